Context: an optimization exercise on an open-source flow, tuned for small area, a short achievable clock period and few clock cycles per item. The choices shown serve that exercise and are no tape-out recipe. RTL that was checked went through simulation tests only; none was proved equivalent to the original. The runs stand in the order in which they began. Some may have run side by side, so a run need not build on the results above it, and the first need not be the original design. Some runs may be left out. An edit can pass the tests and still lose a function that they never use. No functional check of the RTL was part of runs 2 to 5. Power is estimated from default activity; no workload was simulated.

`design.v`:
```
module Multiplicacion_Matricial_Hipercubica (
	input			RST,		 
	input			CLK,		 
	input			STM,		 
	input[3:0]		A00,A01,	 
	input[3:0]		A10,A11,
	input[3:0]		B00,B01,	 
	input[3:0]		B10,B11,
	output reg[7:0]	C00,C01,	 
	output reg[7:0]	C10,C11,
	output			EOM			 
	);
	assign EOM = 1'b1;
	always @ (posedge CLK)
	begin
		if (STM) begin
			C00 <= A00*B00 + A01*B10;
			C01 <= A00*B01 + A01*B11;
			C10 <= A10*B00 + A11*B10;
			C11 <= A10*B01 + A11*B11;
		end
	end
endmodule
```
`run.sh`:
```
#!/bin/bash
# synth_recipe.tcl (not shown) runs the flow's synth.tcl, then flattens the netlist and writes it again
# the make line also repeats each setting of config.mk as NAME=value (left out here)
make -C /OpenROAD-flow-scripts/flow DESIGN_CONFIG=/design/flow/config.mk WORK_HOME=/design/flow/orfs CLKGATE_MAP_FILE= SYNTH_SCRIPT=/design/flow/synth_recipe.tcl finish
```
`config.mk`:
```
export PLATFORM = sky130hd
export DESIGN_NAME = Multiplicacion_Matricial_Hipercubica
export DESIGN_NICKNAME = Multiplicacion_Matricial_Hipercubica
export VERILOG_FILES = /design/flow/design.v
export SDC_FILE = /design/flow/constraint.sdc
export NUM_CORES = 4
export LEC_CHECK = 0
export CAP_MARGIN = 20
export CORE_MARGIN = 2
export CORE_UTILIZATION = 40
export SLEW_MARGIN = 20
```
`constraint.sdc`:
```
create_clock -name core_clock -period 5.0 [get_ports {CLK}]
set_input_delay 1.0000 -clock core_clock [delete_from_list [all_inputs] [get_ports {CLK}]]
set_output_delay 1.0000 -clock core_clock [all_outputs]
set_load 0.01 [all_outputs]
```
==> out/qor.txt, run 1 <==
Outcome: complete, no violations
First-pass GRT wire length: 19.1 mm
Number of I/O port buffers: 65
Antenna fix cells: 0
Max-cap violations: 0
CTS max path bufs: 2
Fin Hold WS: 1.34 ns
WS Path Type: in -> reg
PwrDens: 329 nW/µm²
P_int: 1.31 mW
Cell variety after synth: 17
Ys Warns: 1
Via count: 3552
# H-tree levels: 2
Pre-CTS WS: -0.296 ns
Sequential fraction of design power: 0.232
Core Util, Final: 0.524
CTS root buffer: clkbuf_16
CP Launch Type: input port
CP required: 5.04 ns
Row cnt: 40
Setup Buffers After CTS: 0
CTS tree: done
Clk pwr share: 0.148
Net Switching: 0.777 mW
Residual DRC: 0
Post-synthesis sequential area ratio: 0.192
Core ar.: 12100 µm²
Fmax: 0.206 GHz
DRT antenna net count: 0
Layout cells sized above 1: 0.0998
Syn Std Cell Area: 4990 µm²
All-Layer GR Usage: 0.185
CTS clk-pin slew, worst paths: 0.06 ns
Unrepaired setup endpoints after global routing: no
Most numerous cell on the critical path: fa_1
Area delta synth->final: 27.0%
Synthesized instance count: 494
Ports: 68
Drt total wl: 11.1 mm
Vias per inst: 4.56
CTS Sinks: 32
Worst path arrival time: 4.89 ns
Initial Utilization: 0.412
Die area: 13400 µm²
Max-slew violation count: 0
TritonRoute pass-1 iters: 4
Logic pwr share: 0.621
Tcrit/Tclk final: 0.969
Crit. End Element: flip-flop
VDD IR max: 0.000195 V
Largest net degree at the start of global routing: 33
Hold Crit Class: in -> reg
Nets: 793
RePlAce Congestion: 0.855
GRT overflow: 0
Number of global-route vias before repair: 4001
Initial DRC count: 98
HPWL after DPL: 9.22 mm
Post-Syn Nets: 677
Syn_area_per_cell: 10.1 µm²
Crit path max-delay cell type: clkdlybuf4s50_1
Crit-path max cell delay: 0.61 ns
Hold Vio Cnt, Final: 0
Max FO, Critical Path: 4
Chip Height: 116 µm
Minimum clock period: 4.85 ns
Sw Ratio: 0.372
Initial antenna violation count: 0
Pleak: 3.18 nW
Register bit count reported by yosys: 32
CTS Buf Count: 5
Critical path, cell by cell: clkdlybuf4s50_1 -> nand2_1 -> fa_1 -> fa_1 -> inv_1 -> fa_1 -> inv_1 -> fa_1 -> inv_1 -> ha_1 -> a211oi_2 -> o21bai_1 -> a21oi_2 -> xnor2_1
Die width: 116 µm
Final WS setup: 0.153 ns
Endpoints failing setup: 0
Wire per inst: 14.2 µm
-- worst max-delay path, delay by kind of cell --
family                   cells  cell delay [ns]
adder cells (fa/ha/maj)      5             2.36
AND/OR/NAND/NOR              1             0.12
buffers and inverters        4             0.80
XOR/XNOR                     1             0.09
AO/OA/AOI/OAI                3             0.52
-- cell type report --
type | count | area (µm²)
Sequential cell | 32 | 961
Tap cell | 168 | 210
Fill cell | 1170 | 5770
Inverter | 128 | 480
Clock buffer | 5 | 125
Multi-Input combinational cell | 333 | 3540
Timing Repair Buffer | 110 | 1010
Clock inverter | 3 | 13.8
-- cells in the final DEF (no fill, tap or decap), drive strengths merged --
cell type,synthesis,layout
a211oi,4,4
a21o,8,8
a21oi,12,12
and2,88,88
buf,1,45
clkbuf,0,5
clkdlybuf4s50,0,57
clkinv,0,3
conb,1,1
dlymetal6s2s,0,8
edfxtp,32,32
fa,72,72
ha,76,76
inv,128,128
nand2,40,40
o21ai,4,4
o21bai,4,4
xnor2,21,21
xor2,3,3
-- per-stage QoR --
stage          cell area (µm²)  setup TNS (ns)  std cells  total power [mW]
2_1_floorplan             4990               0        494              1.29
3_3_place_gp              6180           -1.12        771              1.76
3_5_place_dp              6180           -1.78        771              1.80
4_1_cts                   6320               0        779              2.12
5_1_grt                   6340               0        779              2.30
6_report                  6340               0        779              2.09
-- Yosys cell counts --
library cell	count	area [µm²]
inv_1	128	480
and2_1	88	551
ha_1	76	951
fa_1	72	1440
nand2_1	40	150
edfxtp_1	32	961
xnor2_1	21	184
a21oi_1	8	40.0
a21o_1	7	52.6
a211oi_2	4	50.1
a21oi_2	4	35.0
o21ai_0	4	20.0
o21bai_1	4	30.0
xor2_1	3	26.3
a21o_2	1	8.76
buf_4	1	7.51
conb_1	1	3.75
-- kinds of logic (layout without fill, tap and decap cells) --
logic type                 after synthesis  count (layout)  share of synthesized area
buffers and inverters                  129             246                     0.0977
and+or+nand+nor                        128             128                      0.140
adders and majority gates              148             148                      0.479
xor gates and xnor gates                24              24                     0.0421
DFF                                     32              32                      0.192
AOI/OAI and AO/OA                       32              32                     0.0474
other                                    1               1                   0.000751
-- flip-flops by register name, indices dropped and copies added (netlist names) --
register	flops
C11	8
C00	8
C10	8
C01	8
-- power groups by stage --
stage | clock network (mW) | registers, mW | logic, mW
finish | 0.308 | 0.484 | 1.30
global route | 0.326 | 0.494 | 1.48
CTS | 0.316 | 0.486 | 1.32
detailed placement | 0 | 0.490 | 1.31
global placement | 0 | 0.486 | 1.27
floorplan | 0 | 0.546 | 0.746
-- routing by layer --
metal / up-vias / track usage / wire length, µm
met4: 0 / 0.0556 / 163
met3: 10 / 0.0220 / 283
met1: 1758 / 0.239 / 4950
met5: - / 0 / 0
li1: 1730 / - / -
met2: 54 / 0.327 / 5680
-- path summary, 6_finish.rpt --
check | startpoint | endpoint | slack [ns] | depth (start not counted)
max | A10[0] | C11[7] | 0.15 | 14
min | A11[0] | C10[0] | 1.34 | 3
-- timing repair --
action / 4_1_cts / 5_1_grt
resized for setup: 0 / 8
hold buffers: 0 / 0
setup endpoints to repair: 0 / 4
Testbench counts, summed over its fixed seeds: cycles 1,600, items 1,600.
==> run 2, diff against run 1 <==
==> design.v (replaced) <==
module Multiplicacion_Matricial_Hipercubica (
	input			RST,		 
	input			CLK,		 
	input			STM,		 
	input[3:0]		A00,A01,	 
	input[3:0]		A10,A11,
	input[3:0]		B00,B01,	 
	input[3:0]		B10,B11,
	output[7:0]		C00,C01,	 
	output[7:0]		C10,C11,
	output			EOM			 
	);
	assign EOM = 1'b1;
	wire s1 = (A00[0] & B00[1]) ^ (A00[1] & B00[0]) ^ (A01[0] & B10[1]);
	wire c2 = ((A00[0] & B00[1]) & (A00[1] & B00[0])) | ((A00[0] & B00[1]) & (A01[0] & B10[1])) | ((A00[1] & B00[0]) & (A01[0] & B10[1]));
	wire s3 = (A00[0] & B00[2]) ^ (A00[1] & B00[1]) ^ (A00[2] & B00[0]);
	wire c4 = ((A00[0] & B00[2]) & (A00[1] & B00[1])) | ((A00[0] & B00[2]) & (A00[2] & B00[0])) | ((A00[1] & B00[1]) & (A00[2] & B00[0]));
	wire s5 = (A01[0] & B10[2]) ^ (A01[1] & B10[1]) ^ (A01[2] & B10[0]);
	wire c6 = ((A01[0] & B10[2]) & (A01[1] & B10[1])) | ((A01[0] & B10[2]) & (A01[2] & B10[0])) | ((A01[1] & B10[1]) & (A01[2] & B10[0]));
	wire s7 = c2 ^ s3;
	wire c8 = c2 & s3;
	wire s9 = (A00[0] & B00[3]) ^ (A00[1] & B00[2]) ^ (A00[2] & B00[1]);
	wire c10 = ((A00[0] & B00[3]) & (A00[1] & B00[2])) | ((A00[0] & B00[3]) & (A00[2] & B00[1])) | ((A00[1] & B00[2]) & (A00[2] & B00[1]));
	wire s11 = (A00[3] & B00[0]) ^ (A01[0] & B10[3]) ^ (A01[1] & B10[2]);
	wire c12 = ((A00[3] & B00[0]) & (A01[0] & B10[3])) | ((A00[3] & B00[0]) & (A01[1] & B10[2])) | ((A01[0] & B10[3]) & (A01[1] & B10[2]));
	wire s13 = (A01[2] & B10[1]) ^ (A01[3] & B10[0]) ^ c4;
	wire c14 = ((A01[2] & B10[1]) & (A01[3] & B10[0])) | ((A01[2] & B10[1]) & c4) | ((A01[3] & B10[0]) & c4);
	wire s15 = c6 ^ s9 ^ s11;
	wire c16 = (c6 & s9) | (c6 & s11) | (s9 & s11);
	wire s17 = c8 ^ s13;
	wire c18 = c8 & s13;
	wire s19 = (A00[1] & B00[3]) ^ (A00[2] & B00[2]) ^ (A00[3] & B00[1]);
	wire c20 = ((A00[1] & B00[3]) & (A00[2] & B00[2])) | ((A00[1] & B00[3]) & (A00[3] & B00[1])) | ((A00[2] & B00[2]) & (A00[3] & B00[1]));
	wire s21 = (A01[1] & B10[3]) ^ (A01[2] & B10[2]) ^ (A01[3] & B10[1]);
	wire c22 = ((A01[1] & B10[3]) & (A01[2] & B10[2])) | ((A01[1] & B10[3]) & (A01[3] & B10[1])) | ((A01[2] & B10[2]) & (A01[3] & B10[1]));
	wire s23 = c10 ^ c12 ^ s19;
	wire c24 = (c10 & c12) | (c10 & s19) | (c12 & s19);
	wire s25 = s21 ^ c14 ^ c16;
	wire c26 = (s21 & c14) | (s21 & c16) | (c14 & c16);
	wire s27 = s23 ^ c18;
	wire c28 = s23 & c18;
	wire s29 = (A00[2] & B00[3]) ^ (A00[3] & B00[2]) ^ (A01[2] & B10[3]);
	wire c30 = ((A00[2] & B00[3]) & (A00[3] & B00[2])) | ((A00[2] & B00[3]) & (A01[2] & B10[3])) | ((A00[3] & B00[2]) & (A01[2] & B10[3]));
	wire s31 = (A01[3] & B10[2]) ^ c20 ^ c22;
	wire c32 = ((A01[3] & B10[2]) & c20) | ((A01[3] & B10[2]) & c22) | (c20 & c22);
	wire s33 = s29 ^ c24 ^ s31;
	wire c34 = (s29 & c24) | (s29 & s31) | (c24 & s31);
	wire s35 = c26 ^ s33;
	wire c36 = c26 & s33;
	wire s37 = (A00[3] & B00[3]) ^ (A01[3] & B10[3]) ^ c30;
	wire c38 = ((A00[3] & B00[3]) & (A01[3] & B10[3])) | ((A00[3] & B00[3]) & c30) | ((A01[3] & B10[3]) & c30);
	wire s39 = c32 ^ s37 ^ c34;
	wire c40 = (c32 & s37) | (c32 & c34) | (s37 & c34);
	wire s41 = c38 ^ c40;
	wire s43 = (A00[0] & B01[1]) ^ (A00[1] & B01[0]) ^ (A01[0] & B11[1]);
	wire c44 = ((A00[0] & B01[1]) & (A00[1] & B01[0])) | ((A00[0] & B01[1]) & (A01[0] & B11[1])) | ((A00[1] & B01[0]) & (A01[0] & B11[1]));
	wire s45 = (A00[0] & B01[2]) ^ (A00[1] & B01[1]) ^ (A00[2] & B01[0]);
	wire c46 = ((A00[0] & B01[2]) & (A00[1] & B01[1])) | ((A00[0] & B01[2]) & (A00[2] & B01[0])) | ((A00[1] & B01[1]) & (A00[2] & B01[0]));
	wire s47 = (A01[0] & B11[2]) ^ (A01[1] & B11[1]) ^ (A01[2] & B11[0]);
	wire c48 = ((A01[0] & B11[2]) & (A01[1] & B11[1])) | ((A01[0] & B11[2]) & (A01[2] & B11[0])) | ((A01[1] & B11[1]) & (A01[2] & B11[0]));
	wire s49 = c44 ^ s45;
	wire c50 = c44 & s45;
	wire s51 = (A00[0] & B01[3]) ^ (A00[1] & B01[2]) ^ (A00[2] & B01[1]);
	wire c52 = ((A00[0] & B01[3]) & (A00[1] & B01[2])) | ((A00[0] & B01[3]) & (A00[2] & B01[1])) | ((A00[1] & B01[2]) & (A00[2] & B01[1]));
	wire s53 = (A00[3] & B01[0]) ^ (A01[0] & B11[3]) ^ (A01[1] & B11[2]);
	wire c54 = ((A00[3] & B01[0]) & (A01[0] & B11[3])) | ((A00[3] & B01[0]) & (A01[1] & B11[2])) | ((A01[0] & B11[3]) & (A01[1] & B11[2]));
	wire s55 = (A01[2] & B11[1]) ^ (A01[3] & B11[0]) ^ c46;
	wire c56 = ((A01[2] & B11[1]) & (A01[3] & B11[0])) | ((A01[2] & B11[1]) & c46) | ((A01[3] & B11[0]) & c46);
	wire s57 = c48 ^ s51 ^ s53;
	wire c58 = (c48 & s51) | (c48 & s53) | (s51 & s53);
	wire s59 = c50 ^ s55;
	wire c60 = c50 & s55;
	wire s61 = (A00[1] & B01[3]) ^ (A00[2] & B01[2]) ^ (A00[3] & B01[1]);
	wire c62 = ((A00[1] & B01[3]) & (A00[2] & B01[2])) | ((A00[1] & B01[3]) & (A00[3] & B01[1])) | ((A00[2] & B01[2]) & (A00[3] & B01[1]));
	wire s63 = (A01[1] & B11[3]) ^ (A01[2] & B11[2]) ^ (A01[3] & B11[1]);
	wire c64 = ((A01[1] & B11[3]) & (A01[2] & B11[2])) | ((A01[1] & B11[3]) & (A01[3] & B11[1])) | ((A01[2] & B11[2]) & (A01[3] & B11[1]));
	wire s65 = c52 ^ c54 ^ s61;
	wire c66 = (c52 & c54) | (c52 & s61) | (c54 & s61);
	wire s67 = s63 ^ c56 ^ c58;
	wire c68 = (s63 & c56) | (s63 & c58) | (c56 & c58);
	wire s69 = s65 ^ c60;
	wire c70 = s65 & c60;
	wire s71 = (A00[2] & B01[3]) ^ (A00[3] & B01[2]) ^ (A01[2] & B11[3]);
	wire c72 = ((A00[2] & B01[3]) & (A00[3] & B01[2])) | ((A00[2] & B01[3]) & (A01[2] & B11[3])) | ((A00[3] & B01[2]) & (A01[2] & B11[3]));
	wire s73 = (A01[3] & B11[2]) ^ c62 ^ c64;
	wire c74 = ((A01[3] & B11[2]) & c62) | ((A01[3] & B11[2]) & c64) | (c62 & c64);
	wire s75 = s71 ^ c66 ^ s73;
	wire c76 = (s71 & c66) | (s71 & s73) | (c66 & s73);
	wire s77 = c68 ^ s75;
	wire c78 = c68 & s75;
	wire s79 = (A00[3] & B01[3]) ^ (A01[3] & B11[3]) ^ c72;
	wire c80 = ((A00[3] & B01[3]) & (A01[3] & B11[3])) | ((A00[3] & B01[3]) & c72) | ((A01[3] & B11[3]) & c72);
	wire s81 = c74 ^ s79 ^ c76;
	wire c82 = (c74 & s79) | (c74 & c76) | (s79 & c76);
	wire s83 = c80 ^ c82;
	wire s85 = (A10[0] & B00[1]) ^ (A10[1] & B00[0]) ^ (A11[0] & B10[1]);
	wire c86 = ((A10[0] & B00[1]) & (A10[1] & B00[0])) | ((A10[0] & B00[1]) & (A11[0] & B10[1])) | ((A10[1] & B00[0]) & (A11[0] & B10[1]));
	wire s87 = (A10[0] & B00[2]) ^ (A10[1] & B00[1]) ^ (A10[2] & B00[0]);
	wire c88 = ((A10[0] & B00[2]) & (A10[1] & B00[1])) | ((A10[0] & B00[2]) & (A10[2] & B00[0])) | ((A10[1] & B00[1]) & (A10[2] & B00[0]));
	wire s89 = (A11[0] & B10[2]) ^ (A11[1] & B10[1]) ^ (A11[2] & B10[0]);
	wire c90 = ((A11[0] & B10[2]) & (A11[1] & B10[1])) | ((A11[0] & B10[2]) & (A11[2] & B10[0])) | ((A11[1] & B10[1]) & (A11[2] & B10[0]));
	wire s91 = c86 ^ s87;
	wire c92 = c86 & s87;
	wire s93 = (A10[0] & B00[3]) ^ (A10[1] & B00[2]) ^ (A10[2] & B00[1]);
	wire c94 = ((A10[0] & B00[3]) & (A10[1] & B00[2])) | ((A10[0] & B00[3]) & (A10[2] & B00[1])) | ((A10[1] & B00[2]) & (A10[2] & B00[1]));
	wire s95 = (A10[3] & B00[0]) ^ (A11[0] & B10[3]) ^ (A11[1] & B10[2]);
	wire c96 = ((A10[3] & B00[0]) & (A11[0] & B10[3])) | ((A10[3] & B00[0]) & (A11[1] & B10[2])) | ((A11[0] & B10[3]) & (A11[1] & B10[2]));
	wire s97 = (A11[2] & B10[1]) ^ (A11[3] & B10[0]) ^ c88;
	wire c98 = ((A11[2] & B10[1]) & (A11[3] & B10[0])) | ((A11[2] & B10[1]) & c88) | ((A11[3] & B10[0]) & c88);
	wire s99 = c90 ^ s93 ^ s95;
	wire c100 = (c90 & s93) | (c90 & s95) | (s93 & s95);
	wire s101 = c92 ^ s97;
	wire c102 = c92 & s97;
	wire s103 = (A10[1] & B00[3]) ^ (A10[2] & B00[2]) ^ (A10[3] & B00[1]);
	wire c104 = ((A10[1] & B00[3]) & (A10[2] & B00[2])) | ((A10[1] & B00[3]) & (A10[3] & B00[1])) | ((A10[2] & B00[2]) & (A10[3] & B00[1]));
	wire s105 = (A11[1] & B10[3]) ^ (A11[2] & B10[2]) ^ (A11[3] & B10[1]);
	wire c106 = ((A11[1] & B10[3]) & (A11[2] & B10[2])) | ((A11[1] & B10[3]) & (A11[3] & B10[1])) | ((A11[2] & B10[2]) & (A11[3] & B10[1]));
	wire s107 = c94 ^ c96 ^ s103;
	wire c108 = (c94 & c96) | (c94 & s103) | (c96 & s103);
	wire s109 = s105 ^ c98 ^ c100;
	wire c110 = (s105 & c98) | (s105 & c100) | (c98 & c100);
	wire s111 = s107 ^ c102;
	wire c112 = s107 & c102;
	wire s113 = (A10[2] & B00[3]) ^ (A10[3] & B00[2]) ^ (A11[2] & B10[3]);
	wire c114 = ((A10[2] & B00[3]) & (A10[3] & B00[2])) | ((A10[2] & B00[3]) & (A11[2] & B10[3])) | ((A10[3] & B00[2]) & (A11[2] & B10[3]));
	wire s115 = (A11[3] & B10[2]) ^ c104 ^ c106;
	wire c116 = ((A11[3] & B10[2]) & c104) | ((A11[3] & B10[2]) & c106) | (c104 & c106);
	wire s117 = s113 ^ c108 ^ s115;
	wire c118 = (s113 & c108) | (s113 & s115) | (c108 & s115);
	wire s119 = c110 ^ s117;
	wire c120 = c110 & s117;
	wire s121 = (A10[3] & B00[3]) ^ (A11[3] & B10[3]) ^ c114;
	wire c122 = ((A10[3] & B00[3]) & (A11[3] & B10[3])) | ((A10[3] & B00[3]) & c114) | ((A11[3] & B10[3]) & c114);
	wire s123 = c116 ^ s121 ^ c118;
	wire c124 = (c116 & s121) | (c116 & c118) | (s121 & c118);
	wire s125 = c122 ^ c124;
	wire s127 = (A10[0] & B01[1]) ^ (A10[1] & B01[0]) ^ (A11[0] & B11[1]);
	wire c128 = ((A10[0] & B01[1]) & (A10[1] & B01[0])) | ((A10[0] & B01[1]) & (A11[0] & B11[1])) | ((A10[1] & B01[0]) & (A11[0] & B11[1]));
	wire s129 = (A10[0] & B01[2]) ^ (A10[1] & B01[1]) ^ (A10[2] & B01[0]);
	wire c130 = ((A10[0] & B01[2]) & (A10[1] & B01[1])) | ((A10[0] & B01[2]) & (A10[2] & B01[0])) | ((A10[1] & B01[1]) & (A10[2] & B01[0]));
	wire s131 = (A11[0] & B11[2]) ^ (A11[1] & B11[1]) ^ (A11[2] & B11[0]);
	wire c132 = ((A11[0] & B11[2]) & (A11[1] & B11[1])) | ((A11[0] & B11[2]) & (A11[2] & B11[0])) | ((A11[1] & B11[1]) & (A11[2] & B11[0]));
	wire s133 = c128 ^ s129;
	wire c134 = c128 & s129;
	wire s135 = (A10[0] & B01[3]) ^ (A10[1] & B01[2]) ^ (A10[2] & B01[1]);
	wire c136 = ((A10[0] & B01[3]) & (A10[1] & B01[2])) | ((A10[0] & B01[3]) & (A10[2] & B01[1])) | ((A10[1] & B01[2]) & (A10[2] & B01[1]));
	wire s137 = (A10[3] & B01[0]) ^ (A11[0] & B11[3]) ^ (A11[1] & B11[2]);
	wire c138 = ((A10[3] & B01[0]) & (A11[0] & B11[3])) | ((A10[3] & B01[0]) & (A11[1] & B11[2])) | ((A11[0] & B11[3]) & (A11[1] & B11[2]));
	wire s139 = (A11[2] & B11[1]) ^ (A11[3] & B11[0]) ^ c130;
	wire c140 = ((A11[2] & B11[1]) & (A11[3] & B11[0])) | ((A11[2] & B11[1]) & c130) | ((A11[3] & B11[0]) & c130);
	wire s141 = c132 ^ s135 ^ s137;
	wire c142 = (c132 & s135) | (c132 & s137) | (s135 & s137);
	wire s143 = c134 ^ s139;
	wire c144 = c134 & s139;
	wire s145 = (A10[1] & B01[3]) ^ (A10[2] & B01[2]) ^ (A10[3] & B01[1]);
	wire c146 = ((A10[1] & B01[3]) & (A10[2] & B01[2])) | ((A10[1] & B01[3]) & (A10[3] & B01[1])) | ((A10[2] & B01[2]) & (A10[3] & B01[1]));
	wire s147 = (A11[1] & B11[3]) ^ (A11[2] & B11[2]) ^ (A11[3] & B11[1]);
	wire c148 = ((A11[1] & B11[3]) & (A11[2] & B11[2])) | ((A11[1] & B11[3]) & (A11[3] & B11[1])) | ((A11[2] & B11[2]) & (A11[3] & B11[1]));
	wire s149 = c136 ^ c138 ^ s145;
	wire c150 = (c136 & c138) | (c136 & s145) | (c138 & s145);
	wire s151 = s147 ^ c140 ^ c142;
	wire c152 = (s147 & c140) | (s147 & c142) | (c140 & c142);
	wire s153 = s149 ^ c144;
	wire c154 = s149 & c144;
	wire s155 = (A10[2] & B01[3]) ^ (A10[3] & B01[2]) ^ (A11[2] & B11[3]);
	wire c156 = ((A10[2] & B01[3]) & (A10[3] & B01[2])) | ((A10[2] & B01[3]) & (A11[2] & B11[3])) | ((A10[3] & B01[2]) & (A11[2] & B11[3]));
	wire s157 = (A11[3] & B11[2]) ^ c146 ^ c148;
	wire c158 = ((A11[3] & B11[2]) & c146) | ((A11[3] & B11[2]) & c148) | (c146 & c148);
	wire s159 = s155 ^ c150 ^ s157;
	wire c160 = (s155 & c150) | (s155 & s157) | (c150 & s157);
	wire s161 = c152 ^ s159;
	wire c162 = c152 & s159;
	wire s163 = (A10[3] & B01[3]) ^ (A11[3] & B11[3]) ^ c156;
	wire c164 = ((A10[3] & B01[3]) & (A11[3] & B11[3])) | ((A10[3] & B01[3]) & c156) | ((A11[3] & B11[3]) & c156);
	wire s165 = c158 ^ s163 ^ c160;
	wire c166 = (c158 & s163) | (c158 & c160) | (s163 & c160);
	wire s167 = c164 ^ c166;
	reg[7:0]	S00;
	reg[6:0]	T00;
	reg[7:0]	S01;
	reg[6:0]	T01;
	reg[7:0]	S10;
	reg[6:0]	T10;
	reg[7:0]	S11;
	reg[6:0]	T11;
	always @ (posedge CLK)
	begin
		if (STM) begin
			S00[0] <= (A00[0] & B00[0]);
			S00[1] <= (A01[1] & B10[0]);
			S00[2] <= s5;
			S00[3] <= s15;
			S00[4] <= s25;
			S00[5] <= c28;
			S00[6] <= c36;
			S00[7] <= s41;
			T00[0] <= (A01[0] & B10[0]);
			T00[1] <= s1;
			T00[2] <= s7;
			T00[3] <= s17;
			T00[4] <= s27;
			T00[5] <= s35;
			T00[6] <= s39;
			S01[0] <= (A00[0] & B01[0]);
			S01[1] <= (A01[1] & B11[0]);
			S01[2] <= s47;
			S01[3] <= s57;
			S01[4] <= s67;
			S01[5] <= c70;
			S01[6] <= c78;
			S01[7] <= s83;
			T01[0] <= (A01[0] & B11[0]);
			T01[1] <= s43;
			T01[2] <= s49;
			T01[3] <= s59;
			T01[4] <= s69;
			T01[5] <= s77;
			T01[6] <= s81;
			S10[0] <= (A10[0] & B00[0]);
			S10[1] <= (A11[1] & B10[0]);
			S10[2] <= s89;
			S10[3] <= s99;
			S10[4] <= s109;
			S10[5] <= c112;
			S10[6] <= c120;
			S10[7] <= s125;
			T10[0] <= (A11[0] & B10[0]);
			T10[1] <= s85;
			T10[2] <= s91;
			T10[3] <= s101;
			T10[4] <= s111;
			T10[5] <= s119;
			T10[6] <= s123;
			S11[0] <= (A10[0] & B01[0]);
			S11[1] <= (A11[1] & B11[0]);
			S11[2] <= s131;
			S11[3] <= s141;
			S11[4] <= s151;
			S11[5] <= c154;
			S11[6] <= c162;
			S11[7] <= s167;
			T11[0] <= (A11[0] & B11[0]);
			T11[1] <= s127;
			T11[2] <= s133;
			T11[3] <= s143;
			T11[4] <= s153;
			T11[5] <= s161;
			T11[6] <= s165;
		end
	end
	assign C00 = {S00} + {1'b0, T00};
	assign C01 = {S01} + {1'b0, T01};
	assign C10 = {S10} + {1'b0, T10};
	assign C11 = {S11} + {1'b0, T11};
endmodule
==> out/qor.txt, run 2 <==
Outcome: complete, no violations
Max-cap violations: 0 (unchanged)
CTS Sinks: 60 (+88%)
DRT antenna net count: 0 (unchanged)
CP Depth: 7 (-7)
Buffers plus inverters on the worst setup path: 1 (-3)
Tcrit/Tclk final: 0.740 (-0.229)
Sw Ratio: 0.320 (-0.0518)
Wire per inst: 13.8 µm (-2.8%)
Post-synthesis async set-or-reset flop share: 0 (unchanged)
Fin Hold WS: 1.35 ns (+0.00831 ns)
Setup_tns: 0 ns (unchanged)
CP Launch Type: input port
Sequential fraction of design power: 0.288 (+0.056)
CTS root buffer: clkbuf_16
HPWL after DPL: 8.54 mm (-7.4%)
Post-CTS sizing: 0 (unchanged)
Most frequent cells after synthesis: 94 x nand2_1, 83 x inv_1, 68 x fa_1
Number of flops mapped to enable cells by yosys: 60 (+88%)
Antenna fix cells: 0 (unchanged)
Critical path, cell by cell: clkdlybuf4s50_1 -> nand2_1 -> fa_1 -> fa_1 -> fa_1 -> fa_1 -> xor2_1
Post-synth top area cell: edfxtp_1
Ys flop type: edfxtp_1
Row cnt: 42 (+5.0%)
Syn Std Cell Area: 5390 µm² (+8.0%)
Area delta synth->final: 20.8%
Pleak: 2.75 nW (-14%)
Crit-path max cell delay: 0.66 ns (+0.05 ns)
Layout cells sized above 1: 0.0505 (-0.0493)
Vias per inst: 4.77 (+4.5%)
Nets: 716 (-9.7%)
# H-tree levels: 3 (+1)
Net Switching: 0.773 mW (-0.47%)
Drt total wl: 10.4 mm (-6.4%)
Worst relative slew slack: 0.510
VDD IR max: 0.000164 V (-16%)
Most numerous cell on the critical path: fa_1
CTS max path bufs: 2 (unchanged)
Worst slew pin tran: 0.736 ns
First-pass GRT wire length: 18.7 mm (-1.8%)
Fmax: 0.270 GHz (+31%)
Share of the synthesized area in the top cell type: 0.334 (+0.0455)
Number of global-route vias before repair: 3959 (-1.0%)
Crit. End Element: flip-flop
Number of I/O port buffers: 65 (unchanged)
GRT overflow: 0 (unchanged)
Die width: 120 µm (+3.8%)
All-Layer GR Usage: 0.165 (-0.0198)
Logic pwr share: 0.468 (-0.153)
Minimum clock period: 3.70 ns (-1.15 ns)
RePlAce Congestion: 0.832 (-2.7%)
Simple-gate share of the synthesized area: 0.164 (+0.0235)
Most numerous cell in the Yosys netlist: nand2_1
PwrDens: 371 nW/µm² (+13%)
Largest net degree at the start of global routing: 61 (+85%)
Synthesized instance count: 501 (+1.4%)
Combinational family with the most area after synthesis: adder cells
CTS clk-pin slew, worst paths: 0.05 ns (about the same)
FILL cells: 1220 (+4.3%)
Initial DRC count: 205 (+110%)
Post-Syn Nets: 648 (-4.3%)
CP required: 5.07 ns (+0.03 ns)
Post-synthesis xor/xnor area fraction: 0.0357 (-0.00637)
Residual DRC: 0 (unchanged)
Die area: 14400 µm² (+7.7%)
Register bit count reported by yosys: 60 (+88%)
Chip Height: 120 µm (+3.8%)
Setup Buffers After CTS: 0 (unchanged)
Ports: 68 (unchanged)
Worst path arrival time: 3.77 ns (-1.12 ns)
Initial Utilization: 0.409 (-0.00344)
Mux cell area share after synthesis: 0.00371 (+0.00371)
CTS Buf Count: 9 (+4)
P_int: 1.64 mW (+25%)
Hold path cells: 2 (-1)
Post-synthesis compound-gate area fraction: 0.0425 (-0.00490)
CTS tree: done
CTS Hold Buffers Added: 0 (unchanged)
Most frequent cells in the layout: 94 x nand2_1, 83 x inv_1, 68 x fa_1
Initial antenna violation count: 0 (unchanged)
Most common cell after layout, fill and taps aside: nand2_1
Ys Warns: 1 (unchanged)
Core ar.: 13200 µm² (+8.9%)
Syn_area_per_cell: 10.8 µm² (+6.5%)
Hold Vio Cnt, Final: 0 (unchanged)
Crit path capture: S10[7]
Unrepaired setup endpoints after global routing: no
Via count: 3575 (+0.65%)
Synth Area in Adders: 0.355 (-0.125)
Crit path max-delay cell type: clkdlybuf4s50_1
Clk pwr share: 0.243 (+0.095)
Hold Crit Class: in -> reg
Synth area leaders: edfxtp_1 33%, fa_1 25%, ha_1 10%
Delay-heaviest family, CP: adder cells
Endpoints failing setup: 0 (unchanged)
Max FO, Critical Path: 8 (+4)
Worst Setup SP: B00[1]
TritonRoute pass-1 iters: 4 (unchanged)
WS Path Type: in -> reg
Post-synthesis sequential area ratio: 0.334 (+0.142)
Max-slew violation count: 0 (unchanged)
Cell variety after synth: 32 (+15)
==> run 2: power by group through the flow <==
stage	clock [mW]	combinational (mW)	sequential, mW
global placement	0	1.12	0.706
global route	0.628	1.28	0.706
detailed placement	0	1.15	0.708
finish	0.588	1.13	0.697
CTS	0.602	1.15	0.698
floorplan	0	0.686	0.697
==> run 2: final cells by class <==
type	count	area (µm²)	share of cell area
clock buffers	11	233	0.0357
repair buffers	66	653	0.100
multi-input cells	349	3240	0.498
inverters	83	312	0.0478
flip-flops and latches	60	1800	0.277
clock inverters	5	52.6	0.00807
well taps	176	220	0.0338
==> run 2: logic make-up after synthesis <==
| family | Yosys count |
|---|---|
| and+or+nand+nor | 183 |
| adders and majority gates | 112 |
| buffers and inverters | 92 |
| DFF | 60 |
| AOI/OAI and AO/OA | 29 |
| xor gates and xnor gates | 22 |
| muxes | 2 |
| other | 1 |
==> run 2: worst min-delay path by stage <==
stage | to | startpoint | slack, ns
6_report | T00[6] | STM | 1.35
5_1_grt | T00[6] | STM | 1.42
4_1_cts | T00[6] | STM | 1.39
3_5_place_dp | T00[6] | STM | 1.73
3_3_place_gp | T00[6] | STM | 1.71
2_1_floorplan | S00[0] | STM | 1.11
==> run 2: per-stage QoR <==
stage                     worst slack [ns]  area [µm²]  utilization  instances  power (mW)
after CTS                             1.30        6510        0.494        750        2.45
after global routing                  1.21        6510        0.494        750        2.61
after global placement               0.990        6230        0.472        734        1.83
after floorplan                       1.56        5390            -        501        1.38
final                                 1.30        6510        0.494        750        2.41
after detailed placement             0.959        6230        0.472        734        1.85
==> run 2: per-layer routing <==
metal	vias up	wire length, µm	GRT usage
li1	1720	-	-
met5	-	0	0
met4	0	158	0.0522
met3	13	675	0.0304
met1	1730	4540	0.218
met2	112	5000	0.276
==> run 3, diff against run 2 <==
==> design.v (replaced) <==
module Multiplicacion_Matricial_Hipercubica (
	input			RST,		 
	input			CLK,		 
	input			STM,		 
	input[3:0]		A00,A01,	 
	input[3:0]		A10,A11,
	input[3:0]		B00,B01,	 
	input[3:0]		B10,B11,
	output[7:0]		C00,C01,	 
	output[7:0]		C10,C11,
	output			EOM			 
	);
	assign EOM = 1'b1;
	wire s1 = (A00[0] & B00[0]) ^ (A01[0] & B10[0]);
	wire c2 = (A00[0] & B00[0]) & (A01[0] & B10[0]);
	wire s3 = (A00[0] & B00[1]) ^ (A00[1] & B00[0]) ^ (A01[0] & B10[1]);
	wire c4 = ((A00[0] & B00[1]) & (A00[1] & B00[0])) | ((A00[0] & B00[1]) & (A01[0] & B10[1])) | ((A00[1] & B00[0]) & (A01[0] & B10[1]));
	wire s5 = (A01[1] & B10[0]) ^ c2 ^ s3;
	wire c6 = ((A01[1] & B10[0]) & c2) | ((A01[1] & B10[0]) & s3) | (c2 & s3);
	wire s7 = (A00[0] & B00[2]) ^ (A00[1] & B00[1]) ^ (A00[2] & B00[0]);
	wire c8 = ((A00[0] & B00[2]) & (A00[1] & B00[1])) | ((A00[0] & B00[2]) & (A00[2] & B00[0])) | ((A00[1] & B00[1]) & (A00[2] & B00[0]));
	wire s9 = (A01[0] & B10[2]) ^ (A01[1] & B10[1]) ^ (A01[2] & B10[0]);
	wire c10 = ((A01[0] & B10[2]) & (A01[1] & B10[1])) | ((A01[0] & B10[2]) & (A01[2] & B10[0])) | ((A01[1] & B10[1]) & (A01[2] & B10[0]));
	wire s11 = c4 ^ s7 ^ s9;
	wire c12 = (c4 & s7) | (c4 & s9) | (s7 & s9);
	wire s13 = c6 ^ s11;
	wire c14 = c6 & s11;
	wire s15 = (A00[0] & B00[3]) ^ (A00[1] & B00[2]) ^ (A00[2] & B00[1]);
	wire c16 = ((A00[0] & B00[3]) & (A00[1] & B00[2])) | ((A00[0] & B00[3]) & (A00[2] & B00[1])) | ((A00[1] & B00[2]) & (A00[2] & B00[1]));
	wire s17 = (A00[3] & B00[0]) ^ (A01[0] & B10[3]) ^ (A01[1] & B10[2]);
	wire c18 = ((A00[3] & B00[0]) & (A01[0] & B10[3])) | ((A00[3] & B00[0]) & (A01[1] & B10[2])) | ((A01[0] & B10[3]) & (A01[1] & B10[2]));
	wire s19 = (A01[2] & B10[1]) ^ (A01[3] & B10[0]) ^ c8;
	wire c20 = ((A01[2] & B10[1]) & (A01[3] & B10[0])) | ((A01[2] & B10[1]) & c8) | ((A01[3] & B10[0]) & c8);
	wire s21 = c10 ^ s15 ^ s17;
	wire c22 = (c10 & s15) | (c10 & s17) | (s15 & s17);
	wire s23 = c12 ^ s19 ^ s21;
	wire c24 = (c12 & s19) | (c12 & s21) | (s19 & s21);
	wire s25 = (A00[1] & B00[3]) ^ (A00[2] & B00[2]) ^ (A00[3] & B00[1]);
	wire c26 = ((A00[1] & B00[3]) & (A00[2] & B00[2])) | ((A00[1] & B00[3]) & (A00[3] & B00[1])) | ((A00[2] & B00[2]) & (A00[3] & B00[1]));
	wire s27 = (A01[1] & B10[3]) ^ (A01[2] & B10[2]) ^ (A01[3] & B10[1]);
	wire c28 = ((A01[1] & B10[3]) & (A01[2] & B10[2])) | ((A01[1] & B10[3]) & (A01[3] & B10[1])) | ((A01[2] & B10[2]) & (A01[3] & B10[1]));
	wire s29 = c16 ^ c18 ^ s25;
	wire c30 = (c16 & c18) | (c16 & s25) | (c18 & s25);
	wire s31 = s27 ^ c20 ^ c22;
	wire c32 = (s27 & c20) | (s27 & c22) | (c20 & c22);
	wire s33 = s29 ^ c24;
	wire c34 = s29 & c24;
	wire s35 = (A00[2] & B00[3]) ^ (A00[3] & B00[2]) ^ (A01[2] & B10[3]);
	wire c36 = ((A00[2] & B00[3]) & (A00[3] & B00[2])) | ((A00[2] & B00[3]) & (A01[2] & B10[3])) | ((A00[3] & B00[2]) & (A01[2] & B10[3]));
	wire s37 = (A01[3] & B10[2]) ^ c26 ^ c28;
	wire c38 = ((A01[3] & B10[2]) & c26) | ((A01[3] & B10[2]) & c28) | (c26 & c28);
	wire s39 = s35 ^ c30 ^ s37;
	wire c40 = (s35 & c30) | (s35 & s37) | (c30 & s37);
	wire s41 = c32 ^ s39;
	wire c42 = c32 & s39;
	wire s43 = (A00[3] & B00[3]) ^ (A01[3] & B10[3]) ^ c36;
	wire c44 = ((A00[3] & B00[3]) & (A01[3] & B10[3])) | ((A00[3] & B00[3]) & c36) | ((A01[3] & B10[3]) & c36);
	wire s45 = c38 ^ s43 ^ c40;
	wire c46 = (c38 & s43) | (c38 & c40) | (s43 & c40);
	wire s47 = c44 ^ c46;
	wire s49 = (A00[0] & B01[0]) ^ (A01[0] & B11[0]);
	wire c50 = (A00[0] & B01[0]) & (A01[0] & B11[0]);
	wire s51 = (A00[0] & B01[1]) ^ (A00[1] & B01[0]) ^ (A01[0] & B11[1]);
	wire c52 = ((A00[0] & B01[1]) & (A00[1] & B01[0])) | ((A00[0] & B01[1]) & (A01[0] & B11[1])) | ((A00[1] & B01[0]) & (A01[0] & B11[1]));
	wire s53 = (A01[1] & B11[0]) ^ c50 ^ s51;
	wire c54 = ((A01[1] & B11[0]) & c50) | ((A01[1] & B11[0]) & s51) | (c50 & s51);
	wire s55 = (A00[0] & B01[2]) ^ (A00[1] & B01[1]) ^ (A00[2] & B01[0]);
	wire c56 = ((A00[0] & B01[2]) & (A00[1] & B01[1])) | ((A00[0] & B01[2]) & (A00[2] & B01[0])) | ((A00[1] & B01[1]) & (A00[2] & B01[0]));
	wire s57 = (A01[0] & B11[2]) ^ (A01[1] & B11[1]) ^ (A01[2] & B11[0]);
	wire c58 = ((A01[0] & B11[2]) & (A01[1] & B11[1])) | ((A01[0] & B11[2]) & (A01[2] & B11[0])) | ((A01[1] & B11[1]) & (A01[2] & B11[0]));
	wire s59 = c52 ^ s55 ^ s57;
	wire c60 = (c52 & s55) | (c52 & s57) | (s55 & s57);
	wire s61 = c54 ^ s59;
	wire c62 = c54 & s59;
	wire s63 = (A00[0] & B01[3]) ^ (A00[1] & B01[2]) ^ (A00[2] & B01[1]);
	wire c64 = ((A00[0] & B01[3]) & (A00[1] & B01[2])) | ((A00[0] & B01[3]) & (A00[2] & B01[1])) | ((A00[1] & B01[2]) & (A00[2] & B01[1]));
	wire s65 = (A00[3] & B01[0]) ^ (A01[0] & B11[3]) ^ (A01[1] & B11[2]);
	wire c66 = ((A00[3] & B01[0]) & (A01[0] & B11[3])) | ((A00[3] & B01[0]) & (A01[1] & B11[2])) | ((A01[0] & B11[3]) & (A01[1] & B11[2]));
	wire s67 = (A01[2] & B11[1]) ^ (A01[3] & B11[0]) ^ c56;
	wire c68 = ((A01[2] & B11[1]) & (A01[3] & B11[0])) | ((A01[2] & B11[1]) & c56) | ((A01[3] & B11[0]) & c56);
	wire s69 = c58 ^ s63 ^ s65;
	wire c70 = (c58 & s63) | (c58 & s65) | (s63 & s65);
	wire s71 = c60 ^ s67 ^ s69;
	wire c72 = (c60 & s67) | (c60 & s69) | (s67 & s69);
	wire s73 = (A00[1] & B01[3]) ^ (A00[2] & B01[2]) ^ (A00[3] & B01[1]);
	wire c74 = ((A00[1] & B01[3]) & (A00[2] & B01[2])) | ((A00[1] & B01[3]) & (A00[3] & B01[1])) | ((A00[2] & B01[2]) & (A00[3] & B01[1]));
	wire s75 = (A01[1] & B11[3]) ^ (A01[2] & B11[2]) ^ (A01[3] & B11[1]);
	wire c76 = ((A01[1] & B11[3]) & (A01[2] & B11[2])) | ((A01[1] & B11[3]) & (A01[3] & B11[1])) | ((A01[2] & B11[2]) & (A01[3] & B11[1]));
	wire s77 = c64 ^ c66 ^ s73;
	wire c78 = (c64 & c66) | (c64 & s73) | (c66 & s73);
	wire s79 = s75 ^ c68 ^ c70;
	wire c80 = (s75 & c68) | (s75 & c70) | (c68 & c70);
	wire s81 = s77 ^ c72;
	wire c82 = s77 & c72;
	wire s83 = (A00[2] & B01[3]) ^ (A00[3] & B01[2]) ^ (A01[2] & B11[3]);
	wire c84 = ((A00[2] & B01[3]) & (A00[3] & B01[2])) | ((A00[2] & B01[3]) & (A01[2] & B11[3])) | ((A00[3] & B01[2]) & (A01[2] & B11[3]));
	wire s85 = (A01[3] & B11[2]) ^ c74 ^ c76;
	wire c86 = ((A01[3] & B11[2]) & c74) | ((A01[3] & B11[2]) & c76) | (c74 & c76);
	wire s87 = s83 ^ c78 ^ s85;
	wire c88 = (s83 & c78) | (s83 & s85) | (c78 & s85);
	wire s89 = c80 ^ s87;
	wire c90 = c80 & s87;
	wire s91 = (A00[3] & B01[3]) ^ (A01[3] & B11[3]) ^ c84;
	wire c92 = ((A00[3] & B01[3]) & (A01[3] & B11[3])) | ((A00[3] & B01[3]) & c84) | ((A01[3] & B11[3]) & c84);
	wire s93 = c86 ^ s91 ^ c88;
	wire c94 = (c86 & s91) | (c86 & c88) | (s91 & c88);
	wire s95 = c92 ^ c94;
	wire s97 = (A10[0] & B00[0]) ^ (A11[0] & B10[0]);
	wire c98 = (A10[0] & B00[0]) & (A11[0] & B10[0]);
	wire s99 = (A10[0] & B00[1]) ^ (A10[1] & B00[0]) ^ (A11[0] & B10[1]);
	wire c100 = ((A10[0] & B00[1]) & (A10[1] & B00[0])) | ((A10[0] & B00[1]) & (A11[0] & B10[1])) | ((A10[1] & B00[0]) & (A11[0] & B10[1]));
	wire s101 = (A11[1] & B10[0]) ^ c98 ^ s99;
	wire c102 = ((A11[1] & B10[0]) & c98) | ((A11[1] & B10[0]) & s99) | (c98 & s99);
	wire s103 = (A10[0] & B00[2]) ^ (A10[1] & B00[1]) ^ (A10[2] & B00[0]);
	wire c104 = ((A10[0] & B00[2]) & (A10[1] & B00[1])) | ((A10[0] & B00[2]) & (A10[2] & B00[0])) | ((A10[1] & B00[1]) & (A10[2] & B00[0]));
	wire s105 = (A11[0] & B10[2]) ^ (A11[1] & B10[1]) ^ (A11[2] & B10[0]);
	wire c106 = ((A11[0] & B10[2]) & (A11[1] & B10[1])) | ((A11[0] & B10[2]) & (A11[2] & B10[0])) | ((A11[1] & B10[1]) & (A11[2] & B10[0]));
	wire s107 = c100 ^ s103 ^ s105;
	wire c108 = (c100 & s103) | (c100 & s105) | (s103 & s105);
	wire s109 = c102 ^ s107;
	wire c110 = c102 & s107;
	wire s111 = (A10[0] & B00[3]) ^ (A10[1] & B00[2]) ^ (A10[2] & B00[1]);
	wire c112 = ((A10[0] & B00[3]) & (A10[1] & B00[2])) | ((A10[0] & B00[3]) & (A10[2] & B00[1])) | ((A10[1] & B00[2]) & (A10[2] & B00[1]));
	wire s113 = (A10[3] & B00[0]) ^ (A11[0] & B10[3]) ^ (A11[1] & B10[2]);
	wire c114 = ((A10[3] & B00[0]) & (A11[0] & B10[3])) | ((A10[3] & B00[0]) & (A11[1] & B10[2])) | ((A11[0] & B10[3]) & (A11[1] & B10[2]));
	wire s115 = (A11[2] & B10[1]) ^ (A11[3] & B10[0]) ^ c104;
	wire c116 = ((A11[2] & B10[1]) & (A11[3] & B10[0])) | ((A11[2] & B10[1]) & c104) | ((A11[3] & B10[0]) & c104);
	wire s117 = c106 ^ s111 ^ s113;
	wire c118 = (c106 & s111) | (c106 & s113) | (s111 & s113);
	wire s119 = c108 ^ s115 ^ s117;
	wire c120 = (c108 & s115) | (c108 & s117) | (s115 & s117);
	wire s121 = (A10[1] & B00[3]) ^ (A10[2] & B00[2]) ^ (A10[3] & B00[1]);
	wire c122 = ((A10[1] & B00[3]) & (A10[2] & B00[2])) | ((A10[1] & B00[3]) & (A10[3] & B00[1])) | ((A10[2] & B00[2]) & (A10[3] & B00[1]));
	wire s123 = (A11[1] & B10[3]) ^ (A11[2] & B10[2]) ^ (A11[3] & B10[1]);
	wire c124 = ((A11[1] & B10[3]) & (A11[2] & B10[2])) | ((A11[1] & B10[3]) & (A11[3] & B10[1])) | ((A11[2] & B10[2]) & (A11[3] & B10[1]));
	wire s125 = c112 ^ c114 ^ s121;
	wire c126 = (c112 & c114) | (c112 & s121) | (c114 & s121);
	wire s127 = s123 ^ c116 ^ c118;
	wire c128 = (s123 & c116) | (s123 & c118) | (c116 & c118);
	wire s129 = s125 ^ c120;
	wire c130 = s125 & c120;
	wire s131 = (A10[2] & B00[3]) ^ (A10[3] & B00[2]) ^ (A11[2] & B10[3]);
	wire c132 = ((A10[2] & B00[3]) & (A10[3] & B00[2])) | ((A10[2] & B00[3]) & (A11[2] & B10[3])) | ((A10[3] & B00[2]) & (A11[2] & B10[3]));
	wire s133 = (A11[3] & B10[2]) ^ c122 ^ c124;
	wire c134 = ((A11[3] & B10[2]) & c122) | ((A11[3] & B10[2]) & c124) | (c122 & c124);
	wire s135 = s131 ^ c126 ^ s133;
	wire c136 = (s131 & c126) | (s131 & s133) | (c126 & s133);
	wire s137 = c128 ^ s135;
	wire c138 = c128 & s135;
	wire s139 = (A10[3] & B00[3]) ^ (A11[3] & B10[3]) ^ c132;
	wire c140 = ((A10[3] & B00[3]) & (A11[3] & B10[3])) | ((A10[3] & B00[3]) & c132) | ((A11[3] & B10[3]) & c132);
	wire s141 = c134 ^ s139 ^ c136;
	wire c142 = (c134 & s139) | (c134 & c136) | (s139 & c136);
	wire s143 = c140 ^ c142;
	wire s145 = (A10[0] & B01[0]) ^ (A11[0] & B11[0]);
	wire c146 = (A10[0] & B01[0]) & (A11[0] & B11[0]);
	wire s147 = (A10[0] & B01[1]) ^ (A10[1] & B01[0]) ^ (A11[0] & B11[1]);
	wire c148 = ((A10[0] & B01[1]) & (A10[1] & B01[0])) | ((A10[0] & B01[1]) & (A11[0] & B11[1])) | ((A10[1] & B01[0]) & (A11[0] & B11[1]));
	wire s149 = (A11[1] & B11[0]) ^ c146 ^ s147;
	wire c150 = ((A11[1] & B11[0]) & c146) | ((A11[1] & B11[0]) & s147) | (c146 & s147);
	wire s151 = (A10[0] & B01[2]) ^ (A10[1] & B01[1]) ^ (A10[2] & B01[0]);
	wire c152 = ((A10[0] & B01[2]) & (A10[1] & B01[1])) | ((A10[0] & B01[2]) & (A10[2] & B01[0])) | ((A10[1] & B01[1]) & (A10[2] & B01[0]));
	wire s153 = (A11[0] & B11[2]) ^ (A11[1] & B11[1]) ^ (A11[2] & B11[0]);
	wire c154 = ((A11[0] & B11[2]) & (A11[1] & B11[1])) | ((A11[0] & B11[2]) & (A11[2] & B11[0])) | ((A11[1] & B11[1]) & (A11[2] & B11[0]));
	wire s155 = c148 ^ s151 ^ s153;
	wire c156 = (c148 & s151) | (c148 & s153) | (s151 & s153);
	wire s157 = c150 ^ s155;
	wire c158 = c150 & s155;
	wire s159 = (A10[0] & B01[3]) ^ (A10[1] & B01[2]) ^ (A10[2] & B01[1]);
	wire c160 = ((A10[0] & B01[3]) & (A10[1] & B01[2])) | ((A10[0] & B01[3]) & (A10[2] & B01[1])) | ((A10[1] & B01[2]) & (A10[2] & B01[1]));
	wire s161 = (A10[3] & B01[0]) ^ (A11[0] & B11[3]) ^ (A11[1] & B11[2]);
	wire c162 = ((A10[3] & B01[0]) & (A11[0] & B11[3])) | ((A10[3] & B01[0]) & (A11[1] & B11[2])) | ((A11[0] & B11[3]) & (A11[1] & B11[2]));
	wire s163 = (A11[2] & B11[1]) ^ (A11[3] & B11[0]) ^ c152;
	wire c164 = ((A11[2] & B11[1]) & (A11[3] & B11[0])) | ((A11[2] & B11[1]) & c152) | ((A11[3] & B11[0]) & c152);
	wire s165 = c154 ^ s159 ^ s161;
	wire c166 = (c154 & s159) | (c154 & s161) | (s159 & s161);
	wire s167 = c156 ^ s163 ^ s165;
	wire c168 = (c156 & s163) | (c156 & s165) | (s163 & s165);
	wire s169 = (A10[1] & B01[3]) ^ (A10[2] & B01[2]) ^ (A10[3] & B01[1]);
	wire c170 = ((A10[1] & B01[3]) & (A10[2] & B01[2])) | ((A10[1] & B01[3]) & (A10[3] & B01[1])) | ((A10[2] & B01[2]) & (A10[3] & B01[1]));
	wire s171 = (A11[1] & B11[3]) ^ (A11[2] & B11[2]) ^ (A11[3] & B11[1]);
	wire c172 = ((A11[1] & B11[3]) & (A11[2] & B11[2])) | ((A11[1] & B11[3]) & (A11[3] & B11[1])) | ((A11[2] & B11[2]) & (A11[3] & B11[1]));
	wire s173 = c160 ^ c162 ^ s169;
	wire c174 = (c160 & c162) | (c160 & s169) | (c162 & s169);
	wire s175 = s171 ^ c164 ^ c166;
	wire c176 = (s171 & c164) | (s171 & c166) | (c164 & c166);
	wire s177 = s173 ^ c168;
	wire c178 = s173 & c168;
	wire s179 = (A10[2] & B01[3]) ^ (A10[3] & B01[2]) ^ (A11[2] & B11[3]);
	wire c180 = ((A10[2] & B01[3]) & (A10[3] & B01[2])) | ((A10[2] & B01[3]) & (A11[2] & B11[3])) | ((A10[3] & B01[2]) & (A11[2] & B11[3]));
	wire s181 = (A11[3] & B11[2]) ^ c170 ^ c172;
	wire c182 = ((A11[3] & B11[2]) & c170) | ((A11[3] & B11[2]) & c172) | (c170 & c172);
	wire s183 = s179 ^ c174 ^ s181;
	wire c184 = (s179 & c174) | (s179 & s181) | (c174 & s181);
	wire s185 = c176 ^ s183;
	wire c186 = c176 & s183;
	wire s187 = (A10[3] & B01[3]) ^ (A11[3] & B11[3]) ^ c180;
	wire c188 = ((A10[3] & B01[3]) & (A11[3] & B11[3])) | ((A10[3] & B01[3]) & c180) | ((A11[3] & B11[3]) & c180);
	wire s189 = c182 ^ s187 ^ c184;
	wire c190 = (c182 & s187) | (c182 & c184) | (s187 & c184);
	wire s191 = c188 ^ c190;
	reg[7:0]	S00;
	reg[6:3]	T00;
	reg[7:0]	S01;
	reg[6:3]	T01;
	reg[7:0]	S10;
	reg[6:3]	T10;
	reg[7:0]	S11;
	reg[6:3]	T11;
	always @ (posedge CLK)
	begin
		if (STM) begin
			S00[0] <= s1;
			S00[1] <= s5;
			S00[2] <= s13;
			S00[3] <= c14;
			S00[4] <= s31;
			S00[5] <= c34;
			S00[6] <= c42;
			S00[7] <= s47;
			T00[3] <= s23;
			T00[4] <= s33;
			T00[5] <= s41;
			T00[6] <= s45;
			S01[0] <= s49;
			S01[1] <= s53;
			S01[2] <= s61;
			S01[3] <= c62;
			S01[4] <= s79;
			S01[5] <= c82;
			S01[6] <= c90;
			S01[7] <= s95;
			T01[3] <= s71;
			T01[4] <= s81;
			T01[5] <= s89;
			T01[6] <= s93;
			S10[0] <= s97;
			S10[1] <= s101;
			S10[2] <= s109;
			S10[3] <= c110;
			S10[4] <= s127;
			S10[5] <= c130;
			S10[6] <= c138;
			S10[7] <= s143;
			T10[3] <= s119;
			T10[4] <= s129;
			T10[5] <= s137;
			T10[6] <= s141;
			S11[0] <= s145;
			S11[1] <= s149;
			S11[2] <= s157;
			S11[3] <= c158;
			S11[4] <= s175;
			S11[5] <= c178;
			S11[6] <= c186;
			S11[7] <= s191;
			T11[3] <= s167;
			T11[4] <= s177;
			T11[5] <= s185;
			T11[6] <= s189;
		end
	end
	assign C00 = {S00} + {1'b0, T00, 3'b0};
	assign C01 = {S01} + {1'b0, T01, 3'b0};
	assign C10 = {S10} + {1'b0, T10, 3'b0};
	assign C11 = {S11} + {1'b0, T11, 3'b0};
endmodule
==> out/qor.txt, run 3 <==
Outcome: complete, no violations
Register bit count reported by yosys: 48 (-20%)
FILL cells: 1077 (-12%)
Crit path max-delay cell type: clkdlybuf4s50_1
Minimum clock period: 3.58 ns (-0.124 ns)
Sequential fraction of design power: 0.313 (+0.025)
Number of I/O port buffers: 65 (unchanged)
Initial Utilization: 0.415 (+0.00605)
Ports: 68 (unchanged)
CP Launch Type: input port
Most frequent cells in the layout: 93 x inv_1, 85 x nand2_1, 80 x fa_1
Setup Buffers After CTS: 0 (unchanged)
Residual DRC: 0 (unchanged)
Crit. End Element: flip-flop
CTS Sinks: 48 (-20%)
Post-synthesis sequential area ratio: 0.300 (-0.0337)
Tcrit/Tclk final: 0.715 (-0.0247)
Nets: 641 (-10%)
CTS clk-pin slew, worst paths: 0.06 ns (about the same)
Cell variety after synth: 16 (-50%)
Area delta synth->final: 17.7%
Syn_area_per_cell: 10.9 µm² (+1.3%)
CTS Hold Buffers Added: 0 (unchanged)
Net Switching: 0.644 mW (-17%)
Most numerous cell in the Yosys netlist: inv_1
Wire per inst: 13.9 µm (+0.41%)
Logic pwr share: 0.523 (+0.055)
Post-synthesis async set-or-reset flop share: 0 (unchanged)
Hold Vio Cnt, Final: 0 (unchanged)
Synthesized instance count: 440 (-12%)
Most frequent cells after synthesis: 93 x inv_1, 85 x nand2_1, 80 x fa_1
Critical path, cell by cell: clkdlybuf4s50_1 -> and2_1 -> fa_1 -> fa_1 -> inv_1 -> fa_1 -> inv_1 -> ha_1
CP required: 5.03 ns (-0.04 ns)
DRT antenna net count: 0 (unchanged)
Ys Warns: 1 (unchanged)
Setup_tns: 0 ns (unchanged)
RePlAce Congestion: 0.818 (-1.6%)
Sw Ratio: 0.332 (+0.0120)
GRT overflow: 0 (unchanged)
First-pass GRT wire length: 15.6 mm (-17%)
Worst path arrival time: 3.61 ns (-0.16 ns)
Share of the synthesized area in the top cell type: 0.334 (about the same)
Die area: 12900 µm² (-11%)
Vias per inst: 4.73 (-0.79%)
Most common cell after layout, fill and taps aside: inv_1
PwrDens: 343 nW/µm² (-7.5%)
Hold_sp: STM
# H-tree levels: 2 (-1)
CTS max path bufs: 2 (unchanged)
Number of global-route vias before repair: 3293 (-17%)
TritonRoute pass-1 iters: 4 (unchanged)
Placed Cells incl. Taps: 630 (-14%)
Clk pwr share: 0.164 (-0.079)
Die width: 114 µm (-5.5%)
Number of flops mapped to enable cells by yosys: 48 (-20%)
Initial antenna violation count: 0 (unchanged)
Chip Height: 114 µm (-5.5%)
CTS root buffer: clkbuf_16
Pleak: 2.51 nW (-8.7%)
Crit-path max cell delay: 0.64 ns (-0.02 ns)
Post-CTS sizing: 0 (unchanged)
Core Util, Final: 0.488 (-0.00559)
Initial DRC count: 97 (-53%)
Worst relative slew slack: 0.594 (+0.0844)
Row cnt: 39 (-7.1%)
Max-cap violations: 0 (unchanged)
P_int: 1.29 mW (-21%)
HPWL after DPL: 7.45 mm (-13%)
Post-Syn Nets: 587 (-9.4%)
VDD IR max: 0.000177 V (+7.5%)
Hold Crit Class: in -> reg
Unrepaired setup endpoints after global routing: no
All-Layer GR Usage: 0.154 (-0.0111)
Final Non-Filler Cells: 638 (-15%)
Antenna fix cells: 0 (unchanged)
Synth area leaders: fa_1 33%, edfxtp_1 30%, ha_1 8.3%
Post-synth top area cell: fa_1
Largest net degree at the start of global routing: 49 (-20%)
Drt total wl: 8.86 mm (-15%)
Core ar.: 11600 µm² (-12%)
Fmax: 0.280 GHz (+3.5%)
Most numerous cell on the critical path: fa_1
Max-slew violation count: 0 (unchanged)
Worst slew pin tran: 0.609 ns (-0.127 ns)
Syn Std Cell Area: 4800 µm² (-11%)
Layout cells sized above 1: 0.0323 (-0.0182)
Endpoints failing setup: 0 (unchanged)
Worst Setup SP: A01[2]
CTS tree: done
Via count: 3017 (-16%)
WS Path Type: in -> reg
Max FO, Critical Path: 8 (unchanged)
Ys flop type: edfxtp_1
CTS Buf Count: 5 (-4)
Design Power: 1.94 mW (-20%)
run 3: cell types whose count changed in the layout (fill, tap and decap cells not counted), sizes merged, moves of 6 or more:
cell,change
clkbuf,-6
edfxtp,-12
fa,+12
ha,-12
inv,+10
nand2,-9
nor2,-11
nor2b,-13
nor3,-7
o21ai,-6
run 3: power by group through the flow:
stage / logic, mW / registers [mW] / clock network [mW]
after floorplan: 0.612 / 0.606 / 0
after CTS: 1.04 / 0.609 / 0.327
after global routing: 1.15 / 0.618 / 0.342
after detailed placement: 1.03 / 0.618 / 0
after global placement: 1.01 / 0.615 / 0
final: 1.01 / 0.607 / 0.318
run 3: metrics by stage:
step / hold slack (ns) / instance area [µm²] / setup slack, ns
2_1_floorplan: 1.11 / 4800 / 1.71
4_1_cts: 1.50 / 5640 / 1.43
6_report: 1.23 / 5650 / 1.42
3_3_place_gp: 1.79 / 5500 / 1.15
3_5_place_dp: 1.81 / 5500 / 1.13
5_1_grt: 1.26 / 5650 / 1.31
run 3: layer usage:
metal	vias to the layer above	routed length [µm]	part of all wire	GRT usage
li1	1409	-	-	-
met1	1533	4000	0.45	0.214
met2	69	4280	0.48	0.255
met3	6	468	0.053	0.0228
met4	0	109	0.012	0.0415
met5	-	0	0	0
run 3: worst paths after layout:
path,endpoint,cells after the start,slack [ns]
min,T00[5],1,1.23
max,T01[4],8,1.42
run 3: worst max-delay path: cells and delay by family:
family / cells / cell delay, ns
adders and majority gates: 4 / 1.56
buffers and inverters: 3 / 0.75
and+or+nand+nor: 1 / 0.30
run 3: cell families after synthesis:
family,count (synthesis),synth area share
AOI/OAI and AO/OA,12,0.0209
xor gates and xnor gates,16,0.0292
adders and majority gates,112,0.417
buffers and inverters,111,0.0973
DFF,48,0.300
other,1,0.000782
and+or+nand+nor,140,0.134
run 3: final cells by class:
class	count	area [µm²]	share of cell area
clock inverters	3	13.8	0.00244
clock buffers	5	125	0.0222
repair buffers	65	648	0.115
multi-input cells	281	2890	0.512
well taps	143	179	0.0317
flip-flops and latches	48	1440	0.255
inverters	93	349	0.0618
==> run 4, diff against run 3 <==
--- a/config.mk
+++ b/config.mk
@@ -9,3 +9,4 @@
 export CORE_MARGIN = 2
 export CORE_UTILIZATION = 40
+export SETUP_SLACK_MARGIN = 1.5
 export SLEW_MARGIN = 20
==> out/qor.txt, run 4 <==
Outcome: complete, no violations
Number of I/O port buffers: 65 (unchanged)
Syn Std Cell Area: 4800 µm² (unchanged)
GR Util met1: 0.214 (unchanged)
Core Util, Final: 0.493 (+0.00498)
Pleak: 2.75 nW (+9.4%)
CTS Buf Count: 5 (unchanged)
Worst path arrival time: 2.32 ns (-1.29 ns)
CTS Hold Buffers Added: 0 (unchanged)
Most common cell after layout, fill and taps aside: inv_1
Core ar.: 11600 µm² (unchanged)
Worst relative slew slack: 0.590 (-0.00357)
TritonRoute pass-1 iters: 4 (unchanged)
Unrepaired setup endpoints after global routing: no
Area delta synth->final: 18.9%
First-pass GRT wire length: 15.6 mm (unchanged)
Met2 usage: 0.255 (unchanged)
Net Switching: 0.643 mW (about the same)
Post-synthesis sequential area ratio: 0.300 (unchanged)
Chip Height: 114 µm (unchanged)
VDD IR max: 0.000177 V (about the same)
CTS root buffer: clkbuf_16
Die area: 12900 µm² (unchanged)
Share of the synthesized area in the top cell type: 0.334 (unchanged)
Worst slew pin tran: 0.615 ns (+0.00536 ns)
Initial antenna violation count: 1 (+1)
Most numerous cell in the Yosys netlist: inv_1
Sequential fraction of design power: 0.314 (about the same)
Post-Syn Nets: 587 (unchanged)
Layout cells sized above 1: 0.0323 (unchanged)
Max-slew violation count: 0 (unchanged)
P_int: 1.29 mW (-0.27%)
HPWL after DPL: 7.45 mm (unchanged)
Die width: 114 µm (unchanged)
Hold Crit Class: in -> reg
Cell variety after synth: 16 (unchanged)
Hold Vio Cnt, Final: 0 (unchanged)
Register bit count reported by yosys: 48 (unchanged)
Row cnt: 39 (unchanged)
Ys flop type: edfxtp_1
Nets: 641 (unchanged)
Wire per inst: 13.9 µm (about the same)
Max FO, Critical Path: 2 (-6)
CTS max path bufs: 2 (unchanged)
Initial Utilization: 0.415 (unchanged)
Synthesized instance count: 440 (unchanged)
Via count: 3016 (-0.033%)
CTS clk-pin slew, worst paths: 0.06 ns (about the same)
Residual DRC: 0 (unchanged)
Minimum clock period: 3.32 ns (-0.260 ns)
Worst Setup SP: S00[3]
Vias per inst: 4.72 (-0.19%)
Clk pwr share: 0.165 (about the same)
Endpoints failing setup: 0 (unchanged)
Syn_area_per_cell: 10.9 µm² (unchanged)
Most frequent cells in the layout: 93 x inv_1, 85 x nand2_1, 80 x fa_1
Number of global-route vias before repair: 3293 (unchanged)
RePlAce Congestion: 0.818 (unchanged)
Most frequent cells after synthesis: 93 x inv_1, 85 x nand2_1, 80 x fa_1
Logic pwr share: 0.522 (about the same)
All-Layer GR Usage: 0.154 (unchanged)
Max-cap violations: 0 (unchanged)
Fmax: 0.301 GHz (+7.8%)
Initial DRC count: 105 (+8.2%)
CP required: 4.00 ns (-1.03 ns)
Hold_sp: STM
Number of flops mapped to enable cells by yosys: 48 (unchanged)
Tcrit/Tclk final: 0.663 (-0.0521)
Crit. End Element: output pin
WS Path Type: reg -> out
Sw Ratio: 0.333 (+0.000494)
Post-synth top area cell: fa_1
CTS tree: done
PwrDens: 339 nW/µm² (-1.2%)
CTS Sinks: 48 (unchanged)
CP Launch Type: flip-flop
Synth area leaders: fa_1 33%, edfxtp_1 30%, ha_1 8.3%
Setup_tns: 0 ns (unchanged)
GRT overflow: 0 (unchanged)
Post-synthesis async set-or-reset flop share: 0 (unchanged)
DRT antenna net count: 0 (unchanged)
Ys Warns: 1 (unchanged)
Ports: 68 (unchanged)
# H-tree levels: 2 (unchanged)
GR Util met3: 0.0228 (unchanged)
Gr busiest metal: met2
Drt total wl: 8.88 mm (+0.21%)
Largest net degree at the start of global routing: 49 (unchanged)
==> run 4: cell type report <==
| cell class | count | area [µm²] |
|---|---|---|
| flip-flops and latches | 48 | 1440 |
| well taps | 143 | 179 |
| inverters | 93 | 349 |
| repair buffers | 65 | 703 |
| fillers | 1076 | 5860 |
| multi-input cells | 281 | 2890 |
| clock inverters | 3 | 13.8 |
| diodes | 1 | 2.50 |
| clock buffers | 5 | 125 |
==> run 4: repair_timing <==
item	in CTS	in global routing
buffers inserted	0	0
gates resized for setup	6	25
endpoints found under the setup margin	4	16
==> run 4: cells by family (layout without fill, tap and decap cells) <==
group,after synthesis,in the layout,share of synthesized area
and+or+nand+nor,140,140,0.134
adders and majority gates,112,112,0.417
other,1,2,0.000782
xor gates and xnor gates,16,16,0.0292
buffers and inverters,111,166,0.0973
DFF,48,48,0.300
AOI/OAI and AO/OA,12,12,0.0209
==> run 4: metrics by stage <==
step / power (mW) / std cells / hold slack (ns) / worst slack [ns] / area, µm²
floorplan: 1.22 / 440 / 1.11 / 1.71 / 4800
global placement: 1.62 / 630 / 1.79 / 1.15 / 5500
detailed placement: 1.65 / 630 / 1.81 / 1.13 / 5500
CTS: 1.97 / 638 / 1.50 / 1.51 / 5640
global route: 2.11 / 639 / 1.26 / 1.57 / 5700
finish: 1.93 / 639 / 1.23 / 1.68 / 5700
==> run 4: worst max-delay path, cell delays in order, from the launching register on <==
cell and delay [ns]:
edfxtp_1 0.33, ha_1 0.19, inv_1 0.07, fa_1 0.39
nand2b_1 0.17, a21oi_2 0.14, xor2_1 0.19, clkdlybuf4s50_1 0.56
==> run 4: power groups by stage <==
stage	Sequential, mW	Combinational [mW]	Clock (mW)
after global placement	0.615	1.01	0
after detailed placement	0.618	1.03	0
after global routing	0.618	1.15	0.342
after floorplan	0.606	0.612	0
final	0.607	1.01	0.318
after CTS	0.609	1.04	0.327
==> run 4: path summary, 6_finish.rpt <==
kind,endpoint,depth (start not counted)
worst max-delay path,C00[7],7
worst min-delay path,T00[5],1
==> run 4: layer usage <==
| layer | part of all wire | routed length (µm) | vias up |
|---|---|---|---|
| li1 | - | - | 1412 |
| met1 | 0.45 | 4010 | 1526 |
| met2 | 0.48 | 4290 | 72 |
| met3 | 0.054 | 477 | 6 |
| met4 | 0.012 | 109 | 0 |
| met5 | 0 | 0 | - |
==> run 5, diff against run 4 <==
--- a/config.mk
+++ b/config.mk
@@ -9,4 +9,4 @@
 export CORE_MARGIN = 2
 export CORE_UTILIZATION = 40
-export SETUP_SLACK_MARGIN = 1.5
+export SETUP_SLACK_MARGIN = 2.5
 export SLEW_MARGIN = 20
==> out/qor.txt, run 5 <==
Outcome: complete, no violations
Final Non-Filler Cells: 661 (+3.4%)
Number of global-route vias before repair: 3568 (+8.4%)
Endpoints failing setup: 0 (unchanged)
Worst relative slew slack: 0.583 (-0.00721)
Post-synth top area cell: fa_1
Layout cells sized above 1: 0.461 (+0.429)
Placed Cells incl. Taps: 630 (unchanged)
Initial antenna violation count: 0 (-1)
Worst path arrival time: 2.89 ns (+0.57 ns)
Cell variety after synth: 16 (unchanged)
Post-Place Cell Area: 5650 µm² (+2.7%)
All-Layer GR Usage: 0.162 (+0.00763)
VDD IR max: 0.000185 V (+4.7%)
CTS Buf Count: 5 (unchanged)
Worst Setup SP: B01[0]
Pre-CTS WS: 1.07 ns (-0.0647 ns)
Syn Std Cell Area: 4800 µm² (unchanged)
Worst slew pin tran: 0.625 ns (+0.0108 ns)
DRT antenna net count: 0 (unchanged)
Setup_tns: 0 ns (unchanged)
Register bit count reported by yosys: 48 (unchanged)
Hold Crit Class: in -> reg
Post-synthesis sequential area ratio: 0.300 (unchanged)
Vias per inst: 4.76 (+0.77%)
Core ar.: 11600 µm² (unchanged)
Initial DRC count: 86 (-18%)
CTS Sinks: 48 (unchanged)
Residual DRC: 0 (unchanged)
Area delta synth->final: 36.3%
GRT overflow: 0 (unchanged)
HPWL after DPL: 7.12 mm (-4.5%)
Max-cap violations: 0 (unchanged)
Final WS setup: 2.15 ns (+0.470 ns)
# H-tree levels: 2 (unchanged)
Most numerous cell in the Yosys netlist: inv_1
Most common cell after layout, fill and taps aside: inv_1
Most frequent cells in the layout: 52 x inv_1, 51 x nand2_1, 48 x edfxtp_1
Hold_sp: A11[0]
Post-synthesis async set-or-reset flop share: 0 (unchanged)
Syn_area_per_cell: 10.9 µm² (unchanged)
Fmax: 0.351 GHz (+17%)
Chip Height: 114 µm (unchanged)
Unrepaired setup endpoints after global routing: yes
Final instance area: 6540 µm² (+15%)
Antenna fix cells: 0 (-1)
Number of I/O port buffers: 65 (unchanged)
PwrDens: 318 nW/µm² (-6.2%)
First-pass GRT wire length: 16.4 mm (+5.1%)
CTS max path bufs: 2 (unchanged)
Max-slew violation count: 0 (unchanged)
Die width: 114 µm (unchanged)
Ys Warns: 1 (unchanged)
RePlAce Congestion: 0.795 (-2.8%)
CP required: 5.04 ns (+1.04 ns)
Row cnt: 39 (unchanged)
Initial Utilization: 0.415 (unchanged)
Synth area leaders: fa_1 33%, edfxtp_1 30%, ha_1 8.3%
Minimum clock period: 2.85 ns (-0.470 ns)
Most frequent cells after synthesis: 93 x inv_1, 85 x nand2_1, 80 x fa_1
Ys flop type: edfxtp_1
Synthesized instance count: 440 (unchanged)
Drt total wl: 9.56 mm (+7.6%)
Hold Vio Cnt, Final: 0 (unchanged)
FILL cells: 1012 (-5.9%)
CTS tree: done
Wire per inst: 14.5 µm (+4.1%)
Pleak: 2.90 nW (+5.4%)
Crit. End Element: flip-flop
Die area: 12900 µm² (unchanged)
CTS root buffer: clkbuf_16
Post-Syn Nets: 587 (unchanged)
CP Launch Type: input port
CTS Hold Buffers Added: 0 (unchanged)
WS Path Type: in -> reg
TritonRoute pass-1 iters: 4 (unchanged)
Max FO, Critical Path: 6 (+4)
CTS clk-pin slew, worst paths: 0.06 ns (about the same)
Design Power: 2.08 mW (+7.6%)
Number of flops mapped to enable cells by yosys: 48 (unchanged)
Tcrit/Tclk final: 0.569 (-0.0941)
Via count: 3144 (+4.2%)
Fin Hold WS: 1.15 ns (-0.0872 ns)
Nets: 665 (+3.7%)
Share of the synthesized area in the top cell type: 0.334 (unchanged)
Ports: 68 (unchanged)
Largest net degree at the start of global routing: 49 (unchanged)
Core Util, Final: 0.566 (+0.0724)
[run 5: cell types whose count changed in the layout (fill, tap and decap cells not counted), sizes merged]
| cell | previous run | this run |
|---|---|---|
| dlymetal6s2s | 25 | 4 |
| diode | 1 | 0 |
| buf | 1 | 73 |
| dlygate4sd2 | 6 | 0 |
| clkinv | 3 | 2 |
| clkdlybuf4s50 | 33 | 12 |
[run 5: repair_timing]
item	4_1_cts	5_1_grt
pin swaps	72	23
hold endpoints to repair	0	0
setup buffers	15	9
setup endpoints to repair	60	55
gates resized for setup	421	41
[run 5: worst paths after layout]
kind / endpoint / slack, ns / depth (start not counted)
worst max-delay path: T01[4] / 2.15 / 8
worst min-delay path: S10[0] / 1.15 / 3
[run 5: critical path, stage by stage]
cell    delay, ns
buf_12       0.11
and2_4       0.15
fa_2         0.47
fa_1         0.53
inv_2        0.04
fa_2         0.32
inv_2        0.07
ha_4         0.19
[run 5: power breakdown]
part | internal [mW] | switching, mW
registers | 0.576 | 0.0320
clock network | 0.179 | 0.136
logic | 0.594 | 0.563
total | 1.35 | 0.731
[run 5: area by class of cell]
class / count / area [µm²] / area share
clock inverters: 2 / 7.51 / 0.00115
well taps: 143 / 179 / 0.0274
multi-input cells: 281 / 3410 / 0.521
clock buffers: 5 / 125 / 0.0191
flip-flops and latches: 48 / 1440 / 0.220
repair buffers: 89 / 1030 / 0.158
inverters: 93 / 349 / 0.0534
[run 5: cells by family (layout without fill, tap and decap cells)]
group                      after synthesis  after routing  share of synthesized area
buffers and inverters                  111            189                     0.0973
other                                    1              1                   0.000782
and+or+nand+nor                        140            140                      0.134
AOI/OAI and AO/OA                       12             12                     0.0209
DFF                                     48             48                      0.300
adders and majority gates              112            112                      0.417
xor gates and xnor gates                16             16                     0.0292
[run 5: metal layers]
metal | vias to the layer above | wire, µm | part of all wire | track usage
li1 | 1460 | - | - | -
met2 | 56 | 5180 | 0.54 | 0.302
met5 | - | 0 | 0 | 0
met3 | 6 | 338 | 0.035 | 0.0308
met4 | 0 | 87 | 0.0091 | 0.0439
met1 | 1622 | 3960 | 0.41 | 0.190

## re-timing with driven ports
How much do the figures lean on ideal ports? The routed layouts below were timed once more, with nothing changed but the port constraints.
Step 1 assumes that a clkbuf_16 drives the clock port and a buf_2 every other input.
Step 2, shift: input delay + t, output delay - t, t = (earliest + latest rising clock arrival at the registers) / 2. This alone moves slack from input paths to output paths.
Three values: ideal ports, drivers, drivers and shift; two values: the first two.
run	shift t [ns]	setup WS [ns]	worst setup path after step 2
run 1	0.321	0.153 / 0.159 / -0.162	input to register
run 2	0.357	1.299 / 1.310 / 0.953	input to register
run 3	0.322	1.423 / 1.439 / 1.117	input to register
run 4	0.322	1.683 / 1.645 / 1.395	input to register
run 5	0.320	2.153 / 2.142 / 1.823	input to register
With both steps, setup timing fails in run 1, where it was met with ideal ports. For run 2, which loses most, drivers alone change the setup slack by +0.011 ns; drivers and shift together by -0.346 ns.
